Context: an optimization exercise on an open-source flow, tuned for small area. The choices shown serve that exercise and are no tape-out recipe. The RTL was checked by simulation tests, not by an equivalence proof against the original design. Order is by start time. A run may have started before the one above it ended, and the first run may already hold edits. Not every run is shown, and edits may drop behaviour that the tests do not exercise. Power figures rest on the tool's default switching activity, not on a simulated workload.

## run.sh

```bash
#!/bin/bash
# synth_recipe.tcl (not shown) runs the flow's synth.tcl, then flattens the netlist and writes it again
# the make line also repeats each setting of config.mk as NAME=value (left out here)
make -C /OpenROAD-flow-scripts/flow DESIGN_CONFIG=/design/flow/config.mk WORK_HOME=/design/flow/orfs CLKGATE_MAP_FILE= SYNTH_SCRIPT=/design/flow/synth_recipe.tcl finish
```

## constraint.sdc

```tcl
create_clock -name core_clock -period 20.0 [get_ports {CLOCK2_50}]
set_input_delay 4.0000 -clock core_clock [delete_from_list [all_inputs] [get_ports {CLOCK2_50}]]
set_output_delay 4.0000 -clock core_clock [all_outputs]
set_load 0.01 [all_outputs]
```

## config.mk

```make
export PLATFORM = sky130hd
export DESIGN_NAME = top_level
export DESIGN_NICKNAME = top_level
export VERILOG_FILES = /design/flow/design.v
export SDC_FILE = /design/flow/constraint.sdc
export NUM_CORES = 4
export LEC_CHECK = 0
export CAP_MARGIN = 20
export CORE_MARGIN = 2
export CORE_UTILIZATION = 40
export PLACE_DENSITY = 0.6
export SLEW_MARGIN = 20
```

## design.v

```verilog
module synchroniser (input clk, rst, x, output y);
    reg x_q0, x_q1;
    always @(posedge clk)
    begin
        if (rst) begin
            x_q0 <= 1'b0;
            x_q1 <= 1'b0;
        end
        else begin
            x_q0 <= x;     
            x_q1 <= x_q0;  
        end
    end
    assign y = x_q1;
endmodule
module debounce #(
  parameter DELAY_COUNTS = 2500   
) (
    input clk, rst, button,
    output reg button_pressed
);
  wire button_sync;  
  synchroniser button_synchroniser (.clk(clk), .rst(rst), .x(button), .y(button_sync));
  reg [$clog2(DELAY_COUNTS) -1:0] count;
  reg prev_button;
  always @(posedge clk) begin
      if (rst) begin
        count <= 0;
      end
      else if (button_sync != prev_button) begin
        count <= 0;
      end
      else if (count == DELAY_COUNTS) begin
        count <= count;
      end
      else begin
        count <= count + 1; 
      end
  end
  always @(posedge clk) begin
    if (rst) begin
      prev_button <= 1'b0;
    end
    else if (button_sync != prev_button) begin
      prev_button <= button_sync;
    end
    else begin
      prev_button <= prev_button;
    end
  end
  always @(posedge clk) begin
    if (rst) begin
      button_pressed <= 1'b0;
    end
    else if (button_sync == prev_button && count == DELAY_COUNTS) begin
      button_pressed <= prev_button;
    end
    else begin
      button_pressed <= button_pressed; 
    end
  end
endmodule
module posedge_detection(
    input           		  clk,
    input                     rst,
    input           		  button,
    output                button_edge
);
    logic button_q0;
    always_ff @(posedge clk) begin : edge_detect
        if (rst) button_q0 <= 1'b0;
        else     button_q0 <= button;
    end : edge_detect
    assign button_edge = (button > button_q0);
endmodule
module difficulty_fsm(
    input           		  clk,
    input                     rst,
    input           		  button_edge,
    output logic [1:0]        level
);
    typedef enum logic [1:0] {
        LVL1 = 2'b00,
        LVL2 = 2'b01,
        LVL3 = 2'b10,
        LVL4 = 2'b11
    } state_type;
    state_type current_state, next_state;
    always_comb begin
        next_state = current_state;
        case(current_state)
            LVL1: begin
                next_state = (button_edge == 1'b1) ? LVL2 : LVL1;
            end
            LVL2: begin
                next_state = (button_edge == 1'b1) ? LVL3 : LVL2;
            end
            LVL3: begin
                next_state = (button_edge == 1'b1) ? LVL4 : LVL3;
            end
            LVL4: begin
                next_state = (button_edge == 1'b1) ? LVL1: LVL4;
            end
            default: next_state = LVL1;
        endcase
    end
    always_ff @(posedge clk) begin
        if (rst) current_state <= LVL1;
        else     current_state <= next_state;
    end
    assign level = current_state;
endmodule
module rng #(
    parameter OFFSET=200,
    parameter MAX_VALUE=1223,
    parameter SEED= 483   
) (
    input clk,
    input rst,
    output reg [$clog2(MAX_VALUE)-1:0] random_value  
);
    reg [10:1] lfsr;  
    wire feedback;
    assign feedback = lfsr[10] + lfsr[7];  
    always @(posedge clk) begin
        if (rst) lfsr <= SEED;
        else     lfsr <= {lfsr[9:1], feedback};  
    end
	 always @(posedge clk) begin
		if (rst) random_value <= 0;
		else     random_value <= lfsr + OFFSET;
    end
endmodule
module rng_mole #(
    parameter OFFSET=600,
    parameter LVL_OFFSET = 300,
    parameter MAX_VALUE=2047,
    parameter SEED= 483   
) (
    input clk,
    input rst,
    input [1:0] level,
    output reg [$clog2(MAX_VALUE)-1:0] random_value  
);
    wire lvl_adder = level + 1;  
    wire [$clog2(MAX_VALUE)-1:0]init;
    reg [$clog2(MAX_VALUE)-1:0]temp_value;
    reg [10:1] lfsr;  
    wire feedback;
    assign feedback = lfsr[10] + lfsr[7]; 
    always @(posedge clk) begin
        if (rst) lfsr <= SEED;
        else     lfsr <= {lfsr[9:1], feedback};  
    end
    assign init = lfsr + OFFSET;
    always @(posedge clk)begin
        if (rst) temp_value <= 0;
        else case(level)
            2'b00 : temp_value <= init;                  
            2'b01 : temp_value <= {1'b0, init[9:1]};     
            2'b10 : temp_value <= {2'b00, init[9:2]};    
            2'b11 : temp_value <= {3'b000, init[9:3]};   
            default: temp_value <= init;
        endcase
	 end
	 always @(posedge clk) begin
		if (rst) random_value <= 0;
		else     random_value <= temp_value + LVL_OFFSET;
    end
endmodule
module timer #(
    parameter MAX_MS = 2047,             
    parameter CLKS_PER_MS = 50000  
) (
    input                       clk,
    input                       rst,
    input                       reset,
    input                       up,
    input  [$clog2(MAX_MS)-1:0] start_value,  
    input                       enable,
    output [$clog2(MAX_MS)-1:0] timer_value
);
    reg [$clog2(CLKS_PER_MS):0]clock_tracker;  
    reg [$clog2(MAX_MS)-1:0] milli_tracker;
    reg count_up;
    always @(posedge clk)
    begin
        if(rst)
        begin
            clock_tracker <= 0;
            milli_tracker <= 0;
            count_up <= 0;
        end
        else if(reset)
        begin
            if(up)
            begin
                milli_tracker <= 0;
                count_up <= 1;
            end
            else
            begin
                milli_tracker <= start_value;
                count_up <= 0;
            end
        end
        else if(enable)
        begin
            if(clock_tracker >= CLKS_PER_MS -1)
            begin
                clock_tracker <= 0;
                milli_tracker <= (count_up) ? milli_tracker + 1 : milli_tracker - 1;
            end
            else
            begin
                clock_tracker <= clock_tracker + 1;
            end
        end
    end 
    assign timer_value = milli_tracker;
endmodule
module mole_control_fsm #(
    parameter MAX_MS=2047  
)(
    input                             clk,
    input                             rst,
    input        [$clog2(MAX_MS)-1:0] timer_value,
    output logic                      reset,
    output logic                      up,
    output logic                      enable,
    output logic                      led_on
);
    typedef enum logic [1:0] {RESET_0, LED_OFF, RESET_1, LED_ON} state_type;
    (* syn_encoding = "one-hot" *) state_type current_state, next_state;
    always_comb begin
        next_state = current_state;
        case(current_state)
            RESET_0: begin
                next_state = LED_OFF;
            end
            LED_OFF: begin
                next_state = (reset == 1'b1) ? RESET_1 : LED_OFF;
            end
            RESET_1: begin
                next_state = LED_ON;
            end
            LED_ON: begin
                next_state = (reset == 1'b1) ? RESET_0: LED_ON;
            end
        endcase
    end
    always_ff @(posedge clk) begin
        if (rst) current_state <= RESET_0;
        else     current_state <= next_state;
    end
    assign led_on = (current_state == LED_ON) ? 1 : 0;
    always_comb begin
        if(current_state == RESET_0)begin            
            enable = 0;
            reset = 1;
            up = 0;
        end
        else if(current_state == RESET_1) begin      
            enable = 0;
            up = 0;
            reset = 1;
        end
        else if(current_state == LED_OFF) begin      
            enable = 1;
            up = 0;
            reset = (timer_value == 0); 
        end
        else begin                                   
            enable = 1;
            up = 0;
            reset = (timer_value == 0); 
        end
    end
endmodule
module LED_randomiser#(
    parameter SEED=1
)(
    input           		  		enable,
    input                     clk,
    input                     rst,
    input                [6:0]probability,
    output logic              led
);
    logic on_q0, LED_Change;
    logic [10:0] random_value;
    always_ff @(posedge clk) begin : edge_detect
        if (rst) on_q0 <= 1'b0;
        else     on_q0 <= enable;
    end : edge_detect
    assign LED_Change = (enable > on_q0);
    rng #(.SEED(SEED)) random_module (
        .clk(clk),
        .rst(rst),
        .random_value(random_value)
    );
    always_ff @(posedge clk) begin
        if (rst) begin
            led <= 1'b0;
        end
        else if (enable) begin
            if (LED_Change) begin
                led <= (random_value%probability == 0) ? 1'b1 : 1'b0;
            end
        end
        else begin
            led <= 1'b0;
        end
    end
endmodule
module MultiLedRandomiser(
    input           		  enable,
    input                     clk,
    input                     rst,
    input               [1:0] level,
    output logic        [17:0]ledr
);
   logic [6:0] probability;
	logic [6:0] double_level;
	always_comb begin
		double_level = level << 2;
		probability = 15 - double_level;
	end
    genvar i;
    generate
        for(i = 0; i < 18; i++) begin : generateRandomisers
            LED_randomiser #(.SEED(i + 1)) randomiser ( .clk(clk), .rst(rst),
                                                        .enable(enable),
																		  .probability(probability),
                                                        .led(ledr[i]));
        end : generateRandomisers
    endgenerate
endmodule
module edge_detect_posneg #(
	  parameter NUM_BITS = 18
	  )(
    input clk,
    input rst,
    input[NUM_BITS - 1:0] SW_pressed,
    output[NUM_BITS - 1:0] SW_edge_det
);
    logic[NUM_BITS - 1:0] button_current;
    logic [NUM_BITS - 1:0] button_prev;
    always_ff @(posedge clk) begin : edge_detect_posneg
        if (rst) begin
            button_current <= 0;
            button_prev <= 0;
        end
        else begin
            button_current <= SW_pressed;
            button_prev <= button_current;
        end
    end : edge_detect_posneg
    assign SW_edge_det = (button_prev ^ button_current);
endmodule
module game_logic(
    input clk,
    input rst,
    input [17:0] SW_pressed,
    input logic [17:0] input_num,
	output logic [17:0] ledr_real,
    output logic point_1
);
    logic [17:0] SW_edge_det;
    logic [17:0] mole_hit;
	 logic [17:0] ledr_current;
	 logic [17:0] ledr_next;
	 logic [17:0] previous_input;
	 always_ff @(posedge clk) begin
		if (rst) previous_input <= 0;
		else     previous_input <= input_num;
	 end
	 always_ff @(posedge clk) begin
		if (rst) begin
			ledr_current <= 0;
		end
		else if (input_num != previous_input) begin
			ledr_current <= input_num;
		end
		else begin
			ledr_current <= ledr_next;
		end
	 end
	 assign ledr_real = ledr_current;
    edge_detect_posneg u0 ( .clk(clk), .rst(rst),
                    .SW_pressed(SW_pressed),
                    .SW_edge_det(SW_edge_det));
    assign mole_hit = (SW_edge_det & ledr_current);
    always_ff @(posedge clk) begin
        if (rst) begin
            point_1 <= 0;
        end
        else if (mole_hit) begin
            point_1 <= 1;
        end
        else begin
            point_1 <= 0;
        end
    end
	 assign ledr_next = (ledr_current & (~mole_hit));
endmodule
module score_counter #(
    parameter MAX_SCORE = 2047
)(
    input                               clk,
    input                               rst,
    input                               restart,
    input                               increase_score,
    output reg [10:0]  score
);
    always_ff @(posedge clk) begin
        if(rst || restart) begin
            score <= 0;      
        end
        else if(increase_score) begin
            score <= score + 1;   
            end
        else begin
            score <= score;
        end 
    end
endmodule
module seven_seg (
    input      [3:0]  bcd,
    output reg [6:0]  segments  
);
    always @(*) begin
        case (bcd)
        4'd9: segments = 7'b0010000;
        4'd8: segments = 7'b0000000;
        4'd7: segments = 7'b1111000;
        4'd6: segments = 7'b0000010;
        4'd5: segments = 7'b0010010;
        4'd4: segments = 7'b0011001;
        4'd3: segments = 7'b0110000;
        4'd2: segments = 7'b0100100;
        4'd1: segments = 7'b1111001;
        4'd0: segments = 7'b1000000;
        default: segments = 7'b1111111;
        endcase
    end 
endmodule
module display (
    input         clk,
    input         rst,
    input  [10:0] value,
    output [6:0]  display0,
    output [6:0]  display1,
    output [6:0]  display2,
    output [6:0]  display3
);
    enum { Initialise, Add3, Shift, Result } next_state, current_state;  
    logic init, add, done;  
    logic [3:0] count;  
    always_comb begin : double_dabble_fsm_next_state_logic
        case (current_state)
            Shift:      next_state = (count == 10) ? Result: Add3;  
            Result:     next_state = Initialise;
            Initialise: next_state = Add3;
            Add3:       next_state = Shift;
            default:    next_state = Initialise;                     
        endcase
    end
    always_ff @(posedge clk) begin : double_dabble_fsm_ff
        current_state <= rst ? Initialise : next_state;
        if(rst || current_state == Result)begin
            count <= 0;
        end
        else begin
            count <= (current_state == Shift) ? count + 1 : count;
        end
    end
    always_comb begin : double_dabble_fsm_output
        init = (current_state == Initialise) ? 1 : 0;
        add = (current_state == Add3) ? 1 : 0;
        done = (current_state == Result) ? 1 : 0;
    end
    logic [3:0] digit0, digit1, digit2, digit3;
    seven_seg u_digit0 (.bcd(digit0), .segments(display0));
    seven_seg u_digit1 (.bcd(digit1), .segments(display1));
    seven_seg u_digit2 (.bcd(digit2), .segments(display2));
    seven_seg u_digit3 (.bcd(digit3), .segments(display3));
    logic [3:0]  bcd0, bcd1, bcd2, bcd3;  
    logic [10:0] temp_value;  
    always_ff @(posedge clk) begin : double_dabble_shiftreg
        if (init) begin  
            {bcd3, bcd2, bcd1, bcd0, temp_value} <= {16'b0, value};  
        end
        else begin
            if (add) begin  
                bcd0 <= bcd0 > 4 ? bcd0 + 3 : bcd0;   
                bcd1 <= bcd1 > 4 ? bcd1 + 3 : bcd1;
                bcd2 <= bcd2 > 4 ? bcd2 + 3 : bcd2;
                bcd3 <= bcd3 > 4 ? bcd3 + 3 : bcd3;
            end
            else begin  
                {bcd3, bcd2, bcd1, bcd0, temp_value} <= {bcd3, bcd2, bcd1, bcd0, temp_value} << 1;  
            end
        end
    end
    always_ff @(posedge clk) begin : double_dabble_ff_output
        if (rst) begin
            digit0 <= 4'd0;
            digit1 <= 4'd0;
            digit2 <= 4'd0;
            digit3 <= 4'd0;
        end
        else if (done) begin   
            digit0 <= bcd0;
            digit1 <= bcd1;
            digit2 <= bcd2;
            digit3 <= bcd3;
        end
    end
endmodule
module top_level #(
	parameter MAX_MS=2047,
	parameter CLKS_PER_MS=4,        
	parameter DEBOUNCE_COUNTS=100   
)(
	input 	CLOCK2_50,
	input   rst,                    
	input	[3:0]  KEY,
   input   [17:0] SW,
	output	[17:0] LEDR,
	output 	[6:0]  HEX0,
	output 	[6:0]  HEX1,
	output 	[6:0]  HEX2,
	output 	[6:0]  HEX3,
	output	[6:0]  HEX4
);
    logic reset, up, enable;
	logic [$clog2(MAX_MS)-1:0] timer_value;
	logic [$clog2(MAX_MS)-1:0] random_value;
    logic increment;
    logic [1:0] level;
	 logic level_pressed;
	 logic [3:0] segment_level;
    logic [17:0] switches;
    logic restart, restart_pressed;
    logic activate_mole;
    logic increase_point;
    logic [10:0] score;
    debounce #(.DELAY_COUNTS(DEBOUNCE_COUNTS)) d0 (.clk(CLOCK2_50), .rst(rst),               
                 .button(KEY[1]),
                 .button_pressed(increment));
    genvar i;
    generate
        for(i=0; i<18; i++) begin  : debounce_switches
            debounce #(.DELAY_COUNTS(DEBOUNCE_COUNTS)) d_i (.clk(CLOCK2_50), .rst(rst),
                          .button(SW[i]),
                          .button_pressed(switches[i]));
        end : debounce_switches
    endgenerate
    debounce #(.DELAY_COUNTS(DEBOUNCE_COUNTS)) d2 (.clk(CLOCK2_50), .rst(rst),
                 .button(KEY[0]),
                 .button_pressed(restart));
    posedge_detection pos1 (.clk(CLOCK2_50), .rst(rst), .button(restart), .button_edge(restart_pressed));
    posedge_detection pos2 (.clk(CLOCK2_50), .rst(rst), .button(increment), .button_edge(level_pressed));
	difficulty_fsm diff_fsm ( .clk(CLOCK2_50), .rst(rst),
                              .button_edge(level_pressed),
                              .level(level));
   rng_mole mole_timing (.clk(CLOCK2_50), .rst(rst),
                         .level(level),
                         .random_value(random_value));
    timer #(.CLKS_PER_MS(CLKS_PER_MS)) u0 (.clk(CLOCK2_50), .rst(rst),
              .reset(reset),
              .up(up),
              .start_value(random_value),
              .enable(enable),
              .timer_value(timer_value));
    mole_control_fsm mole_fsm (
        .clk(CLOCK2_50),
        .rst(rst),
        .timer_value(timer_value),
        .reset(reset),
        .up(up),
        .enable(enable),
        .led_on(activate_mole)
    );
    logic [17:0]input_num;
    MultiLedRandomiser led_randomiser (.clk(CLOCK2_50), .rst(rst),
                                       .enable(activate_mole),
                                       .ledr(input_num),
													.level(level));
    always_comb begin
		segment_level = {2'b00, level};
	end
	seven_seg sseg (.bcd(segment_level),
						 .segments(HEX4));
    game_logic g_logic (
        .clk(CLOCK2_50),
        .rst(rst),
        .SW_pressed(switches),
        .input_num(input_num),
        .ledr_real(LEDR),
        .point_1(increase_point)
    );
    score_counter score_count (
        .clk(CLOCK2_50),
        .rst(rst),
        .restart(restart_pressed),
        .increase_score(increase_point),
        .score(score)
    );
    display display_0 (
        .clk(CLOCK2_50),
        .rst(rst),
        .value(score),
        .display0(HEX0),
        .display1(HEX1),
        .display2(HEX2),
        .display3(HEX3)
    );
endmodule
```

==> run notes, run 1 <==
- Post-CTS Setup Inserts: 0
- CTS Buffer Depth: 3
- Slowest stage delay, CP: 660 ps
- Die Width: 465 um
- Placed cells: 13937
- Post-Synth XOR/XNOR Area: 0.0935
- RR Startpoint: diff_fsm.current_state[0]$_SDFF_PP0_
- Final GP Congestion: 0.892
- Post-synth cell types: 156
- Row count: 169
- Lkg Pwr: 38.0 nW
- Adder-cell share of the synthesized area: 0.0688
- Root buf cell: clkbuf_16
- Routed Wire Length: 229000 um
- Setup TNS: 0 ps
- Post-synthesis sequential area ratio: 0.191
- Tot Pwr: 0.00547 W
- Max Cap Violations: 0
- Synth Cell Area: 84900 um^2
- Status: finished clean
- Synth top area cells: dfxtp_1, ha_1, xnor2_1
- DIE AREA: 216000 um^2
- Starting Density: 0.401
- Post-DR wirelength/cell: 16.3 um
- Hold_buf cts: 0
- Top FF cell, synth: dfxtp_1
- DRT iter0 DRCs: 5110
- Initial antenna violation count: 3
- Port-buffer cells: 73
- Post-Synthesis Cells: 11324
- Arr. time, crit path: 19150 ps
- Core box area: 211000 um^2
- PwrDens: 59.9 nW/um^2
- Detailed Routing Iterations Pass 1: 8
- Fin crit share: 0.927
- Mean Syn Cell Area: 7.49 um^2
- First-pass GRT wire length: 382000 um
- Max-Slew Margin vs Limit: 0.263
- Critical Path RT: 20620 ps
- Worst Tran Pin Value: 1100 ps
- Pin count of the biggest net entering global routing: 93
- Vias in the first global route: 79239
- DP Wirelength: 173000 um
- Top-count cell post-synth: nand2_1
- Setup Viol. Count Final: 0
- Synth Area in Compound Gates: 0.261
- Simple-gate share of the synthesized area: 0.306
- Register-to-Register Path Depth: 70
- Max Slew Vio Count: 0
- Worst path most repeated cell: ha_1
- Top-area cell type share of the netlist area: 0.188
- Number of synthesized flops with an enable pin: 11
- Synth top cells by count: nand2_1, nor2_1, dfxtp_1
- Final-report hold violation count: 0
- Final hold slack: 417 ps
- Post-route ant nets: 0
- CTS clock-pin slew for the worst setup and hold paths: 70 ps
- Synthesis warning total: 50
- Vias after detailed routing: 84125
- Final Non-Filler Cells: 14109
- Worst setup EP type: register
- Slowest cell on crit path: nor4_1
- IO Pins: 77
- CTS Sinks: 806
- Critical Path Start Type: register
- GRT Residual Overflow: 0
- P&R area growth vs syn: 7.62%
- Yosys reg bits: 806
- Tightest Hold Check Type: register to register
- Synth area leader: dfxtp_1
- CTS tree: yes
- Total Routing Usage GR: 0.201
- Maximum VDD drop: 0.0671 mV
- Hold Path Stages: 1
- DRC errors left: 0
- Worst clock skew: 39.7 ps
- R2r setup slk: 1460 ps
- Number of H-tree levels: 3
- CTS buffer count: 90
- CP Class: register to register
- Ys async rst share: 0
- RSZ-0062 raised after global routing: no
- Worst skew pair latency: 720 ps
- Combinational family with the most area after synthesis: simple AND/OR/NAND/NOR gates
- Peak Freq: 53.9 MHz
- Mux cell area share after synthesis: 0.0426
- Die height: 465 um
- Fin nets: 11695
- Crit path time final: 18540 ps
- Vias per cell: 5.96
- CTS resizes: 0
- CP max FO: 17
- Layout cell share with drive strength beyond 1: 0.0721
[power by group]
part / switching [W] / internal (W) / leakage (nW)
logic: 0.00118 / 0.000794 / 29.9
clock network: 0.000743 / 0.00102 / 1.53
registers: 0.0000726 / 0.00167 / 6.62
total: 0.00200 / 0.00348 / 38.0
[critical path: cells and delay by family, from the launching register on]
| family | cells | cell delay (ps) |
|---|---|---|
| xor gates and xnor gates | 5 | 1000 |
| buffers and inverters | 4 | 380 |
| DFF | 1 | 590 |
| adders and majority gates | 9 | 3070 |
| and+or+nand+nor | 28 | 6520 |
| muxes | 1 | 180 |
| AOI/OAI and AO/OA | 23 | 6720 |
[cell families after synthesis]
group           after synthesis
compound gates             3134
xor+xnor                    904
fa+ha+maj                   468
buf+inv                     746
flops                       806
mux                         342
other cells                   1
simple gates               4923
[worst max path at each step]
| stage | start | slack, ps | cells past startpoint | end |
|---|---|---|---|---|
| 6_report | diff_fsm.current_state[0]$_SDFF_PP0_ | 1460 | 70 | register |
| 5_1_grt | diff_fsm.current_state[0]$_SDFF_PP0_ | 20 | 70 | register |
| 4_1_cts | diff_fsm.current_state[0]$_SDFF_PP0_ | 1350 | 67 | register |
| 3_5_place_dp | diff_fsm.current_state[0]$_SDFF_PP0_ | 1440 | 67 | register |
| 3_3_place_gp | diff_fsm.current_state[0]$_SDFF_PP0_ | 1740 | 68 | register |
| 2_1_floorplan | diff_fsm.current_state[0]$_SDFF_PP0_ | 50 | 77 | register |
[routing by layer]
| layer | track usage | part of all wire | vias up |
|---|---|---|---|
| met1 | 0.267 | 0.48 | 39956 |
| met5 | 0 | 0 | - |
| li1 | - | - | 42111 |
| met3 | 0.0191 | 0.039 | 331 |
| met4 | 0.0580 | 0.023 | 0 |
| met2 | 0.343 | 0.46 | 1727 |
[placed cells by master, fill, tap and decap left out, types with 62 or more instances in the layout]
cell type | netlist | layout
or4_1 | 90 | 90
o31ai_1 | 123 | 123
nor3_1 | 323 | 322
clkbuf_16 | 0 | 90
and3_1 | 235 | 235
o21ai_0 | 518 | 517
nor4_1 | 173 | 160
nand2b_1 | 125 | 125
nand3_1 | 529 | 529
a21oi_1 | 689 | 689
clkdlybuf4s50_1 | 0 | 72
mux2_2 | 117 | 117
nor2b_1 | 359 | 358
nand4_1 | 162 | 162
nor2_1 | 987 | 986
a21boi_0 | 62 | 62
inv_1 | 405 | 405
nand2_1 | 1036 | 1036
a211oi_1 | 139 | 139
dfxtp_1 | 795 | 793
or3_1 | 165 | 164
mux2i_1 | 216 | 216
ha_1 | 461 | 461
a31oi_1 | 167 | 167
or2_2 | 150 | 150
a21o_1 | 208 | 208
and2_1 | 196 | 194
xnor2_1 | 550 | 550
o211ai_1 | 121 | 121
o21a_1 | 85 | 85
a211o_1 | 62 | 62
xor2_1 | 352 | 352
[metrics by stage]
| stage | util | instance area (um^2) | setup WS [ps] |
|---|---|---|---|
| after floorplan | - | 84900 | 54.1 |
| after global placement | 0.416 | 88100 | 1740 |
| after detailed placement | 0.416 | 88100 | 1440 |
| after CTS | 0.431 | 91200 | 1350 |
| after global routing | 0.432 | 91300 | 23.7 |
| final | 0.432 | 91300 | 1460 |
[cell type report]
type	count	area, um^2
Clock buffer	118	2510
Multi-Input combinational cell	9783	65700
Timing Repair Buffer	119	1110
Fill cell	21524	120000
Tap cell	2821	3530
Antenna cell	3	7.51
Sequential cell	806	16300
Inverter	410	1540
Clock inverter	49	663
==> run 2, diff against run 1 <==
==> design.v (replaced) <==
module debounce_key (
    input  clk, rst, x,
    output rise,           
    output rise_next       
);
  localparam [6:0] EQ1 = 7'b0001111, EQ = 7'b1001111, D100 = 7'b1000111;
  reg q0, q1, prev;
  reg [6:0] s;
  wire e     = q1 ^ prev;
  wire eqt   = (s[5:0] == EQ1[5:0]);
  wire eq1   = eqt & ~s[6];
  wire [6:0] stp = {s[5:0], s[6] ^ s[5] ^ eq1};
  always @(posedge clk) begin
    if (rst) begin q0 <= 1'b0; q1 <= 1'b0; prev <= 1'b0; end
    else     begin q0 <= x;    q1 <= q0;   prev <= q1;   end
  end
  always @(posedge clk) begin
    if (rst)            s <= EQ;
    else if (e == eqt)  s <= stp;
    else                s <= EQ;
  end
  assign rise      = eq1 & prev;
  assign rise_next = (s == D100) & ~e & prev;
endmodule
module debounce_sw (
    input  clk, rst, x,
    output edg
);
  localparam [6:0] EQ1 = 7'b0001111, EQ = 7'b1001111;
  reg q0, q1, prev;
  reg [6:0] s;
  reg was;
  wire e     = q1 ^ prev;
  wire eqt   = (s[5:0] == EQ1[5:0]);
  wire eq1   = eqt & ~s[6];
  wire [6:0] stp = {s[5:0], s[6] ^ s[5] ^ eq1};
  always @(posedge clk) begin
    if (rst) begin q0 <= 1'b0; q1 <= 1'b0; prev <= 1'b0; end
    else     begin q0 <= x;    q1 <= q0;   prev <= q1;   end
  end
  always @(posedge clk) begin
    if (rst)            s <= EQ;
    else if (e == eqt)  s <= stp;
    else                s <= EQ;
    was <= eq1;
  end
  assign edg = was;
endmodule
module seven_seg (
    input      [3:0]  bcd,
    output     [6:0]  segments
);
    localparam [15:0] TT0 = 16'b1111110000010010;
    localparam [15:0] TT1 = 16'b1111110001100000;
    localparam [15:0] TT2 = 16'b1111110000000100;
    localparam [15:0] TT3 = 16'b1111110010010010;
    localparam [15:0] TT4 = 16'b1111111010111010;
    localparam [15:0] TT5 = 16'b1111110010001110;
    localparam [15:0] TT6 = 16'b1111110010000011;
    assign segments[0] = TT0[bcd];
    assign segments[1] = TT1[bcd];
    assign segments[2] = TT2[bcd];
    assign segments[3] = TT3[bcd];
    assign segments[4] = TT4[bcd];
    assign segments[5] = TT5[bcd];
    assign segments[6] = TT6[bcd];
endmodule
module top_level #(
	parameter MAX_MS=2047,
	parameter CLKS_PER_MS=4,
	parameter DEBOUNCE_COUNTS=100
)(
	input 	CLOCK2_50,
	input   rst,
	input	[3:0]  KEY,
	input   [17:0] SW,
	output	[17:0] LEDR,
	output 	[6:0]  HEX0,
	output 	[6:0]  HEX1,
	output 	[6:0]  HEX2,
	output 	[6:0]  HEX3,
	output	[6:0]  HEX4
);
  wire clk = CLOCK2_50;
  wire [17:0] sw_edge;
  genvar gi;
  generate
    for (gi = 0; gi < 18; gi = gi + 1) begin : dsw
      debounce_sw u (.clk(clk), .rst(rst), .x(SW[gi]), .edg(sw_edge[gi]));
    end
  endgenerate
  wire restart, lp_now, lp_next, unused_next0;
  debounce_key d_key0 (.clk(clk), .rst(rst), .x(KEY[0]), .rise(restart), .rise_next(unused_next0));
  debounce_key d_key1 (.clk(clk), .rst(rst), .x(KEY[1]), .rise(lp_now), .rise_next(lp_next));
  reg [1:0] level;
  reg lp_d1, lp_d2;             
  always @(posedge clk) begin
    if (rst) level <= 2'd0;
    else     level <= level + {1'b0, lp_now};
    lp_d1 <= lp_now;
    lp_d2 <= lp_d1;
  end
  localparam [2:0] S_OFF = 3'd0, S_OFF1 = 3'd1, S_R1 = 3'd2, S_ON1 = 3'd3,
                   S_ON2 = 3'd4, S_ON = 3'd5, S_R0 = 3'd6;
  reg [2:0] ms;
  reg [1:0] ct;                 
  reg [10:0] mt;                
  reg [10:1] L;                 
  wire z      = (mt == 11'd1748);    
  wire off_t  = (ms == S_OFF) | (ms == S_OFF1);
  wire on_t   = (ms == S_ON1) | (ms == S_ON2) | (ms == S_ON);
  wire cnt_en = (off_t | on_t) & ~z;
  wire load   = (ms == S_R0) | (ms == S_R1);
  wire [1:0] lvl2 = level - {1'b0, lp_d1 | lp_d2};    
  wire [10:0] a = {1'b0, L} + 11'd600;
  reg  [10:0] loadval;
  always @* begin
    case (lvl2)
      2'd0: loadval = a;
      2'd1: loadval = {1'b0, a[9:1]};
      2'd2: loadval = {2'b0, a[9:2]};
      default: loadval = {3'b0, a[9:3]};
    endcase
  end
  always @(posedge clk) begin
    if (rst) begin
      ms <= S_OFF; ct <= 2'd3; mt <= 11'd1749;
    end else begin
      case (ms)
        S_OFF, S_OFF1: ms <= z ? S_R1 : S_OFF;
        S_R1:          ms <= S_ON1;
        S_ON1:         ms <= z ? S_R0 : S_ON2;
        S_ON2, S_ON:   ms <= z ? S_R0 : S_ON;
        default:       ms <= S_OFF1;
      endcase
      if (cnt_en) ct <= ct + 2'd1;
      if (load) mt <= loadval;
      else if (cnt_en & (ct == 2'd3)) mt <= mt - 11'd1;
    end
  end
  always @(posedge clk) begin
    if (rst) L <= 10'd120;
    else     L <= {L[9:1], L[10] ^ L[7]};
  end
  wire tb_b = L[1] ^ L[3] ^ L[6] ^ L[7] ^ L[8];
  wire tb_f = L[1] ^ L[4] ^ L[6] ^ L[10];
  reg [3:0] r15, r11;
  reg [2:0] r7;
  wire [3:0] n15, n11;
  wire [2:0] n7;
  localparam [63:0] T15_0 = 64'h655555198aaaaa66;
  localparam [63:0] T15_1 = 64'h4a5a5a52d0f0f0b4;
  localparam [63:0] T15_2 = 64'h836c936c13cc33c8;
  localparam [63:0] T15_3 = 64'hcfb3204cdf3300cc;
  assign n15[0] = T15_0[{r15, tb_b, tb_f}];
  assign n15[1] = T15_1[{r15, tb_b, tb_f}];
  assign n15[2] = T15_2[{r15, tb_b, tb_f}];
  assign n15[3] = T15_3[{r15, tb_b, tb_f}];
  localparam [63:0] T11_0 = 64'h6666299999466662;
  localparam [63:0] T11_1 = 64'h4b4b42d2d294b4b4;
  localparam [63:0] T11_2 = 64'h4fb000df2004fb00;
  localparam [63:0] T11_3 = 64'hb0004f2000db0004;
  assign n11[0] = T11_0[{r11, tb_b, tb_f}];
  assign n11[1] = T11_1[{r11, tb_b, tb_f}];
  assign n11[2] = T11_2[{r11, tb_b, tb_f}];
  assign n11[3] = T11_3[{r11, tb_b, tb_f}];
  localparam [31:0] T7_0 = 32'h65518aa6;
  localparam [31:0] T7_1 = 32'h86961c38;
  localparam [31:0] T7_2 = 32'hcb24d30c;
  assign n7[0] = T7_0[{r7, tb_b, tb_f}];
  assign n7[1] = T7_1[{r7, tb_b, tb_f}];
  assign n7[2] = T7_2[{r7, tb_b, tb_f}];
  always @(posedge clk) begin
    if (rst) begin r15 <= 4'd2; r11 <= 4'd2; r7 <= 3'd2; end
    else begin r15 <= n15; r11 <= n11; r7 <= n7; end
  end
  function [3:0] conds(input [3:0] x15, input [3:0] x11, input [2:0] x7);
    conds = {(x15 == 4'd1) | (x15 == 4'd4) | (x15 == 4'd7) | (x15 == 4'd10) | (x15 == 4'd13),
             x7 == 3'd3, x11 == 4'd9, x15 == 4'd10};
  endfunction
  wire [3:0] cnd_r  = conds(r15, r11, r7);
  wire [3:0] cnd_rn = conds(n15, n11, n7);
  wire lv_inc = (off_t & (lp_now | lp_next)) | ((ms == S_R1) & lp_now);
  wire lv_dec = (ms == S_ON2) & lp_d1;
  wire [1:0] lvT = level + {lv_dec, lv_dec | lv_inc};
  wire cr  = cnd_r[lvT];
  wire crn = cnd_rn[lvT];
  reg n0, n1, n2;
  always @(posedge clk) begin
    if (off_t & z) n0 <= cr;
    if (ms == S_R1) begin n1 <= cr; n2 <= crn; end
  end
  wire wr_1014 = off_t & (mt == 11'd2002) & (ct == 2'd3);
  reg [3:0] far_8;
  reg [3:0] far_17;
  wire wr_947 = off_t & (mt == 11'd1985) & (ct == 2'd2);
  reg [3:0] far_2;
  reg [3:0] far_5;
  wire wr_945 = off_t & (mt == 11'd1984) & (ct == 2'd0);
  reg [3:0] far_11;
  wire wr_870 = off_t & (mt == 11'd1966) & (ct == 2'd3);
  reg [3:0] far_4;
  reg [3:0] far_9;
  wire wr_793 = off_t & (mt == 11'd1946) & (ct == 2'd0);
  reg [3:0] far_14;
  wire wr_716 = off_t & (mt == 11'd1927) & (ct == 2'd1);
  reg [3:0] far_16;
  wire wr_699 = off_t & (mt == 11'd1923) & (ct == 2'd2);
  reg [3:0] far_10;
  wire wr_406 = off_t & (mt == 11'd1850) & (ct == 2'd3);
  reg [3:0] far_12;
  wire wr_68 = off_t & (mt == 11'd1765) & (ct == 2'd1);
  reg [3:0] far_6;
  reg [3:0] far_13;
  always @(posedge clk) begin
    if (rst) far_8[0] <= 1'b0;
    else if (wr_1014) far_8[0] <= cnd_r[0];
    if (wr_1014) far_8[3:1] <= cnd_r[3:1];
    if (rst) far_17[0] <= 1'b0;
    else if (wr_1014) far_17[0] <= cnd_rn[0];
    if (wr_1014) far_17[3:1] <= cnd_rn[3:1];
    if (rst) far_2[0] <= 1'b0;
    else if (wr_947) far_2[0] <= cnd_r[0];
    if (wr_947) far_2[3:1] <= cnd_r[3:1];
    if (rst) far_5[0] <= 1'b0;
    else if (wr_947) far_5[0] <= cnd_rn[0];
    if (wr_947) far_5[3:1] <= cnd_rn[3:1];
    if (rst) far_11[0] <= 1'b0;
    else if (wr_945) far_11[0] <= cnd_r[0];
    if (wr_945) far_11[3:1] <= cnd_r[3:1];
    if (rst) far_4[0] <= 1'b0;
    else if (wr_870) far_4[0] <= cnd_r[0];
    if (wr_870) far_4[3:1] <= cnd_r[3:1];
    if (rst) far_9[0] <= 1'b1;
    else if (wr_870) far_9[0] <= cnd_rn[0];
    if (wr_870) far_9[3:1] <= cnd_rn[3:1];
    if (rst) far_14[0] <= 1'b0;
    else if (wr_793) far_14[0] <= cnd_r[0];
    if (wr_793) far_14[3:1] <= cnd_r[3:1];
    if (rst) far_16[0] <= 1'b0;
    else if (wr_716) far_16[0] <= cnd_r[0];
    if (wr_716) far_16[3:1] <= cnd_r[3:1];
    if (rst) far_10[0] <= 1'b0;
    else if (wr_699) far_10[0] <= cnd_r[0];
    if (wr_699) far_10[3:1] <= cnd_r[3:1];
    if (rst) far_12[0] <= 1'b0;
    else if (wr_406) far_12[0] <= cnd_r[0];
    if (wr_406) far_12[3:1] <= cnd_r[3:1];
    if (rst) far_6[0] <= 1'b0;
    else if (wr_68) far_6[0] <= cnd_r[0];
    if (wr_68) far_6[3:1] <= cnd_r[3:1];
    if (rst) far_13[0] <= 1'b0;
    else if (wr_68) far_13[0] <= cnd_rn[0];
    if (wr_68) far_13[3:1] <= cnd_rn[3:1];
  end
  wire [17:0] pat;
  assign pat[2] = far_2[lvT];
  assign pat[4] = far_4[lvT];
  assign pat[5] = far_5[lvT];
  assign pat[6] = far_6[lvT];
  assign pat[8] = far_8[lvT];
  assign pat[9] = far_9[lvT];
  assign pat[10] = far_10[lvT];
  assign pat[11] = far_11[lvT];
  assign pat[12] = far_12[lvT];
  assign pat[13] = far_13[lvT];
  assign pat[14] = far_14[lvT];
  assign pat[16] = far_16[lvT];
  assign pat[17] = far_17[lvT];
  assign pat[0] = n0;
  assign pat[1] = n1;
  assign pat[3] = n2;
  assign pat[7] = cr;
  assign pat[15] = crn;
  reg [17:0] ledr;
  reg point;
  wire [17:0] hit = sw_edge & ledr;
  always @(posedge clk) begin
    if (rst) begin
      ledr <= 18'd0; point <= 1'b0;
    end else begin
      if (ms == S_ON2)       ledr <= pat;
      else if (ms == S_OFF1) ledr <= 18'd0;
      else                   ledr <= ledr & ~hit;
      point <= |hit;
    end
  end
  assign LEDR = ledr;
  reg [3:0] s0, s1, s2;
  reg [1:0] s3;
  wire wrap = (s3 == 2'd2) & (s2 == 4'd0) & (s1 == 4'd4) & (s0 == 4'd7);
  always @(posedge clk) begin
    if (rst | restart | (point & wrap)) begin
      s0 <= 4'd0; s1 <= 4'd0; s2 <= 4'd0; s3 <= 2'd0;
    end else if (point) begin
      if (s0 != 4'd9) s0 <= s0 + 4'd1;
      else begin
        s0 <= 4'd0;
        if (s1 != 4'd9) s1 <= s1 + 4'd1;
        else begin
          s1 <= 4'd0;
          if (s2 != 4'd9) s2 <= s2 + 4'd1;
          else begin
            s2 <= 4'd0;
            s3 <= s3 + 2'd1;
          end
        end
      end
    end
  end
  reg [4:0] ph;
  reg [13:0] samp;
  reg [13:0] dig;
  always @(posedge clk) begin
    if (rst) ph <= 5'd0;
    else     ph <= (ph == 5'd23) ? 5'd0 : ph + 5'd1;
    if (ph == 5'd0) samp <= {s3, s2, s1, s0};
    if (rst) dig <= 14'd0;
    else if (ph == 5'd23) dig <= samp;
  end
  seven_seg u_hex0 (.bcd(dig[3:0]),            .segments(HEX0));
  seven_seg u_hex1 (.bcd(dig[7:4]),            .segments(HEX1));
  seven_seg u_hex2 (.bcd(dig[11:8]),           .segments(HEX2));
  seven_seg u_hex3 (.bcd({2'b00, dig[13:12]}), .segments(HEX3));
  seven_seg u_hex4 (.bcd({2'b00, level}),      .segments(HEX4));
endmodule
==> run 2 against run 1 <==
First-iteration DRC count down 86%. Wire length down 87%. Largest power group is now sequential cells. Sequential share of layout area grew 28 points. Fmax rose to 2.9 times the previous value. Combinational power down about 80%. Register-to-register slack improved by 14000 ps. Sequential power decreased by 48%. Clock power is 59% lower. Largest cell class is now flip-flops and latches. Synthesized cell count fell by 86%.
==> run notes, run 2 <==
- Critical Path Start Type: register (unchanged)
- Max Cap Violations: 0 (unchanged)
- Number of H-tree levels: 2 (was 3)
- Antenna fix cells: 0 (was 3)
- Register-to-Register Path Depth: 12 (was 70)
- Synth top area cells: dfxtp_1, edfxtp_1, or3_1 (was dfxtp_1, ha_1, xnor2_1)
- Root buf cell: clkbuf_16 (unchanged)
- Crit path time final: 6480 ps (was 18540 ps)
- Filler cells: 3639 (was 21524)
- Max Slew Vio Count: 0 (unchanged)
- CTS Buffer Depth: 3 (unchanged)
- Post-synth cell types: 78 (was 156)
- Setup TNS: 0 ps (unchanged)
- Vias in the first global route: 10411 (was 79239)
- Worst skew pair latency: 530 ps (was 720 ps)
- Fin nets: 1666 (was 11695)
- Design Area, Final: 17900 um^2 (was 91300 um^2)
- Vias after detailed routing: 10840 (was 84125)
- Synth top cells by count: dfxtp_1, nor2_1, nand2_1 (was nand2_1, nor2_1, dfxtp_1)
- R2r setup slk: 15880 ps (was 1460 ps)
- Mean Syn Cell Area: 9.94 um^2 (was 7.49 um^2)
- Status: finished clean (unchanged)
- Ys async rst share: 0 (unchanged)
- Slowest cell on crit path: dfxtp_1 (was nor4_1)
- CTS Sinks: 380 (was 806)
- P&R area growth vs syn: 15.6% (was 7.62%)
- Reg-to-Reg End: n2$_DFFE_PP_
- Slowest stage delay, CP: 800 ps (was 660 ps)
- Layout cell share with drive strength beyond 1: 0.0704 (was 0.0721)
- CTS clock-pin slew for the worst setup and hold paths: 60 ps (was 70 ps)
- Setup crit end: HEX4[2]
- IO Pins: 77 (unchanged)
- Worst clock skew: 13.0 ps (was 39.7 ps)
- CP max FO: 20 (was 17)
- Final-report hold violation count: 0 (unchanged)
- Arr. time, crit path: 2490 ps (was 19150 ps)
- Die Width: 201 um (was 465 um)
- Yosys reg bits: 380 (was 806)
- CP Class: register to output pin (was register to register)
- Most frequent cells in the layout: dfxtp_1, nor2_1, nand2_1 (was nand2_1, nor2_1, dfxtp_1)
- CP Cell Sequence: clkinv_1 -> nor2_1 -> clkdlybuf4s50_1
- Post-Synthesis Cells: 1561 (was 11324)
- DIE AREA: 40400 um^2 (was 216000 um^2)
- Synth area leader: dfxtp_1 (unchanged)
- Placed cells: 2081 (was 13937)
- Final Non-Filler Cells: 2151 (was 14109)
- Core box area: 38500 um^2 (was 211000 um^2)
- Initial antenna violation count: 1 (was 3)
- Top-area cell type share of the netlist area: 0.418 (was 0.188)
- Crit path buffers/inverters: 2 (was 4)
- DRC errors left: 0 (unchanged)
- Tightest Hold Check Type: register to register (unchanged)
- Pin count of the biggest net entering global routing: 176 (was 93)
- Critical Path RT: 16000 ps (was 20620 ps)
- Starting Density: 0.404 (was 0.401)
- Maximum VDD drop: 0.0571 mV (was 0.0671 mV)
- CP top delay family: buffers and inverters (was compound AO/OA/AOI/OAI gates)
- Die height: 201 um (was 465 um)
- Synth Cell Area: 15500 um^2 (was 84900 um^2)
- Vias per cell: 5.04 (was 5.96)
- Max-Slew Margin vs Limit: 0.367 (was 0.263)
- Post-route ant nets: 0 (unchanged)
- DP Wirelength: 20500 um (was 173000 um)
- CTS tree: yes (unchanged)
- Logic depth of the worst path, buffers included: 3 (was 70)
- First-pass GRT wire length: 51500 um (was 382000 um)
- Worst Tran Pin Value: 926 ps (was 1100 ps)
- PwrDens: 112 nW/um^2 (was 59.9 nW/um^2)
- Lkg Pwr: 6.65 nW (was 38.0 nW)
- Top reg by flops: dsw.u.s
- Number of synthesized flops with an enable pin: 56 (was 11)
- Detailed Routing Iterations Pass 1: 5 (was 8)
- Port-buffer cells: 72 (was 73)
- Post-DR wirelength/cell: 14.2 um (was 16.3 um)
- DRT iter0 DRCs: 708 (was 5110)
- Setup Viol. Count Final: 0 (unchanged)
- Commonest non-fill, non-tap cell in the layout: dfxtp_1 (was nand2_1)
- Post-synthesis sequential area ratio: 0.526 (was 0.191)
- Hold_buf cts: 0 (unchanged)
- Top-count cell post-synth: dfxtp_1 (was nand2_1)
- RR Startpoint: L[7]$_SDFF_PP1_ (was diff_fsm.current_state[0]$_SDFF_PP0_)
- CTS resizes: 0 (unchanged)
- RSZ-0062 raised after global routing: no (unchanged)
- Post-CTS Setup Inserts: 0 (unchanged)
- Row count: 72 (was 169)
- Worst setup EP type: output pin (was register)
- Synthesis warning total: 3 (was 50)
- Final core utilization: 0.466 (was 0.432)
- Largest register FFs: 126
- Worst Setup SP: level[1]$_SDFF_PP0_ (was diff_fsm.current_state[0]$_SDFF_PP0_)
- DP Area: 16600 um^2 (was 88100 um^2)
- Peak Freq: 154 MHz (was 53.9 MHz)
- CTS buffer count: 40 (was 90)
- Final hold slack: 396 ps (was 417 ps)
- Fin crit share: 0.324 (was 0.927)
- Top FF cell, synth: dfxtp_1 (unchanged)
- Routed Wire Length: 30500 um (was 229000 um)
- Total Routing Usage GR: 0.152 (was 0.201)
- GRT Residual Overflow: 0 (unchanged)
- Final GP Congestion: 0.829 (was 0.892)
run 2: changes by cell type after synthesis, sizes merged, moves of 314 or more:
| cell | previous run | this run |
|---|---|---|
| nand2 | 1040 | 113 |
| inv | 409 | 60 |
| nand3 | 538 | 37 |
| o21ai | 574 | 51 |
| nor3 | 340 | 26 |
| ha | 461 | 37 |
| xor2 | 352 | 30 |
| a21oi | 699 | 54 |
| dfxtp | 795 | 324 |
| xnor2 | 552 | 60 |
| nor2 | 996 | 155 |
run 2: worst register-to-register path, stage by stage, from the launching register on:
cell      delay [ps]
dfxtp_1          510
xnor3_1          480
xnor2_4          390
inv_2            180
ha_1             350
or4bb_1          510
o311ai_0         110
mux2i_1          170
a211oi_4         330
o21a_1           200
and3b_1          330
a211oi_1         120
a31oi_1          260
run 2: area by class of cell:
class | count | area (um^2) | share of cell area
inverters | 61 | 229 | 0.0128
multi-input cells | 1043 | 6830 | 0.381
well taps | 518 | 648 | 0.0361
clock inverters | 19 | 190 | 0.0106
flip-flops and latches | 380 | 8170 | 0.455
clock buffers | 51 | 1090 | 0.0609
repair buffers | 79 | 787 | 0.0439
run 2: cell families (layout without fill, tap and decap cells):
group,Yosys count,after routing,synth area share
AOI/OAI and AO/OA,224,224,0.0979
xor gates and xnor gates,91,91,0.0551
adders and majority gates,38,38,0.0305
buffers and inverters,139,210,0.0358
DFF,380,380,0.526
muxes,36,36,0.0366
other,1,2,0.000242
and+or+nand+nor,652,652,0.218
run 2: worst min path at each step:
stage | startpoint | endpoint | depth (start not counted)
final | lp_d1$_DFF_P_ | lp_d2$_DFF_P_ | 0
after global routing | lp_d1$_DFF_P_ | lp_d2$_DFF_P_ | 0
after CTS | lp_d1$_DFF_P_ | lp_d2$_DFF_P_ | 0
after detailed placement | lp_d1$_DFF_P_ | lp_d2$_DFF_P_ | 0
after global placement | lp_d1$_DFF_P_ | lp_d2$_DFF_P_ | 0
after floorplan | lp_d1$_DFF_P_ | lp_d2$_DFF_P_ | 0
run 2: layer usage:
layer / track usage / routed length (um) / vias up
met5: 0 / 10 / -
met1: 0.199 / 14300 / 5097
met2: 0.246 / 13800 / 183
met3: 0.0385 / 1650 / 48
li1: - / - / 5510
met4: 0.0460 / 672 / 2
run 2: power breakdown:
part	switching, W	total [W]	internal [W]
combinational	0.000228	0.000390	0.000162
sequential	0.0000702	0.000913	0.000843
clock	0.000290	0.000715	0.000425
run 2: per-stage QoR:
step | power, W | setup slack, ps
floorplan | 0.00122 | 14700
global placement | 0.00131 | 14100
detailed placement | 0.00131 | 14070
CTS | 0.00204 | 13500
global route | 0.00213 | 13370
finish | 0.00202 | 13520
==> run 3, diff against run 2 <==
==> config.mk (replaced) <==
export PLATFORM = sky130hd
export DESIGN_NAME = top_level
export DESIGN_NICKNAME = top_level
export VERILOG_FILES = /design/flow/design.v
export SDC_FILE = /design/flow/constraint.sdc
export NUM_CORES = 4
export LEC_CHECK = 0
export CAP_MARGIN = 0
export CORE_MARGIN = 2
export CORE_UTILIZATION = 60
export CTS_BUF_LIST = sky130_fd_sc_hd__clkbuf_4
export CTS_CLUSTER_SIZE = 20
export PLACE_DENSITY = 0.7
export SLEW_MARGIN = 0
==> run 3 against run 2 <==
Still clean on timing, DRC and antenna. Synthesized cell count unchanged. Final area down 2.1%. Fmax down 1.5%. First-iteration DRC count down 1.4%. Sequential power about the same. Clock skew up 51 ps. Register-to-register slack better by 200 ps. Critical endpoint unchanged. Highest routed layer is now met4.
==> run notes, run 3 <==
- RR Startpoint: L[7]$_SDFF_PP1_ (unchanged)
- Top-count cell post-synth: dfxtp_1 (unchanged)
- Vias in the first global route: 10524 (was 10411)
- PwrDens: 109 nW/um^2 (was 112 nW/um^2)
- Largest register FFs: 126 (unchanged)
- Filler cells: 2051 (was 3639)
- Post-route ant nets: 0 (unchanged)
- Root buf cell: clkbuf_4 (was clkbuf_16)
- Number of synthesized flops with an enable pin: 56 (unchanged)
- Row count: 58 (was 72)
- Top reg by flops: dsw.u.s (unchanged)
- CTS Buffer Depth: 3 (unchanged)
- Starting Density: 0.613 (was 0.404)
- Post-synthesis sequential area ratio: 0.526 (unchanged)
- R2r setup slk: 16080 ps (was 15880 ps)
- Final setup margin: 13420 ps (was 13520 ps)
- Yosys reg bits: 380 (unchanged)
- CTS Sinks: 380 (unchanged)
- Status: finished clean (unchanged)
- Max Slew Vio Count: 0 (unchanged)
- Post-Synthesis Cells: 1561 (unchanged)
- Max-Slew Margin vs Limit: 0.205 (was 0.367)
- Peak Freq: 152 MHz (was 154 MHz)
- Synth Cell Area: 15500 um^2 (unchanged)
- Synth area leader: dfxtp_1 (unchanged)
- CP Class: register to output pin (unchanged)
- Register-to-Register Path Depth: 12 (unchanged)
- Setup Viol. Count Final: 0 (unchanged)
- Fin nets: 1718 (was 1666)
- Vias per cell: 5.47 (was 5.04)
- Top FF cell, synth: dfxtp_1 (unchanged)
- Post-CTS Setup Inserts: 0 (unchanged)
- CP Cell Sequence: clkinv_1 -> nor2_1 -> clkdlybuf4s50_1 (unchanged)
- Detailed Routing Iterations Pass 1: 6 (was 5)
- CTS resizes: 0 (unchanged)
- Synth top area cells: dfxtp_1, edfxtp_1, or3_1 (unchanged)
- Reg-to-Reg End: n2$_DFFE_PP_ (unchanged)
- Post-DR wirelength/cell: 14.6 um (was 14.2 um)
- Worst Tran Pin Value: 1180 ps (was 926 ps)
- Lkg Pwr: 6.70 nW (was 6.65 nW)
- Critical Path RT: 16000 ps (about the same)
- Pin count of the biggest net entering global routing: 95 (was 176)
- Vias after detailed routing: 11253 (was 10840)
- Hold Path Stages: 0 (unchanged)
- Port-buffer cells: 72 (unchanged)
- P&R area growth vs syn: 13.2% (was 15.6%)
- Core box area: 25300 um^2 (was 38500 um^2)
- Number of H-tree levels: 3 (was 2)
- Design Area, Final: 17600 um^2 (was 17900 um^2)
- Post-synth cell types: 78 (unchanged)
- DRT iter0 DRCs: 698 (was 708)
- Initial antenna violation count: 1 (unchanged)
- Synthesis warning total: 3 (unchanged)
- Total Routing Usage GR: 0.225 (was 0.152)
- Setup TNS: 0 ps (unchanged)
- Final GP Congestion: 0.879 (was 0.829)
- Hold Path Sink: lp_d2$_DFF_P_ (unchanged)
- GRT Residual Overflow: 0 (unchanged)
- Arr. time, crit path: 2580 ps (was 2490 ps)
- Worst setup EP type: output pin (unchanged)
- DP Area: 16400 um^2 (was 16600 um^2)
- Fin crit share: 0.329 (was 0.324)
- Hold_buf cts: 0 (unchanged)
- RSZ-0062 raised after global routing: no (unchanged)
- IO Pins: 77 (unchanged)
- Top-area cell type share of the netlist area: 0.418 (unchanged)
- Crit path buffers/inverters: 2 (unchanged)
- CP top delay family: buffers and inverters (unchanged)
- Ys async rst share: 0 (unchanged)
- Layout cell share with drive strength beyond 1: 0.112 (was 0.0704)
- Critical Path Start Type: register (unchanged)
- DP Wirelength: 20200 um (was 20500 um)
- First-pass GRT wire length: 49800 um (was 51500 um)
- Die height: 165 um (was 201 um)
- Commonest non-fill, non-tap cell in the layout: dfxtp_1 (unchanged)
- Mean Syn Cell Area: 9.94 um^2 (unchanged)
- CTS clock-pin slew for the worst setup and hold paths: 70 ps (was 60 ps)
- Worst skew pair latency: 710 ps (was 530 ps)
- Hold Path Origin: lp_d1$_DFF_P_ (unchanged)
- DIE AREA: 27200 um^2 (was 40400 um^2)
- Synth top cells by count: dfxtp_1, nor2_1, nand2_1 (unchanged)
- Pre-CTS setup slack: 13560 ps (was 14070 ps)
- CTS tree: yes (unchanged)
- Slowest stage delay, CP: 780 ps (was 800 ps)
- Max Cap Violations: 0 (unchanged)
- Worst clock skew: 63.7 ps (was 13.0 ps)
- DRC errors left: 0 (unchanged)
- Die Width: 165 um (was 201 um)
- Slowest cell on crit path: dfxtp_1 (unchanged)
- CP max FO: 20 (unchanged)
- Final-report hold violation count: 0 (unchanged)
- CTS buffer count: 93 (was 40)
- Maximum VDD drop: 0.0776 mV (was 0.0571 mV)
- Crit path time final: 6580 ps (was 6480 ps)
- Routed Wire Length: 30100 um (was 30500 um)
- Final core utilization: 0.694 (was 0.466)
- Logic depth of the worst path, buffers included: 3 (unchanged)
- Most frequent cells in the layout: dfxtp_1, nor2_1, clkbuf_4 (was dfxtp_1, nor2_1, nand2_1)
- Tightest Hold Check Type: register to register (unchanged)
==> run 3: worst register-to-register path: cells and delay by family (launching register included) <==
kind / cells / cell delay [ps]
XOR/XNOR: 2 / 820
AO/OA/AOI/OAI: 5 / 930
buffers and inverters: 1 / 170
AND/OR/NAND/NOR: 2 / 830
multiplexers: 1 / 180
flip-flops: 1 / 510
adder cells (fa/ha/maj): 1 / 340
==> run 3: area by class of cell <==
class | instances | area (um^2) | area share
Tap cell | 330 | 413 | 0.0235
Inverter | 61 | 229 | 0.0130
Multi-Input combinational cell | 1043 | 6820 | 0.388
Clock inverter | 35 | 186 | 0.0106
Clock buffer | 131 | 983 | 0.0560
Antenna cell | 1 | 2.50 | 0.000142
Sequential cell | 380 | 8170 | 0.465
Timing Repair Buffer | 78 | 767 | 0.0437
==> run 3: worst max-delay path by stage <==
stage,startpoint,endpoint,slack [ps]
after floorplan,rst,ph[0]$_SDFF_PP0_,14700
after global placement,rst,d_key1.s[5]$_SDFF_PP0_,13590
after detailed placement,rst,d_key1.s[4]$_SDFF_PP0_,13560
after CTS,level[1]$_SDFF_PP0_,HEX4[2],13390
after global routing,level[1]$_SDFF_PP0_,HEX4[2],13250
final,level[1]$_SDFF_PP0_,HEX4[2],13420
==> run 3: cells by family after synthesis <==
| kind of cell | Yosys count | share of synthesized area |
|---|---|---|
| AO/OA/AOI/OAI | 224 | 0.0979 |
| buffers and inverters | 139 | 0.0358 |
| adder cells (fa/ha/maj) | 38 | 0.0305 |
| flip-flops | 380 | 0.526 |
| multiplexers | 36 | 0.0366 |
| other | 1 | 0.000242 |
| XOR/XNOR | 91 | 0.0551 |
| AND/OR/NAND/NOR | 652 | 0.218 |
==> run 3: power breakdown <==
part / internal (W) / switching, W
registers: 0.000843 / 0.0000701
clock network: 0.000318 / 0.000295
logic: 0.000159 / 0.000227
==> run 3: per-layer routing <==
metal  share of wire  vias up  routed length (um)  GRT usage
met1            0.47     5243               14100      0.308
met3           0.065       42                1950     0.0593
li1                -     5683                   -          -
met2            0.45      285               13500      0.350
met5               0        -                   0          0
met4           0.016        0                 468     0.0743
==> run 3: metrics by stage <==
stage                     std cells  power [W]  hold slack [ps]
after CTS                      2058    0.00193              392
final                          2059    0.00191              393
after floorplan                1562    0.00122              359
after global placement         1892    0.00130              381
after global routing           2059    0.00203              406
after detailed placement       1892    0.00131              381
==> run 4, diff against run 3 <==
--- a/design.v
+++ b/design.v
@@ -3,21 +3,24 @@
     output rise,           
     output rise_next       
 );
+  localparam [6:0] P = 7'b1010101;
   localparam [6:0] EQ1 = 7'b0001111, EQ = 7'b1001111, D100 = 7'b1000111;
-  reg q0, q1, prev;
-  reg [6:0] s;
+  reg q0n, q1, prevn;
+  reg [6:0] t;
+  wire [6:0] s = t ^ P;
+  wire prev  = ~prevn;
   wire e     = q1 ^ prev;
   wire eqt   = (s[5:0] == EQ1[5:0]);
   wire eq1   = eqt & ~s[6];
   wire [6:0] stp = {s[5:0], s[6] ^ s[5] ^ eq1};
   always @(posedge clk) begin
-    if (rst) begin q0 <= 1'b0; q1 <= 1'b0; prev <= 1'b0; end
-    else     begin q0 <= x;    q1 <= q0;   prev <= q1;   end
+    if (rst) begin q0n <= 1'b1; q1 <= 1'b0; prevn <= 1'b1; end
+    else     begin q0n <= ~x;   q1 <= ~q0n; prevn <= ~q1;  end
   end
   always @(posedge clk) begin
-    if (rst)            s <= EQ;
-    else if (e == eqt)  s <= stp;
-    else                s <= EQ;
+    if (rst)            t <= EQ ^ P;
+    else if (e == eqt)  t <= stp ^ P;
+    else                t <= EQ ^ P;
   end
   assign rise      = eq1 & prev;
   assign rise_next = (s == D100) & ~e & prev;
@@ -26,22 +29,24 @@
     input  clk, rst, x,
     output edg
 );
+  localparam [6:0] P = 7'b1010101;
   localparam [6:0] EQ1 = 7'b0001111, EQ = 7'b1001111;
-  reg q0, q1, prev;
-  reg [6:0] s;
+  reg q0n, q1, prevn;
+  reg [6:0] t;
   reg was;
-  wire e     = q1 ^ prev;
+  wire [6:0] s = t ^ P;
+  wire e     = q1 ^ ~prevn;
   wire eqt   = (s[5:0] == EQ1[5:0]);
   wire eq1   = eqt & ~s[6];
   wire [6:0] stp = {s[5:0], s[6] ^ s[5] ^ eq1};
   always @(posedge clk) begin
-    if (rst) begin q0 <= 1'b0; q1 <= 1'b0; prev <= 1'b0; end
-    else     begin q0 <= x;    q1 <= q0;   prev <= q1;   end
+    if (rst) begin q0n <= 1'b1; q1 <= 1'b0; prevn <= 1'b1; end
+    else     begin q0n <= ~x;   q1 <= ~q0n; prevn <= ~q1;  end
   end
   always @(posedge clk) begin
-    if (rst)            s <= EQ;
-    else if (e == eqt)  s <= stp;
-    else                s <= EQ;
+    if (rst)            t <= EQ ^ P;
+    else if (e == eqt)  t <= stp ^ P;
+    else                t <= EQ ^ P;
     was <= eq1;
   end
   assign edg = was;
@@ -50,20 +55,13 @@
     input      [3:0]  bcd,
     output     [6:0]  segments
 );
-    localparam [15:0] TT0 = 16'b1111110000010010;
-    localparam [15:0] TT1 = 16'b1111110001100000;
-    localparam [15:0] TT2 = 16'b1111110000000100;
-    localparam [15:0] TT3 = 16'b1111110010010010;
-    localparam [15:0] TT4 = 16'b1111111010111010;
-    localparam [15:0] TT5 = 16'b1111110010001110;
-    localparam [15:0] TT6 = 16'b1111110010000011;
-    assign segments[0] = TT0[bcd];
-    assign segments[1] = TT1[bcd];
-    assign segments[2] = TT2[bcd];
-    assign segments[3] = TT3[bcd];
-    assign segments[4] = TT4[bcd];
-    assign segments[5] = TT5[bcd];
-    assign segments[6] = TT6[bcd];
+    assign segments[0] = ~((~bcd[2] & ~bcd[0]) | (bcd[1]) | (bcd[3]) | (bcd[2] & bcd[0]));
+    assign segments[1] = ~((~bcd[2]) | (~bcd[1] & ~bcd[0]) | (bcd[1] & bcd[0]));
+    assign segments[2] = (~bcd[2] & bcd[1] & ~bcd[0]);
+    assign segments[3] = (~bcd[3] & ~bcd[2] & ~bcd[1] & bcd[0]) | (bcd[2] & ~bcd[1] & ~bcd[0]) | (bcd[2] & bcd[1] & bcd[0]);
+    assign segments[4] = (bcd[0]) | (bcd[2] & ~bcd[1]);
+    assign segments[5] = (~bcd[3] & ~bcd[2] & bcd[0]) | (~bcd[2] & bcd[1]) | (bcd[1] & bcd[0]);
+    assign segments[6] = (~bcd[3] & ~bcd[2] & ~bcd[1]) | (bcd[2] & bcd[1] & bcd[0]);
 endmodule
 module top_level #(
 	parameter MAX_MS=2047,
@@ -148,28 +146,17 @@
   reg [2:0] r7;
   wire [3:0] n15, n11;
   wire [2:0] n7;
-  localparam [63:0] T15_0 = 64'h655555198aaaaa66;
-  localparam [63:0] T15_1 = 64'h4a5a5a52d0f0f0b4;
-  localparam [63:0] T15_2 = 64'h836c936c13cc33c8;
-  localparam [63:0] T15_3 = 64'hcfb3204cdf3300cc;
-  assign n15[0] = T15_0[{r15, tb_b, tb_f}];
-  assign n15[1] = T15_1[{r15, tb_b, tb_f}];
-  assign n15[2] = T15_2[{r15, tb_b, tb_f}];
-  assign n15[3] = T15_3[{r15, tb_b, tb_f}];
-  localparam [63:0] T11_0 = 64'h6666299999466662;
-  localparam [63:0] T11_1 = 64'h4b4b42d2d294b4b4;
-  localparam [63:0] T11_2 = 64'h4fb000df2004fb00;
-  localparam [63:0] T11_3 = 64'hb0004f2000db0004;
-  assign n11[0] = T11_0[{r11, tb_b, tb_f}];
-  assign n11[1] = T11_1[{r11, tb_b, tb_f}];
-  assign n11[2] = T11_2[{r11, tb_b, tb_f}];
-  assign n11[3] = T11_3[{r11, tb_b, tb_f}];
-  localparam [31:0] T7_0 = 32'h65518aa6;
-  localparam [31:0] T7_1 = 32'h86961c38;
-  localparam [31:0] T7_2 = 32'hcb24d30c;
-  assign n7[0] = T7_0[{r7, tb_b, tb_f}];
-  assign n7[1] = T7_1[{r7, tb_b, tb_f}];
-  assign n7[2] = T7_2[{r7, tb_b, tb_f}];
+  assign n15[0] = ~((~r15[3] & ~tb_b & ~tb_f) | (~r15[3] & ~r15[2] & ~r15[1] & tb_b & tb_f) | (~r15[3] & r15[1] & ~tb_f) | (r15[3] & ~tb_b & tb_f) | (r15[3] & ~r15[2] & ~r15[1] & tb_b & ~tb_f) | (r15[3] & r15[1] & tb_f) | (~r15[3] & r15[2] & ~tb_f) | (r15[2] & r15[1] & r15[0] & ~tb_b) | (r15[3] & r15[2] & tb_f) | (r15[3] & r15[0] & tb_f));
+  assign n15[1] = ~((~r15[3] & ~r15[2] & ~r15[1] & r15[0] & tb_b & ~tb_f) | (r15[3] & r15[0] & tb_f) | (~r15[3] & ~r15[0] & ~tb_b) | (r15[3] & ~r15[0] & ~tb_f) | (~r15[3] & ~r15[0] & tb_f) | (r15[1] & ~r15[0] & ~tb_f) | (r15[2] & ~r15[0] & ~tb_f) | (r15[3] & ~r15[2] & ~r15[1] & tb_b & tb_f) | (r15[2] & r15[1] & r15[0] & ~tb_b & tb_f));
+  assign n15[2] = ~((~r15[3] & ~r15[1] & ~tb_b) | (~r15[3] & r15[1] & tb_b) | (~r15[1] & ~r15[0] & ~tb_b) | (~r15[1] & ~tb_b & ~tb_f) | (r15[3] & ~r15[1] & r15[0] & tb_b & tb_f) | (r15[1] & ~r15[0] & tb_b) | (r15[3] & r15[1] & r15[0] & ~tb_b & tb_f) | (r15[1] & tb_b & ~tb_f) | (r15[2] & r15[1] & r15[0] & tb_f) | (~r15[3] & ~r15[2] & ~r15[1] & ~r15[0] & ~tb_f));
+  assign n15[3] = (~r15[3] & ~r15[2] & ~r15[1] & tb_b) | (r15[2] & ~r15[1] & ~tb_b) | (~r15[2] & ~r15[1] & ~r15[0] & tb_b) | (~r15[2] & ~r15[1] & tb_b & ~tb_f) | (r15[3] & r15[1] & r15[0] & ~tb_b & tb_f) | (r15[3] & r15[2] & r15[0] & tb_f) | (r15[2] & r15[1] & tb_b) | (r15[2] & r15[1] & ~r15[0]) | (r15[2] & r15[1] & ~tb_f);
+  assign n11[0] = (~r11[3] & ~r11[2] & ~tb_b & tb_f) | (r11[3] & ~tb_b & ~tb_f) | (r11[3] & tb_b & tb_f) | (~r11[3] & ~r11[2] & r11[1] & tb_b & ~tb_f) | (r11[2] & ~r11[1] & tb_b & ~tb_f) | (r11[2] & r11[1] & ~tb_b & ~tb_f) | (r11[2] & r11[1] & tb_b & tb_f) | (~r11[3] & ~r11[2] & r11[0] & tb_b & ~tb_f) | (r11[2] & ~r11[1] & ~r11[0] & ~tb_b & tb_f);
+  assign n11[1] = (~r11[3] & ~r11[2] & ~r11[0] & tb_b & ~tb_f) | (r11[3] & ~r11[0] & ~tb_b & tb_f) | (r11[0] & ~tb_b & ~tb_f) | (r11[0] & tb_b & tb_f) | (r11[2] & r11[1] & ~r11[0] & ~tb_b & tb_f) | (~r11[3] & ~r11[2] & r11[0] & ~tb_b) | (r11[3] & r11[0] & ~tb_f) | (r11[2] & r11[1] & r11[0] & tb_b) | (~r11[3] & ~r11[1] & ~r11[0] & tb_b & ~tb_f);
+  assign n11[2] = ~((r11[3] & r11[1]) | (~r11[3] & ~r11[2] & ~r11[1]) | (r11[2] & ~r11[1] & tb_f) | (r11[2] & ~tb_b & ~tb_f) | (r11[2] & r11[1] & tb_b) | (r11[2] & ~r11[0] & ~tb_b) | (r11[2] & ~r11[1] & r11[0]) | (r11[3] & r11[0] & ~tb_b & tb_f) | (r11[1] & ~r11[0] & tb_b & ~tb_f));
+  assign n11[3] = ~((~r11[3] & r11[1]) | (r11[2] & ~r11[0] & tb_b & ~tb_f) | (~r11[2] & r11[0] & tb_b) | (~r11[3] & ~r11[2] & ~tb_b) | (r11[3] & ~r11[1] & ~r11[0]) | (~r11[3] & ~r11[2] & tb_f) | (~r11[2] & r11[0] & ~tb_f) | (~r11[3] & r11[0] & ~tb_b & tb_f));
+  assign n7[0] = ~((~r7[2] & ~tb_b & ~tb_f) | (~r7[1] & ~r7[0] & tb_b & tb_f) | (~r7[2] & r7[0] & ~tb_f) | (~r7[2] & r7[1] & ~tb_f) | (r7[1] & r7[0] & ~tb_b) | (r7[2] & tb_f) | (r7[2] & ~r7[1] & ~r7[0] & tb_b));
+  assign n7[1] = (~r7[2] & ~r7[0] & tb_b & tb_f) | (~r7[2] & ~r7[1] & r7[0] & ~tb_b) | (r7[0] & ~tb_b & ~tb_f) | (r7[2] & ~r7[0] & ~tb_b & tb_f) | (r7[2] & ~r7[0] & tb_b & ~tb_f) | (r7[2] & r7[0] & tb_b & tb_f) | (~r7[2] & r7[1] & ~r7[0] & tb_b);
+  assign n7[2] = (~r7[2] & ~r7[1] & ~r7[0] & tb_b) | (r7[1] & ~r7[0] & ~tb_b) | (r7[1] & r7[0] & tb_b) | (~r7[1] & ~r7[0] & tb_b & ~tb_f) | (r7[2] & r7[1] & tb_f) | (r7[2] & r7[0] & ~tb_b & tb_f) | (r7[1] & ~tb_b & ~tb_f);
   always @(posedge clk) begin
     if (rst) begin r15 <= 4'd2; r11 <= 4'd2; r7 <= 3'd2; end
     else begin r15 <= n15; r11 <= n11; r7 <= n7; end
==> config.mk (replaced) <==
export PLATFORM = sky130hd
export DESIGN_NAME = top_level
export DESIGN_NICKNAME = top_level
export VERILOG_FILES = /design/flow/design.v
export SDC_FILE = /design/flow/constraint.sdc
export NUM_CORES = 4
export LEC_CHECK = 0
export CAP_MARGIN = 20
export CORE_MARGIN = 2
export CORE_UTILIZATION = 60
export CTS_BUF_LIST = sky130_fd_sc_hd__clkbuf_8
export CTS_CLUSTER_DIAMETER = 60
export CTS_CLUSTER_SIZE = 14
export PLACE_DENSITY = 0.7
export SLEW_MARGIN = 20
==> run 4 against run 3 <==
Via count decreased by 11%. Highest routed layer unchanged. Setup slack better by 170 ps. Still clean. Clock-buffer cell count down 96. Critical endpoint unchanged. Total power decreased by 12%. Flip-flop and latch count stayed put. Critical path depth stayed put. Largest power group unchanged. Synthesized cell count is 6.1% lower. Wire length decreased by 12%. Hold slack worse by 17 ps. Critical path type unchanged.
==> run notes, run 4 <==
- Synth top area cells: dfxtp_1, edfxtp_1, nor2_1 (was dfxtp_1, edfxtp_1, or3_1)
- DIE AREA: 26100 um^2 (was 27200 um^2)
- Synth area leader: dfxtp_1 (unchanged)
- DRC errors left: 0 (unchanged)
- Final setup margin: 13590 ps (was 13420 ps)
- Ys async rst share: 0 (unchanged)
- Row count: 57 (was 58)
- P_sw: 0.000503 W (was 0.000592 W)
- Number of H-tree levels: 2 (was 3)
- FF+latch area: 8170 um^2 (unchanged)
- Initial antenna violation count: 0 (was 1)
- Worst clock skew: 31.2 ps (was 63.7 ps)
- CTS tree: yes (unchanged)
- CTS clock-pin slew for the worst setup and hold paths: 90 ps (was 70 ps)
- Maximum VDD drop: 0.0678 mV (was 0.0776 mV)
- Top-count cell post-synth: dfxtp_1 (unchanged)
- CTS buffer count: 34 (was 93)
- Status: finished clean (unchanged)
- Antenna fix cells: 0 (was 1)
- Placed cells: 1792 (was 1892)
- Core box area: 24300 um^2 (was 25300 um^2)
- Commonest non-fill, non-tap cell in the layout: dfxtp_1 (unchanged)
- CTS resizes: 0 (unchanged)
- Synth Cell Area: 14900 um^2 (was 15500 um^2)
- Peak Freq: 156 MHz (was 152 MHz)
- Setup TNS: 0 ps (unchanged)
- Final Non-Filler Cells: 1844 (was 2059)
- Internal power: 0.00117 W (was 0.00132 W)
- GRT Residual Overflow: 0 (unchanged)
- Worst setup EP type: output pin (unchanged)
- Mean Syn Cell Area: 10.1 um^2 (was 9.94 um^2)
- IO Pins: 77 (unchanged)
- P&R area growth vs syn: 9.81% (was 13.2%)
- Synthesis warning total: 3 (unchanged)
- Comb pwr share: 0.203 (was 0.202)
- First-pass GRT wire length: 45300 um (was 49800 um)
- Top FF cell, synth: dfxtp_1 (unchanged)
- Post-synthesis sequential area ratio: 0.549 (was 0.526)
- RSZ-0062 raised after global routing: no (unchanged)
- Sw frac: 0.300 (was 0.310)
- Sequential share of power: 0.548 (was 0.477)
- Yosys reg bits: 380 (unchanged)
- Routed Wire Length: 26400 um (was 30100 um)
- Total Routing Usage GR: 0.207 (was 0.225)
- Largest register FFs: 126 (unchanged)
- DRT iter0 DRCs: 580 (was 698)
- Top reg by flops: dsw.u.t (was dsw.u.s)
- Clock Power Share: 0.249 (was 0.321)
- Setup Viol. Count Final: 0 (unchanged)
- Critical Path Start Type: register (unchanged)
- Worst skew pair latency: 550 ps (was 710 ps)
- Final GP Congestion: 0.853 (was 0.879)
- Post-synth cell types: 76 (was 78)
- Worst Tran Pin Value: 1070 ps (was 1180 ps)
- DP Wirelength: 18200 um (was 20200 um)
- Final core utilization: 0.671 (was 0.694)
- Post-DR wirelength/cell: 14.3 um (was 14.6 um)
- CP Cell Sequence: clkinv_1 -> nor2_1 -> clkdlybuf4s50_1 (unchanged)
- Register-to-Register Path Depth: 8 (was 12)
- Pin count of the biggest net entering global routing: 105 (was 95)
- Synth top cells by count: dfxtp_1, nor2_1, nand2_1 (unchanged)
- Starting Density: 0.611 (was 0.613)
- Final-report hold violation count: 0 (unchanged)
- Slowest stage delay, CP: 710 ps (was 780 ps)
- Hold_buf cts: 0 (unchanged)
- Crit path time final: 6410 ps (was 6580 ps)
- RR Startpoint: L[8]$_SDFF_PP0_ (was L[7]$_SDFF_PP1_)
- CP max FO: 14 (was 20)
- CP Class: register to output pin (unchanged)
- Post-CTS Setup Inserts: 0 (unchanged)
- CTS Buffer Depth: 3 (unchanged)
- CTS Sinks: 380 (unchanged)
- Critical Path RT: 16000 ps (about the same)
- Max Slew Vio Count: 0 (unchanged)
- Fin crit share: 0.321 (was 0.329)
- Tot Pwr: 0.00168 W (was 0.00191 W)
- Number of synthesized flops with an enable pin: 56 (unchanged)
- Vias after detailed routing: 10034 (was 11253)
- Top-area cell type share of the netlist area: 0.436 (was 0.418)
- PwrDens: 103 nW/um^2 (was 109 nW/um^2)
- Die height: 161 um (was 165 um)
- Fin nets: 1543 (was 1718)
- Arr. time, crit path: 2420 ps (was 2580 ps)
- Pre-CTS setup slack: 14080 ps (was 13560 ps)
- Hold Path Stages: 1 (was 0)
- Layout cell share with drive strength beyond 1: 0.0691 (was 0.112)
- Post-Synthesis Cells: 1465 (was 1561)
- Vias in the first global route: 9513 (was 10524)
- Root buf cell: clkbuf_8 (was clkbuf_4)
- Filler cells: 1962 (was 2051)
- Lkg Pwr: 5.98 nW (was 6.70 nW)
- Die Width: 161 um (was 165 um)
- Post-route ant nets: 0 (unchanged)
- Slowest cell on crit path: dfxtp_1 (unchanged)
- Detailed Routing Iterations Pass 1: 5 (was 6)
- Hold Path Origin: dsw[3].u.q0n$_SDFF_PP1_ (was lp_d1$_DFF_P_)
- Multi-input gate area: 6180 um^2 (was 6820 um^2)
- Max Cap Violations: 0 (unchanged)
- Max-Slew Margin vs Limit: 0.278 (was 0.205)
- Vias per cell: 5.44 (was 5.47)
- Tightest Hold Check Type: register to register (unchanged)
- Port-buffer cells: 72 (unchanged)
- Worst Setup SP: level[1]$_SDFF_PP0_ (unchanged)
- Most frequent cells in the layout: dfxtp_1, nor2_1, nand2_1 (was dfxtp_1, nor2_1, clkbuf_4)
run 4: changes by cell type after synthesis, moves of 10 or more:
cell	delta
nand3_1	-23
o21ai_0	-23
nor3b_1	+10
nor2b_1	-64
and2_1	-25
ha_1	-22
nand2b_1	+40
or3_1	-100
inv_1	-13
nor4_1	+13
nor3_1	+64
nand4_1	-24
nand2_1	+26
run 4: per-layer routing:
| metal | global-route usage | vias to the layer above | part of all wire |
|---|---|---|---|
| li1 | - | 5127 | - |
| met1 | 0.293 | 4699 | 0.48 |
| met3 | 0.0290 | 36 | 0.038 |
| met5 | 0 | - | 0 |
| met4 | 0.0463 | 0 | 0.017 |
| met2 | 0.341 | 172 | 0.46 |
run 4: kinds of logic (layout without fill, tap and decap cells):
kind of cell,after synthesis,count (layout),share of synthesized area
buffers and inverters,128,182,0.0359
flip-flops,380,380,0.549
other,1,2,0.000252
XOR/XNOR,107,107,0.0709
multiplexers,36,36,0.0363
AO/OA/AOI/OAI,184,184,0.0841
AND/OR/NAND/NOR,614,614,0.210
adder cells (fa/ha/maj),15,15,0.0126
run 4: area by class of cell:
cell class,count,share of cell area
Inverter,47,0.0108
Sequential cell,380,0.500
Tap cell,324,0.0248
Clock buffer,35,0.0295
Multi-Input combinational cell,958,0.379
Timing Repair Buffer,83,0.0493
Clock inverter,17,0.00659
run 4: worst paths after layout:
path                            end  slack [ps]
max                         HEX4[2]       13590
min          dsw[3].u.q1$_SDFF_PP0_         380
max reg2reg            n2$_DFFE_PP_       16410
min reg2reg  dsw[3].u.q1$_SDFF_PP0_         380
run 4: power by group through the flow:
stage	clock network [W]	registers, W	logic [W]
after global placement	0	0.000933	0.000331
after CTS	0.000434	0.000917	0.000341
after floorplan	0	0.000902	0.000290
after detailed placement	0	0.000934	0.000339
final	0.000418	0.000918	0.000340
after global routing	0.000465	0.000929	0.000387
run 4: metrics by stage:
stage,hold slack (ps),area [um^2]
2_1_floorplan,353,14900
3_3_place_gp,357,15700
3_5_place_dp,364,15700
4_1_cts,375,16300
5_1_grt,381,16300
6_report,375,16300
run 4: worst max-delay path, delay by kind of cell, from the launching register on:
family	cells	cell delay [ps]
flip-flops	1	710
AND/OR/NAND/NOR	1	180
buffers and inverters	2	970
==> run 5, diff against run 4 <==
--- a/config.mk
+++ b/config.mk
@@ -8,8 +8,8 @@
 export CAP_MARGIN = 20
 export CORE_MARGIN = 2
 export CORE_UTILIZATION = 60
-export CTS_BUF_LIST = sky130_fd_sc_hd__clkbuf_8
-export CTS_CLUSTER_DIAMETER = 60
-export CTS_CLUSTER_SIZE = 14
+export CTS_BUF_LIST = sky130_fd_sc_hd__clkbuf_16
+export CTS_CLUSTER_DIAMETER = 100
+export CTS_CLUSTER_SIZE = 24
 export PLACE_DENSITY = 0.7
 export SLEW_MARGIN = 20
==> run 5 against run 4 <==
Hold slack improved by 2.1 ps. Register-to-register slack improved by 30 ps. Highest routed layer unchanged. Still clean on timing, DRC and antenna. Clock skew fell by 13 ps. Sequential share of layout area rose by 0.17 points. Fmax rose by 0.49%. Largest cell class unchanged. Cell count fell by 1.3%.
==> run notes, run 5 <==
- Filler cells: 1961 (was 1962)
- CTS tree: yes (unchanged)
- Final GP Congestion: 0.853 (unchanged)
- Largest register FFs: 126 (unchanged)
- P&R area growth vs syn: 9.45% (was 9.81%)
- Hold Path Stages: 1 (unchanged)
- CTS clock-pin slew for the worst setup and hold paths: 100 ps (was 90 ps)
- Port-buffer cells: 72 (unchanged)
- Slowest stage delay, CP: 710 ps (about the same)
- Synth top cells by count: dfxtp_1, nor2_1, nand2_1 (unchanged)
- Critical Path Start Type: register (unchanged)
- Vias per cell: 5.45 (was 5.44)
- Top-count cell post-synth: dfxtp_1 (unchanged)
- DP Wirelength: 18200 um (unchanged)
- FF+latch area: 8170 um^2 (unchanged)
- Status: finished clean (unchanged)
- Root buf cell: clkbuf_16 (was clkbuf_8)
- DRT iter0 DRCs: 489 (was 580)
- CP Cell Sequence: clkinv_1 -> nor2_1 -> clkdlybuf4s50_1 (unchanged)
- Pin count of the biggest net entering global routing: 105 (unchanged)
- Synth top area cells: dfxtp_1, edfxtp_1, nor2_1 (unchanged)
- DP Area: 15700 um^2 (unchanged)
- Core box area: 24300 um^2 (unchanged)
- Post-route ant nets: 0 (unchanged)
- Worst Tran Pin Value: 1050 ps (was 1070 ps)
- Worst setup EP type: output pin (unchanged)
- Post-synth cell types: 76 (unchanged)
- CTS Buffer Depth: 3 (unchanged)
- CTS Sinks: 380 (unchanged)
- Initial antenna violation count: 0 (unchanged)
- RSZ-0062 raised after global routing: no (unchanged)
- GRT Residual Overflow: 0 (unchanged)
- Die Width: 161 um (unchanged)
- Synth Cell Area: 14900 um^2 (unchanged)
- CP Class: register to output pin (unchanged)
- Top-area cell type share of the netlist area: 0.436 (unchanged)
- Mean Syn Cell Area: 10.1 um^2 (unchanged)
- Max Slew Vio Count: 0 (unchanged)
- Post-DR wirelength/cell: 14.4 um (was 14.3 um)
- Final-report hold violation count: 0 (unchanged)
- Setup Viol. Count Final: 0 (unchanged)
- Vias after detailed routing: 9917 (was 10034)
- Top FF cell, synth: dfxtp_1 (unchanged)
- Setup TNS: 0 ps (unchanged)
- Fin nets: 1528 (was 1543)
- Logic depth of the worst path, buffers included: 3 (unchanged)
- CTS buffer count: 19 (was 34)
- Fin crit share: 0.319 (was 0.321)
- Peak Freq: 157 MHz (was 156 MHz)
- DRC errors left: 0 (unchanged)
- Die height: 161 um (unchanged)
- Final core utilization: 0.669 (was 0.671)
- DIE AREA: 26100 um^2 (unchanged)
- Number of H-tree levels: 1 (was 2)
- Hold Path Origin: dsw[11].u.q0n$_SDFF_PP1_ (was dsw[3].u.q0n$_SDFF_PP1_)
- Slowest cell on crit path: dfxtp_1 (unchanged)
- Register-to-Register Path Depth: 8 (unchanged)
- Routed Wire Length: 26300 um (was 26400 um)
- Worst clock skew: 18.0 ps (was 31.2 ps)
- Vias in the first global route: 9436 (was 9513)
- Multi-input gate area: 6180 um^2 (unchanged)
- Worst skew pair latency: 520 ps (was 550 ps)
- Detailed Routing Iterations Pass 1: 4 (was 5)
- First-pass GRT wire length: 45300 um (about the same)
- RR Startpoint: L[8]$_SDFF_PP0_ (unchanged)
- Hold_buf cts: 0 (unchanged)
- Worst Setup SP: level[1]$_SDFF_PP0_ (unchanged)
- Row count: 57 (unchanged)
- PwrDens: 103 nW/um^2 (about the same)
- Critical Path RT: 16000 ps (about the same)
- IO Pins: 77 (unchanged)
- Synth area leader: dfxtp_1 (unchanged)
- Total Routing Usage GR: 0.206 (was 0.207)
- CTS resizes: 0 (unchanged)
- Design Area, Final: 16300 um^2 (about the same)
- Post-Synthesis Cells: 1465 (unchanged)
- Max-Slew Margin vs Limit: 0.293 (was 0.278)
- CP top delay family: buffers and inverters (unchanged)
- Yosys reg bits: 380 (unchanged)
- Starting Density: 0.611 (unchanged)
- Post-synthesis sequential area ratio: 0.549 (unchanged)
- CP max FO: 14 (unchanged)
- Lkg Pwr: 5.92 nW (was 5.98 nW)
- Top reg by flops: dsw.u.t (unchanged)
- Crit path buffers/inverters: 2 (unchanged)
- Antenna fix cells: 0 (unchanged)
- Arr. time, crit path: 2380 ps (was 2420 ps)
- Max Cap Violations: 0 (unchanged)
- Layout cell share with drive strength beyond 1: 0.0568 (was 0.0691)
- Ys async rst share: 0 (unchanged)
- Maximum VDD drop: 0.0688 mV (was 0.0678 mV)
- Most frequent cells in the layout: dfxtp_1, nor2_1, nand2_1 (unchanged)
- Tightest Hold Check Type: register to register (unchanged)
- Crit path time final: 6380 ps (was 6410 ps)
- Commonest non-fill, non-tap cell in the layout: dfxtp_1 (unchanged)
- Synthesis warning total: 3 (unchanged)
- Number of synthesized flops with an enable pin: 56 (unchanged)
- Post-CTS Setup Inserts: 0 (unchanged)
==> run 5: cell counts after synthesis <==
No cell type changed its count.
==> run 5: worst reg2reg max path: cells and delay by family (launching register included) <==
family,cells,cell delay (ps)
simple gates,2,520
xor+xnor,2,1290
flops,1,470
compound gates,4,1030
==> run 5: final cells by class <==
cell class              instances  area share
clock buffers                  19      0.0292
clock inverters                 9     0.00369
inverters                      47      0.0108
multi-input cells             958       0.380
flip-flops and latches        380       0.502
well taps                     324      0.0249
repair buffers                 83      0.0494
==> run 5: final timing paths <==
check / end / slack [ps]
setup / recovery: HEX4[2] / 13620
hold / removal: dsw[11].u.q1$_SDFF_PP0_ / 380
setup reg to reg: n2$_DFFE_PP_ / 16440
hold reg to reg: dsw[11].u.q1$_SDFF_PP0_ / 380
==> run 5: kinds of logic after synthesis <==
| kind of cell | after synthesis | synth area share |
|---|---|---|
| AOI/OAI and AO/OA | 184 | 0.0841 |
| other | 1 | 0.000252 |
| DFF | 380 | 0.549 |
| and+or+nand+nor | 614 | 0.210 |
| adders and majority gates | 15 | 0.0126 |
| buffers and inverters | 128 | 0.0359 |
| xor gates and xnor gates | 107 | 0.0709 |
| muxes | 36 | 0.0363 |
==> run 5: layer usage <==
metal | global-route usage | wire length (um) | vias to the layer above
li1 | - | - | 5085
met1 | 0.291 | 12700 | 4675
met2 | 0.350 | 12300 | 131
met3 | 0.0247 | 829 | 26
met4 | 0.0321 | 350 | 0
met5 | 0 | 0 | -
==> run 5: metrics by stage <==
| step | cells | total power, W | setup WS, ps | hold WS, ps |
|---|---|---|---|---|
| 4_1_cts | 1820 | 0.00169 | 13630 | 378 |
| 3_3_place_gp | 1792 | 0.00126 | 14120 | 357 |
| 5_1_grt | 1820 | 0.00177 | 13480 | 392 |
| 3_5_place_dp | 1792 | 0.00127 | 14080 | 364 |
| 2_1_floorplan | 1466 | 0.00119 | 14940 | 353 |
| 6_report | 1820 | 0.00167 | 13620 | 378 |
==> run 5: power breakdown <==
group / switching [W] / internal, W
Clock: 0.000226 / 0.000186
Sequential: 0.0000658 / 0.000852
Combinational: 0.000196 / 0.000144
==> run 6, diff against run 5 <==
--- a/config.mk
+++ b/config.mk
@@ -7,9 +7,9 @@
 export LEC_CHECK = 0
 export CAP_MARGIN = 20
 export CORE_MARGIN = 2
-export CORE_UTILIZATION = 60
+export CORE_UTILIZATION = 70
 export CTS_BUF_LIST = sky130_fd_sc_hd__clkbuf_16
 export CTS_CLUSTER_DIAMETER = 100
-export CTS_CLUSTER_SIZE = 24
-export PLACE_DENSITY = 0.7
+export CTS_CLUSTER_SIZE = 30
+export PLACE_DENSITY = 0.8
 export SLEW_MARGIN = 20
==> run 6 against run 5 <==
Hold slack better by 3.4 ps. Flip-flop and latch count did not move. Via count increased by 2.2%.
==> run notes, run 6 <==
- RSZ-0062 raised after global routing: no (unchanged)
- Post-route ant nets: 0 (unchanged)
- Synth Area in Compound Gates: 0.0841 (unchanged)
- Synth Cell Area: 14900 um^2 (unchanged)
- IO Pins: 77 (unchanged)
- Adder-cell share of the synthesized area: 0.0126 (unchanged)
- Setup Viol. Count Final: 0 (unchanged)
- Number of synthesized flops with an enable pin: 56 (unchanged)
- Fin crit share: 0.315 (was 0.319)
- Commonest non-fill, non-tap cell in the layout: dfxtp_1 (unchanged)
- CP max FO: 14 (unchanged)
- Placed cells: 1741 (was 1792)
- Vias after detailed routing: 10135 (was 9917)
- Largest register FFs: 126 (unchanged)
- CTS clock-pin slew for the worst setup and hold paths: 110 ps (was 100 ps)
- Filler cells: 1490 (was 1961)
- Vias per cell: 5.74 (was 5.45)
- Met2 global-route usage: 0.414 (was 0.350)
- Top FF cell, synth: dfxtp_1 (unchanged)
- Worst setup EP type: output pin (unchanged)
- Final GP Congestion: 0.848 (was 0.853)
- Synth top cells by count: dfxtp_1, nor2_1, nand2_1 (unchanged)
- Fin nets: 1523 (was 1528)
- Worst clock skew: 18.5 ps (was 18.0 ps)
- DP Wirelength: 18400 um (was 18200 um)
- Peak Freq: 159 MHz (was 157 MHz)
- Met3 GRT Util: 0.0274 (was 0.0247)
- Max Cap Violations: 0 (unchanged)
- Simple-gate share of the synthesized area: 0.210 (unchanged)
- Critical Path Start Type: register (unchanged)
- First-pass GRT wire length: 44600 um (was 45300 um)
- Hold_buf cts: 0 (unchanged)
- Design Area, Final: 16100 um^2 (was 16300 um^2)
- Top-area cell type share of the netlist area: 0.436 (unchanged)
- Final-report hold violation count: 0 (unchanged)
- Top reg by flops: dsw.u.t (unchanged)
- Lkg Pwr: 5.87 nW (was 5.92 nW)
- Ys async rst share: 0 (unchanged)
- Top-count cell post-synth: dfxtp_1 (unchanged)
- Final Non-Filler Cells: 1766 (was 1820)
- Vias in the first global route: 9389 (was 9436)
- Status: finished clean (unchanged)
- Starting Density: 0.709 (was 0.611)
- Row count: 53 (was 57)
- CTS buffer count: 16 (was 19)
- DIE AREA: 22400 um^2 (was 26100 um^2)
- Post-Synthesis Cells: 1465 (unchanged)
- Yosys reg bits: 380 (unchanged)
- DRT iter0 DRCs: 521 (was 489)
- Post-synth cell types: 76 (unchanged)
- Critical Path RT: 16000 ps (about the same)
- Routed Wire Length: 26800 um (was 26300 um)
- Die height: 150 um (was 161 um)
- FF+latch area: 8170 um^2 (unchanged)
- Top Usage Layer GRT: met2 (unchanged)
- Die Width: 150 um (was 161 um)
- Arr. time, crit path: 2300 ps (was 2380 ps)
- P&R area growth vs syn: 8.40% (was 9.45%)
- DRC errors left: 0 (unchanged)
- Port-buffer cells: 72 (unchanged)
- Mean Syn Cell Area: 10.1 um^2 (unchanged)
- Core box area: 21000 um^2 (was 24300 um^2)
- Detailed Routing Iterations Pass 1: 5 (was 4)
- Synthesis warning total: 3 (unchanged)
- Maximum VDD drop: 0.105 mV (was 0.0688 mV)
- Mux cell area share after synthesis: 0.0363 (unchanged)
- Antenna fix cells: 0 (unchanged)
- CP Class: register to output pin (unchanged)
- Worst Tran Pin Value: 1060 ps (was 1050 ps)
- PwrDens: 101 nW/um^2 (was 103 nW/um^2)
- Post-CTS Setup Inserts: 0 (unchanged)
- GRT Residual Overflow: 0 (unchanged)
- Most frequent cells in the layout: dfxtp_1, nor2_1, nand2_1 (unchanged)
- Combinational family with the most area after synthesis: simple AND/OR/NAND/NOR gates (unchanged)
- Setup TNS: 0 ps (unchanged)
- CTS Sinks: 380 (unchanged)
- Post-DR wirelength/cell: 15.2 um (was 14.4 um)
- Layout cell share with drive strength beyond 1: 0.0537 (was 0.0568)
- Post-Synth XOR/XNOR Area: 0.0709 (unchanged)
- Synth top area cells: dfxtp_1, edfxtp_1, nor2_1 (unchanged)
- Pin count of the biggest net entering global routing: 129 (was 105)
- Initial antenna violation count: 0 (unchanged)
- CTS Buffer Depth: 3 (unchanged)
- Crit path time final: 6300 ps (was 6380 ps)
- Number of H-tree levels: 1 (unchanged)
- Max-Slew Margin vs Limit: 0.284 (was 0.293)
- Worst skew pair latency: 510 ps (was 520 ps)
- DP Area: 15700 um^2 (about the same)
- Max Slew Vio Count: 0 (unchanged)
- Multi-input gate area: 6170 um^2 (was 6180 um^2)
- Tot Pwr: 0.00163 W (was 0.00167 W)
- Post-synthesis sequential area ratio: 0.549 (unchanged)
- CTS resizes: 0 (unchanged)
- CTS tree: yes (unchanged)
- Tightest Hold Check Type: register to register (unchanged)
- Synth area leader: dfxtp_1 (unchanged)
- Grt met1 use: 0.329 (was 0.291)
- Total Routing Usage GR: 0.241 (was 0.206)
- Root buf cell: clkbuf_16 (unchanged)
==> run 6: cell counts after synthesis <==
No cell type changed its count.
==> run 6: path summary, 6_finish.rpt <==
check                           start                      end  slack, ps  depth (start not counted)
min reg2reg  dsw[10].u.q0n$_SDFF_PP1_  dsw[10].u.q1$_SDFF_PP0_        380                          1
max reg2reg           L[6]$_SDFF_PP1_             n2$_DFFE_PP_      16280                          8
max               level[1]$_SDFF_PP0_                  HEX4[2]      13700                          3
min          dsw[10].u.q0n$_SDFF_PP1_  dsw[10].u.q1$_SDFF_PP0_        380                          1
==> run 6: kinds of logic (layout without fill, tap and decap cells) <==
| kind of cell | Yosys count | in the layout |
|---|---|---|
| buffers and inverters | 128 | 153 |
| AND/OR/NAND/NOR | 614 | 614 |
| other | 1 | 2 |
| XOR/XNOR | 107 | 107 |
| AO/OA/AOI/OAI | 184 | 184 |
| multiplexers | 36 | 36 |
| flip-flops | 380 | 380 |
| adder cells (fa/ha/maj) | 15 | 15 |
==> run 6: per-stage QoR <==
step / util / setup slack, ps / hold slack [ps]
final: 0.769 / 13700 / 381
after global routing: 0.769 / 13540 / 388
after CTS: 0.769 / 13660 / 382
after detailed placement: 0.747 / 13920 / 364
after global placement: 0.747 / 13920 / 357
after floorplan: - / 14940 / 353
==> run 6: area by class of cell <==
| type | instances | area share |
|---|---|---|
| clock buffers | 17 | 0.0264 |
| clock inverters | 8 | 0.00233 |
| inverters | 47 | 0.0109 |
| multi-input cells | 958 | 0.383 |
| flip-flops and latches | 380 | 0.507 |
| well taps | 275 | 0.0214 |
| repair buffers | 81 | 0.0490 |
==> run 6: worst max-delay path, cell delays in order (launching register included) <==
cell	delay, ps
dfxtp_1	690
clkinv_1	390
nor2_1	170
clkdlybuf4s50_1	550
==> run 6: metal layers <==
layer  vias up  routed length (um)  part of all wire
li1       5081                   -                 -
met4         0                 588             0.022
met5         -                   0                 0
met3        34                1070             0.040
met1      4797               12200              0.46
met2       223               12900              0.48
==> run 6: power by group <==
| group | internal (W) | switching, W |
|---|---|---|
| Combinational | 0.000144 | 0.000198 |
| Clock | 0.000157 | 0.000218 |
| Sequential | 0.000852 | 0.0000650 |
| Total | 0.00115 | 0.000481 |
==> run 7, diff against run 6 <==
--- a/design.v
+++ b/design.v
@@ -13,14 +13,12 @@
   wire eqt   = (s[5:0] == EQ1[5:0]);
   wire eq1   = eqt & ~s[6];
   wire [6:0] stp = {s[5:0], s[6] ^ s[5] ^ eq1};
+  wire ld    = rst | (e != eqt);
   always @(posedge clk) begin
-    if (rst) begin q0n <= 1'b1; q1 <= 1'b0; prevn <= 1'b1; end
-    else     begin q0n <= ~x;   q1 <= ~q0n; prevn <= ~q1;  end
-  end
-  always @(posedge clk) begin
-    if (rst)            t <= EQ ^ P;
-    else if (e == eqt)  t <= stp ^ P;
-    else                t <= EQ ^ P;
+    q0n <= ~x | rst;
+    q1 <= ~q0n & ~rst;
+    prevn <= ~q1 | rst;
+    t <= ld ? (EQ ^ P) : (stp ^ P);
   end
   assign rise      = eq1 & prev;
   assign rise_next = (s == D100) & ~e & prev;
@@ -39,14 +37,12 @@
   wire eqt   = (s[5:0] == EQ1[5:0]);
   wire eq1   = eqt & ~s[6];
   wire [6:0] stp = {s[5:0], s[6] ^ s[5] ^ eq1};
+  wire ld    = rst | (e != eqt);
   always @(posedge clk) begin
-    if (rst) begin q0n <= 1'b1; q1 <= 1'b0; prevn <= 1'b1; end
-    else     begin q0n <= ~x;   q1 <= ~q0n; prevn <= ~q1;  end
-  end
-  always @(posedge clk) begin
-    if (rst)            t <= EQ ^ P;
-    else if (e == eqt)  t <= stp ^ P;
-    else                t <= EQ ^ P;
+    q0n <= ~x | rst;
+    q1 <= ~q0n & ~rst;
+    prevn <= ~q1 | rst;
+    t <= ld ? (EQ ^ P) : (stp ^ P);
     was <= eq1;
   end
   assign edg = was;
==> flow/run.sh (new file) <==
#!/bin/bash
# The standard layout (standard.sh, unchanged synthesis and steps), with
# one change: the input/output port buffers that global placement inserts are
# the smallest buffer cell instead of the default pick.  All of make's output
# goes to standard.log here; ORFS's per-step logs stay under orfs/logs.
set -euo pipefail
export BUFFER_PORTS_ARGS="-buffer_cell sky130_fd_sc_hd__buf_1"
bash standard.sh > standard.log 2>&1
==> standard.sh (new file) <==
#!/bin/bash
# synth_recipe.tcl (not shown) runs the flow's synth.tcl, then flattens the netlist and writes it again
# the make line also repeats each setting of config.mk as NAME=value (left out here)
make -C /OpenROAD-flow-scripts/flow DESIGN_CONFIG=/design/flow/config.mk WORK_HOME=/design/flow/orfs CLKGATE_MAP_FILE= SYNTH_SCRIPT=/design/flow/synth_recipe.tcl "${@:-finish}"
removed: run.sh
==> run 7 against run 6 <==
Wire length is 0.89% lower. Still clean on timing, DRC and antenna. Highest routed layer unchanged. Combinational power about the same. Cell count is 0.17% lower. Global-route usage shrank 0.40 points.
==> run notes, run 7 <==
- Logic depth of the worst path, buffers included: 3 (unchanged)
- Fin nets: 1520 (was 1523)
- Synth Cell Area: 14800 um^2 (was 14900 um^2)
- Peak Freq: 173 MHz (was 159 MHz)
- Final setup margin: 14210 ps (was 13700 ps)
- Mean Syn Cell Area: 10.1 um^2 (about the same)
- Register-to-Register Path Depth: 9 (was 8)
- CTS Sinks: 380 (unchanged)
- Detailed Routing Iterations Pass 1: 5 (unchanged)
- Post-DR wirelength/cell: 15.0 um (was 15.2 um)
- RSZ-0062 raised after global routing: no (unchanged)
- Arr. time, crit path: 1790 ps (was 2300 ps)
- IO Pins: 77 (unchanged)
- Top-area cell type share of the netlist area: 0.438 (was 0.436)
- Worst Setup SP: level[1]$_SDFF_PP0_ (unchanged)
- Pre-CTS setup slack: 13800 ps (was 13920 ps)
- DIE AREA: 22400 um^2 (about the same)
- Max-Slew Margin vs Limit: 0.260 (was 0.284)
- Starting Density: 0.710 (was 0.709)
- Post-synthesis sequential area ratio: 0.551 (was 0.549)
- CTS clock-pin slew for the worst setup and hold paths: 120 ps (was 110 ps)
- DP Wirelength: 18300 um (was 18400 um)
- Max Slew Vio Count: 0 (unchanged)
- Worst setup EP type: output pin (unchanged)
- GRT Residual Overflow: 0 (unchanged)
- Critical Path Start Type: register (unchanged)
- Lkg Pwr: 5.69 nW (was 5.87 nW)
- CTS tree: yes (unchanged)
- Top FF cell, synth: dfxtp_1 (unchanged)
- CTS buffer count: 16 (unchanged)
- Status: finished clean (unchanged)
- CTS resizes: 0 (unchanged)
- Vias after detailed routing: 10126 (was 10135)
- Critical Path RT: 16000 ps (about the same)
- CTS Buffer Depth: 3 (unchanged)
- DRC errors left: 0 (unchanged)
- Worst Tran Pin Value: 1090 ps (was 1060 ps)
- First-pass GRT wire length: 43800 um (was 44600 um)
- Number of H-tree levels: 1 (unchanged)
- Top-count cell post-synth: dfxtp_1 (unchanged)
- Vias in the first global route: 9284 (was 9389)
- Hold Path Stages: 0 (was 1)
- RR Startpoint: L[6]$_SDFF_PP1_ (unchanged)
- Worst skew pair latency: 520 ps (was 510 ps)
- Number of synthesized flops with an enable pin: 56 (unchanged)
- Met2 WL: 12900 um (about the same)
- Die Width: 150 um (about the same)
- Commonest non-fill, non-tap cell in the layout: dfxtp_1 (unchanged)
- Pin count of the biggest net entering global routing: 85 (was 129)
- Slowest stage delay, CP: 770 ps (was 690 ps)
- DRT iter0 DRCs: 559 (was 521)
- Final-report hold violation count: 0 (unchanged)
- Top sig layer: met4 (unchanged)
- Synth top area cells: dfxtp_1, edfxtp_1, nor2_1 (unchanged)
- CP Class: register to output pin (unchanged)
- Ys async rst share: 0 (unchanged)
- Synth top cells by count: dfxtp_1, nor2_1, nand2_1 (unchanged)
- Total Routing Usage GR: 0.237 (was 0.241)
- CP max FO: 18 (was 14)
- Core box area: 20900 um^2 (was 21000 um^2)
- Post-route ant nets: 0 (unchanged)
- Initial antenna violation count: 0 (unchanged)
- Metal-1 WL: 12100 um (was 12200 um)
- CP Cell Sequence: inv_2 -> nor2_1 -> buf_1 (was clkinv_1 -> nor2_1 -> clkdlybuf4s50_1)
- Post-CTS Setup Inserts: 0 (unchanged)
- Row count: 53 (unchanged)
- Post-synth cell types: 74 (was 76)
- Routed Wire Length: 26500 um (was 26800 um)
- Max Cap Violations: 0 (unchanged)
- Fin crit share: 0.290 (was 0.315)
- CP top delay family: flip-flops (was buffers and inverters)
- Setup Viol. Count Final: 0 (unchanged)
- Vias per cell: 5.74 (about the same)
- Antenna fix cells: 0 (unchanged)
- Crit path buffers/inverters: 2 (unchanged)
- Met3 WL post-DR: 945 um (was 1070 um)
- Tightest Hold Check Type: register to register (unchanged)
- Synth area leader: dfxtp_1 (unchanged)
- Hold Path Origin: lp_d1$_DFF_P_ (was dsw[10].u.q0n$_SDFF_PP1_)
- Maximum VDD drop: 0.0990 mV (was 0.105 mV)
- Top reg by flops: dsw.u.t (unchanged)
- Layout cell share with drive strength beyond 1: 0.0497 (was 0.0537)
- Final GP Congestion: 0.846 (was 0.848)
- Yosys reg bits: 380 (unchanged)
- Hold_buf cts: 0 (unchanged)
- Die height: 150 um (about the same)
- Crit path time final: 5790 ps (was 6300 ps)
- Post-Synthesis Cells: 1469 (was 1465)
- Most frequent cells in the layout: dfxtp_1, nor2_1, nand2_1 (unchanged)
- Root buf cell: clkbuf_16 (unchanged)
- PwrDens: 105 nW/um^2 (was 101 nW/um^2)
- Slowest cell on crit path: dfxtp_1 (unchanged)
- Worst clock skew: 19.0 ps (was 18.5 ps)
- P&R area growth vs syn: 5.30% (was 8.40%)
- Synthesis warning total: 3 (unchanged)
- Setup TNS: 0 ps (unchanged)
- Largest register FFs: 126 (unchanged)
- Port-buffer cells: 72 (unchanged)
## run 7: cells by family (layout without fill, tap and decap cells)
group	count (synthesis)	after routing	share of synthesized area
mux	36	36	0.0366
other cells	1	2	0.000253
xor+xnor	101	101	0.0645
simple gates	616	616	0.212
flops	380	380	0.551
fa+ha+maj	15	15	0.0127
buf+inv	129	147	0.0371
compound gates	191	191	0.0861
## run 7: worst paths after layout
check                  endpoint  slack (ps)
setup / recovery        HEX4[2]       14210
hold / removal    lp_d2$_DFF_P_         370
setup reg to reg   n2$_DFFE_PP_       16420
hold reg to reg   lp_d2$_DFF_P_         370
## run 7: final cells by class
class	count	area, um^2
Sequential cell	380	8170
Fill cell	1506	5280
Tap cell	275	344
Multi-Input combinational cell	961	6140
Timing Repair Buffer	80	334
Clock inverter	8	37.5
Clock buffer	17	425
Inverter	42	158
## run 7: where the power goes
group,internal (W),switching (W)
Clock,0.000157,0.000220
Combinational,0.000144,0.000199
Sequential,0.000854,0.0000705
## run 7: per-layer routing
metal,up-vias,global-route usage
met2,189,0.409
met1,4812,0.314
met5,-,0
met4,0,0.0681
met3,43,0.0305
li1,5082,-
## run 7: worst register-to-register path: stages, from the launching register on
cell and delay [ps]:
dfxtp_1 400, xnor2_1 850, xnor2_2 430, or4_1 590, o221ai_2 120, a21boi_1 260
nor3b_4 330, mux2_4 220, nor2_1 40, a21oi_1 180
## run 7: stage by stage
| stage | total power [W] | hold slack (ps) | std cells | utilization | area (um^2) |
|---|---|---|---|---|---|
| 2_1_floorplan | 0.00121 | 343 | 1470 | - | 14800 |
| 3_5_place_dp | 0.00128 | 365 | 1738 | 0.724 | 15100 |
| 3_3_place_gp | 0.00127 | 358 | 1738 | 0.724 | 15100 |
| 6_report | 0.00165 | 368 | 1763 | 0.747 | 15600 |
| 5_1_grt | 0.00174 | 390 | 1763 | 0.747 | 15600 |
| 4_1_cts | 0.00165 | 380 | 1763 | 0.746 | 15600 |
==> run 8, diff against run 7 <==
--- a/design.v
+++ b/design.v
@@ -59,6 +59,26 @@
     assign segments[5] = (~bcd[3] & ~bcd[2] & bcd[0]) | (~bcd[2] & bcd[1]) | (bcd[1] & bcd[0]);
     assign segments[6] = (~bcd[3] & ~bcd[2] & ~bcd[1]) | (bcd[2] & bcd[1] & bcd[0]);
 endmodule
+module dstep (
+    input  [3:0] c,
+    output [3:0] n,       
+    output       last     
+);
+  assign n = {c[2:0], ~((c[3] & ~c[0]) | (~c[3] & c[1] & c[0]))};
+  assign last = (c[3] & ~c[2] & ~c[1]);
+endmodule
+module dseg (
+    input  [3:0] c,
+    output [6:0] segments    
+);
+  assign segments[0] = (~c[1] & c[0]);
+  assign segments[1] = ~((~c[3] & ~c[2]) | (~c[0]) | (~c[1]));
+  assign segments[2] = (~c[3] & ~c[2] & c[1]);
+  assign segments[3] = (~c[1] & c[0]) | (c[3] & c[2] & c[1]);
+  assign segments[4] = (~c[1] & c[0]) | (c[3] & ~c[2]) | (c[1] & ~c[0]);
+  assign segments[5] = (c[1] & ~c[0]) | (~c[3] & ~c[2] & c[0]);
+  assign segments[6] = (~c[3] & ~c[1]) | (c[3] & c[2] & c[1]);
+endmodule
 module top_level #(
 	parameter MAX_MS=2047,
 	parameter CLKS_PER_MS=4,
@@ -173,6 +193,11 @@
     if (off_t & z) n0 <= cr;
     if (ms == S_R1) begin n1 <= cr; n2 <= crn; end
   end
+  reg first;
+  always @(posedge clk) begin
+    if (rst) first <= 1'b1;
+    else if (ms == S_OFF1) first <= 1'b0;
+  end
   wire wr_1014 = off_t & (mt == 11'd2002) & (ct == 2'd3);
   reg [3:0] far_8;
   reg [3:0] far_17;
@@ -196,60 +221,34 @@
   reg [3:0] far_6;
   reg [3:0] far_13;
   always @(posedge clk) begin
-    if (rst) far_8[0] <= 1'b0;
-    else if (wr_1014) far_8[0] <= cnd_r[0];
-    if (wr_1014) far_8[3:1] <= cnd_r[3:1];
-    if (rst) far_17[0] <= 1'b0;
-    else if (wr_1014) far_17[0] <= cnd_rn[0];
-    if (wr_1014) far_17[3:1] <= cnd_rn[3:1];
-    if (rst) far_2[0] <= 1'b0;
-    else if (wr_947) far_2[0] <= cnd_r[0];
-    if (wr_947) far_2[3:1] <= cnd_r[3:1];
-    if (rst) far_5[0] <= 1'b0;
-    else if (wr_947) far_5[0] <= cnd_rn[0];
-    if (wr_947) far_5[3:1] <= cnd_rn[3:1];
-    if (rst) far_11[0] <= 1'b0;
-    else if (wr_945) far_11[0] <= cnd_r[0];
-    if (wr_945) far_11[3:1] <= cnd_r[3:1];
-    if (rst) far_4[0] <= 1'b0;
-    else if (wr_870) far_4[0] <= cnd_r[0];
-    if (wr_870) far_4[3:1] <= cnd_r[3:1];
-    if (rst) far_9[0] <= 1'b1;
-    else if (wr_870) far_9[0] <= cnd_rn[0];
-    if (wr_870) far_9[3:1] <= cnd_rn[3:1];
-    if (rst) far_14[0] <= 1'b0;
-    else if (wr_793) far_14[0] <= cnd_r[0];
-    if (wr_793) far_14[3:1] <= cnd_r[3:1];
-    if (rst) far_16[0] <= 1'b0;
-    else if (wr_716) far_16[0] <= cnd_r[0];
-    if (wr_716) far_16[3:1] <= cnd_r[3:1];
-    if (rst) far_10[0] <= 1'b0;
-    else if (wr_699) far_10[0] <= cnd_r[0];
-    if (wr_699) far_10[3:1] <= cnd_r[3:1];
-    if (rst) far_12[0] <= 1'b0;
-    else if (wr_406) far_12[0] <= cnd_r[0];
-    if (wr_406) far_12[3:1] <= cnd_r[3:1];
-    if (rst) far_6[0] <= 1'b0;
-    else if (wr_68) far_6[0] <= cnd_r[0];
-    if (wr_68) far_6[3:1] <= cnd_r[3:1];
-    if (rst) far_13[0] <= 1'b0;
-    else if (wr_68) far_13[0] <= cnd_rn[0];
-    if (wr_68) far_13[3:1] <= cnd_rn[3:1];
+    if (wr_1014) far_8 <= cnd_r;
+    if (wr_1014) far_17 <= cnd_rn;
+    if (wr_947) far_2 <= cnd_r;
+    if (wr_947) far_5 <= cnd_rn;
+    if (wr_945) far_11 <= cnd_r;
+    if (wr_870) far_4 <= cnd_r;
+    if (wr_870) far_9 <= cnd_rn;
+    if (wr_793) far_14 <= cnd_r;
+    if (wr_716) far_16 <= cnd_r;
+    if (wr_699) far_10 <= cnd_r;
+    if (wr_406) far_12 <= cnd_r;
+    if (wr_68) far_6 <= cnd_r;
+    if (wr_68) far_13 <= cnd_rn;
   end
   wire [17:0] pat;
-  assign pat[2] = far_2[lvT];
-  assign pat[4] = far_4[lvT];
-  assign pat[5] = far_5[lvT];
-  assign pat[6] = far_6[lvT];
-  assign pat[8] = far_8[lvT];
-  assign pat[9] = far_9[lvT];
-  assign pat[10] = far_10[lvT];
-  assign pat[11] = far_11[lvT];
-  assign pat[12] = far_12[lvT];
-  assign pat[13] = far_13[lvT];
-  assign pat[14] = far_14[lvT];
-  assign pat[16] = far_16[lvT];
-  assign pat[17] = far_17[lvT];
+  assign pat[2] = first ? 1'b0 : far_2[lvT];
+  assign pat[4] = first ? 1'b0 : far_4[lvT];
+  assign pat[5] = first ? 1'b0 : far_5[lvT];
+  assign pat[6] = first ? 1'b0 : far_6[lvT];
+  assign pat[8] = first ? 1'b0 : far_8[lvT];
+  assign pat[9] = first ? 1'b1 : far_9[lvT];
+  assign pat[10] = first ? 1'b0 : far_10[lvT];
+  assign pat[11] = first ? 1'b0 : far_11[lvT];
+  assign pat[12] = first ? 1'b0 : far_12[lvT];
+  assign pat[13] = first ? 1'b0 : far_13[lvT];
+  assign pat[14] = first ? 1'b0 : far_14[lvT];
+  assign pat[16] = first ? 1'b0 : far_16[lvT];
+  assign pat[17] = first ? 1'b0 : far_17[lvT];
   assign pat[0] = n0;
   assign pat[1] = n1;
   assign pat[3] = n2;
@@ -271,39 +270,38 @@
   assign LEDR = ledr;
   reg [3:0] s0, s1, s2;
   reg [1:0] s3;
-  wire wrap = (s3 == 2'd2) & (s2 == 4'd0) & (s1 == 4'd4) & (s0 == 4'd7);
+  wire [3:0] sn0, sn1, sn2;
+  wire l0, l1, l2;
+  dstep u_st0 (.c(s0), .n(sn0), .last(l0));
+  dstep u_st1 (.c(s1), .n(sn1), .last(l1));
+  dstep u_st2 (.c(s2), .n(sn2), .last(l2));
+  wire wrap = (s3 == 2'd2) & (s2 == 4'd0) & (s1 == 4'd13) & (s0 == 4'd14);
+  wire c1 = point & l0, c2 = c1 & l1, c3 = c2 & l2;
   always @(posedge clk) begin
     if (rst | restart | (point & wrap)) begin
       s0 <= 4'd0; s1 <= 4'd0; s2 <= 4'd0; s3 <= 2'd0;
-    end else if (point) begin
-      if (s0 != 4'd9) s0 <= s0 + 4'd1;
-      else begin
-        s0 <= 4'd0;
-        if (s1 != 4'd9) s1 <= s1 + 4'd1;
-        else begin
-          s1 <= 4'd0;
-          if (s2 != 4'd9) s2 <= s2 + 4'd1;
-          else begin
-            s2 <= 4'd0;
-            s3 <= s3 + 2'd1;
-          end
-        end
-      end
+    end else begin
+      if (point) s0 <= sn0;
+      if (c1) s1 <= sn1;
+      if (c2) s2 <= sn2;
+      if (c3) s3 <= s3 + 2'd1;
     end
   end
   reg [4:0] ph;
   reg [13:0] samp;
   reg [13:0] dig;
+  wire ph_first = (~ph[4] & ~ph[3] & ~ph[1] & ~ph[0]);
+  wire ph_last  = (ph[4] & ~ph[3] & ~ph[2] & ~ph[0]);
   always @(posedge clk) begin
     if (rst) ph <= 5'd0;
-    else     ph <= (ph == 5'd23) ? 5'd0 : ph + 5'd1;
-    if (ph == 5'd0) samp <= {s3, s2, s1, s0};
+    else     ph <= {ph[3:0], ~((~ph[4] & ph[3] & ph[1]) | (ph[4] & ~ph[1]) | (ph[4] & ph[2] & ph[0]))};
+    if (ph_first) samp <= {s3, s2, s1, s0};
     if (rst) dig <= 14'd0;
-    else if (ph == 5'd23) dig <= samp;
+    else if (ph_last) dig <= samp;
   end
-  seven_seg u_hex0 (.bcd(dig[3:0]),            .segments(HEX0));
-  seven_seg u_hex1 (.bcd(dig[7:4]),            .segments(HEX1));
-  seven_seg u_hex2 (.bcd(dig[11:8]),           .segments(HEX2));
+  dseg      u_hex0 (.c(dig[3:0]),             .segments(HEX0));
+  dseg      u_hex1 (.c(dig[7:4]),             .segments(HEX1));
+  dseg      u_hex2 (.c(dig[11:8]),            .segments(HEX2));
   seven_seg u_hex3 (.bcd({2'b00, dig[13:12]}), .segments(HEX3));
   seven_seg u_hex4 (.bcd({2'b00, level}),      .segments(HEX4));
 endmodule
==> run 8 against run 7 <==
Non-clock buffer count is 3 higher. Clock power hardly changed. Final area is 2.0% lower. Via count is 3.2% lower. Hold slack better by 2.6 ps. Sequential share of layout area is 2.1 points higher. Combinational power is 4% lower. Total power is 0.49% lower. Fmax is 3.7% lower. Cell count is 3.3% lower. Clock skew is 7.4 ps higher. Die area is 2.7% lower. Critical path type unchanged. Largest power group unchanged.
==> run notes, run 8 <==
- Status: finished clean (unchanged)
- Max-Slew Margin vs Limit: 0.276 (was 0.260)
- Mean Syn Cell Area: 10.3 um^2 (was 10.1 um^2)
- Combinational family with the most area after synthesis: simple AND/OR/NAND/NOR gates (unchanged)
- CTS clock-pin slew for the worst setup and hold paths: 100 ps (was 120 ps)
- Synth Cell Area: 14400 um^2 (was 14800 um^2)
- IO Pins: 77 (unchanged)
- Final GP Congestion: 0.820 (was 0.846)
- Tot Pwr: 0.00164 W (was 0.00165 W)
- Post-Synthesis Cells: 1399 (was 1469)
- Final core utilization: 0.756 (was 0.747)
- Post-synthesis sequential area ratio: 0.577 (was 0.551)
- CP max FO: 22 (was 18)
- Post-CTS Setup Inserts: 0 (unchanged)
- Adder-cell share of the synthesized area: 0.0113 (was 0.0127)
- Routed Wire Length: 27200 um (was 26500 um)
- CP Class: register to output pin (unchanged)
- Critical Path Start Type: register (unchanged)
- Commonest non-fill, non-tap cell in the layout: dfxtp_1 (unchanged)
- CTS tree: yes (unchanged)
- Worst setup EP type: output pin (unchanged)
- Post-synth cell types: 76 (was 74)
- CTS Buffer Depth: 3 (unchanged)
- Ys async rst share: 0 (unchanged)
- Synth top cells by count: dfxtp_1, nand2_1, nor2_1 (was dfxtp_1, nor2_1, nand2_1)
- CTS buffer count: 16 (unchanged)
- Number of H-tree levels: 1 (unchanged)
- Top FF cell, synth: dfxtp_1 (unchanged)
- Initial antenna violation count: 0 (unchanged)
- Worst skew pair latency: 520 ps (about the same)
- Post-route ant nets: 0 (unchanged)
- Yosys reg bits: 381 (was 380)
- DP Wirelength: 18500 um (was 18300 um)
- Final setup margin: 13990 ps (was 14210 ps)
- Synth top area cells: dfxtp_1, edfxtp_1, nand2_1 (was dfxtp_1, edfxtp_1, nor2_1)
- DIE AREA: 21800 um^2 (was 22400 um^2)
- Die Width: 148 um (was 150 um)
- Post-Synth XOR/XNOR Area: 0.0647 (was 0.0645)
- DRT iter0 DRCs: 724 (was 559)
- Peak Freq: 166 MHz (was 173 MHz)
- Final hold slack: 371 ps (was 368 ps)
- Antenna fix cells: 0 (unchanged)
- Synthesis warning total: 3 (unchanged)
- Worst clock skew: 26.4 ps (was 19.0 ps)
- Critical Path RT: 16000 ps (about the same)
- Port-buffer cells: 72 (unchanged)
- Most frequent cells in the layout: dfxtp_1, nand2_1, nor2_1 (was dfxtp_1, nor2_1, nand2_1)
- Row count: 52 (was 53)
- Fin nets: 1464 (was 1520)
- GRT Residual Overflow: 0 (unchanged)
- Number of synthesized flops with an enable pin: 69 (was 56)
- Vias in the first global route: 9230 (was 9284)
- Crit path time final: 6010 ps (was 5790 ps)
- P&R area growth vs syn: 6.12% (was 5.30%)
- Mux cell area share after synthesis: 0.0332 (was 0.0366)
- Starting Density: 0.712 (was 0.710)
- Maximum VDD drop: 0.0878 mV (was 0.0990 mV)
- Core box area: 20200 um^2 (was 20900 um^2)
- Largest register FFs: 126 (unchanged)
- Final-report hold violation count: 0 (unchanged)
- Top reg by flops: dsw.u.t (unchanged)
- Arr. time, crit path: 2010 ps (was 1790 ps)
- Root buf cell: clkbuf_16 (unchanged)
- Die height: 148 um (was 150 um)
- PwrDens: 107 nW/um^2 (was 105 nW/um^2)
- Top-area cell type share of the netlist area: 0.433 (was 0.438)
- DRC errors left: 0 (unchanged)
- Simple-gate share of the synthesized area: 0.201 (was 0.212)
- Top-count cell post-synth: dfxtp_1 (unchanged)
- Pin count of the biggest net entering global routing: 85 (unchanged)
- Max Slew Vio Count: 0 (unchanged)
- Lkg Pwr: 5.49 nW (was 5.69 nW)
- Hold_buf cts: 0 (unchanged)
- Max Cap Violations: 0 (unchanged)
- First-pass GRT wire length: 44600 um (was 43800 um)
- Fin crit share: 0.301 (was 0.290)
- Detailed Routing Iterations Pass 1: 5 (unchanged)
- Synth Area in Compound Gates: 0.0799 (was 0.0861)
- Worst Tran Pin Value: 1080 ps (was 1090 ps)
- Layout cell share with drive strength beyond 1: 0.0537 (was 0.0497)
- Setup TNS: 0 ps (unchanged)
- Setup Viol. Count Final: 0 (unchanged)
- CTS Sinks: 381 (was 380)
- RSZ-0062 raised after global routing: no (unchanged)
- CTS resizes: 0 (unchanged)
- Synth area leader: dfxtp_1 (unchanged)
- Total Routing Usage GR: 0.250 (was 0.237)
- Pre-CTS setup slack: 13720 ps (was 13800 ps)
- Post-DR wirelength/cell: 15.9 um (was 15.0 um)
- Tightest Hold Check Type: register to register (unchanged)
- Vias per cell: 5.75 (was 5.74)
- Vias after detailed routing: 9802 (was 10126)
- Filler cells: 1429 (was 1506)
run 8: cell types whose count changed in the layout (fill, tap and decap cells not counted), sizes merged, moves of 5 or more:
cell and change:
nand2b -47, nand2 +34, edfxtp +13, dfxtp -12
a21oi -11, and3 -8, xor2 -8, a211oi +7
o21ai -7, a21boi -6, mux2i -6, nor3 -5
xnor2 +5
run 8: worst paths after layout:
kind                              start              endpoint  slack (ps)  cells after the start
setup reg to reg        L[7]$_SDFF_PP1_          n2$_DFFE_PP_       16360                      9
hold reg to reg   dsw[15].u.q0n$_DFF_P_  dsw[15].u.q1$_DFF_P_         370                      1
setup / recovery    level[1]$_SDFF_PP0_               HEX4[2]       13990                      3
hold / removal    dsw[15].u.q0n$_DFF_P_  dsw[15].u.q1$_DFF_P_         370                      1
run 8: kinds of logic (layout without fill, tap and decap cells):
logic type	after synthesis	in the layout
compound gates	166	166
xor+xnor	97	97
fa+ha+maj	13	13
buf+inv	117	151
flops	381	381
mux	30	30
other cells	1	2
simple gates	594	594
run 8: routing by layer:
layer,GRT usage,vias to the layer above,share of wire
li1,-,4876,-
met1,0.339,4622,0.44
met5,0,-,0
met3,0.0336,50,0.056
met2,0.424,254,0.47
met4,0.0740,0,0.029
run 8: critical path: stages, from the launching register on:
cell and delay, ps:
dfxtp_1 860, inv_1 320, nor2_1 150, buf_1 170
run 8: where the power goes:
part           switching [W]  leakage (nW)  total, W  internal, W
registers          0.0000717          3.19  0.000929     0.000857
logic               0.000195          2.05  0.000329     0.000134
clock network       0.000222         0.253  0.000379     0.000157
total               0.000489          5.49   0.00164      0.00115
run 8: metrics by stage:
| stage | area (um^2) | std cells |
|---|---|---|
| 3_3_place_gp | 14800 | 1679 |
| 3_5_place_dp | 14800 | 1679 |
| 5_1_grt | 15300 | 1704 |
| 6_report | 15300 | 1704 |
| 2_1_floorplan | 14400 | 1400 |
| 4_1_cts | 15300 | 1704 |
run 8: cell type report:
| cell class | instances | area, um^2 | share of cell area |
|---|---|---|---|
| multi-input combinational | 902 | 5660 | 0.370 |
| clock inverter | 8 | 37.5 | 0.00245 |
| clock buffer | 17 | 425 | 0.0278 |
| inverter | 43 | 161 | 0.0106 |
| sequential | 381 | 8320 | 0.544 |
| timing repair buffer | 83 | 357 | 0.0233 |
| tap | 270 | 338 | 0.0221 |

==> afterwards: timing with drivers on the ports <==
In the flow no input, the clock included, has a driving cell. The finished layouts below were timed again as built, in two steps.
Step 1 sets driving cells, clkbuf_16 on the clock port and buf_2 on the other inputs (assumed; they add their load-dependent delay and slew).
Step 2 also shifts input and output timing later by t, the mid clock arrival at the registers, as if the neighbouring blocks saw the same clock.
a / b / c = ideal ports / drivers / drivers and shift; a / b = the first two.
run | shift t [ns] | setup slack, ns | worst setup path after step 2 | clock arrival spread, ns | slew at the worst register clock pin (ns)
run 1 | 0.774 | 1.461 / 1.461 / 1.461 | register to register | 0.041 / 0.040 | 0.07 / 0.07
run 2 | 0.577 | 13.515 / 13.465 / 14.042 | register to output | 0.015 / 0.014 | 0.06 / 0.06
run 3 | 0.723 | 13.416 / 13.372 / 13.562 | input to register | 0.064 / 0.064 | 0.07 / 0.07
run 4 | 0.572 | 13.585 / 13.545 / 14.103 | input to register | 0.031 / 0.031 | 0.09 / 0.09
run 5 | 0.557 | 13.617 / 13.567 / 14.112 | input to register | 0.021 / 0.021 | 0.10 / 0.10
run 6 | 0.546 | 13.696 / 13.646 / 13.903 | input to register | 0.025 / 0.025 | 0.12 / 0.12
run 7 | 0.553 | 14.207 / 14.160 / 13.807 | input to register | 0.021 / 0.021 | 0.12 / 0.12
run 8 | 0.556 | 13.986 / 13.938 / 13.692 | input to register | 0.031 / 0.030 | 0.12 / 0.12
After both steps every run listed still meets setup and hold. For run 7, which loses most, drivers alone change the setup slack by -0.047 ns; drivers and shift together by -0.400 ns.
